This is an optimization exercise on Yosys and OpenROAD, whose aim is small area and a short achievable clock period, not a production implementation. At most, simulation tests tie the RTL to the original design; equivalence was not proved. The runs stand in the order in which they began. Some may have run side by side, so a run need not build on the results above it, and the first need not be the original design. Some runs may be left out. An edit can pass the tests and still lose a function that they never use. The RTL of runs 2 to 4 was laid out without a check of its function. Power is estimated from default activity; no workload was simulated.

## flow/constraint.sdc

```tcl
create_clock -name core_clock -period 12.5 [get_ports {clk}]
set_input_delay 2.5000 -clock core_clock [delete_from_list [all_inputs] [get_ports {clk}]]
set_output_delay 2.5000 -clock core_clock [all_outputs]
set_load 0.01 [all_outputs]
```

## flow/config.mk

```make
export PLATFORM = sky130hd
export DESIGN_NAME = AGC
export DESIGN_NICKNAME = AGC
export VERILOG_FILES = /design/flow/design.v
export SDC_FILE = /design/flow/constraint.sdc
export NUM_CORES = 4
export LEC_CHECK = 0
export CAP_MARGIN = 20
export CORE_MARGIN = 2
export CORE_UTILIZATION = 40
export SLEW_MARGIN = 20
```

## flow/run.sh

```bash
#!/bin/bash
# synth_recipe.tcl (not shown) runs the flow's synth.tcl, then flattens the netlist and writes it again
# the make line also repeats each setting of config.mk as NAME=value (left out here)
make -C /OpenROAD-flow-scripts/flow DESIGN_CONFIG=/design/flow/config.mk WORK_HOME=/design/flow/orfs CLKGATE_MAP_FILE= SYNTH_SCRIPT=/design/flow/synth_recipe.tcl finish
```

## flow/design.v

```verilog
`default_nettype none
module isqrt
  #(parameter WIDTH = 8)
   (input  wire  [WIDTH*2-1:0] x,
    output logic [WIDTH-1:0] root);
    logic [WIDTH+3:0] rem;
    logic [WIDTH+3:0] trial;
    integer i;
    always_comb begin
        rem = '0;
        root = '0;
        for (i = WIDTH-1; i >= 0; i = i - 1) begin
            rem = {rem[WIDTH+1:0], x[2*i+1], x[2*i]};
            trial = {2'b00, root, 2'b01};
            if (rem >= trial) begin
                rem = rem - trial;
                root = {root[WIDTH-2:0], 1'b1};
            end else begin
                root = {root[WIDTH-2:0], 1'b0};
            end
        end
    end
endmodule
`default_nettype none
module udiv
  #(parameter DW = 16,
    parameter VW = 8,
    parameter QW = 8,
    parameter BITS_PER_STAGE = 2)
   (input  wire clk, reset_n,
    input  wire  [DW-1:0] dividend,
    input  wire  [VW-1:0] divisor,
    input  wire  in_valid,
    output logic [QW-1:0] quotient,
    output logic out_valid);
    localparam STAGES = DW / BITS_PER_STAGE;
    logic [VW:0]   rem_q [STAGES-1:0];
    logic [DW-1:0] dd_q  [STAGES-1:0];    
    logic [QW-1:0] quo_q [STAGES-1:0];
    logic [VW-1:0] dv_q  [STAGES-1:0];
    logic [STAGES-1:0] v_q;
    logic [VW:0]   rem_n [STAGES-1:0];
    logic [DW-1:0] dd_n  [STAGES-1:0];
    logic [QW-1:0] quo_n [STAGES-1:0];
    logic [VW-1:0] dv_n  [STAGES-1:0];
    integer s, b;
    always_comb begin
        for (s = 0; s < STAGES; s = s + 1) begin
            if (s == 0) begin
                rem_n[s] = '0;
                dd_n[s]  = dividend;
                quo_n[s] = '0;
                dv_n[s]  = divisor;
            end else begin
                rem_n[s] = rem_q[s-1];
                dd_n[s]  = dd_q[s-1];
                quo_n[s] = quo_q[s-1];
                dv_n[s]  = dv_q[s-1];
            end
            for (b = 0; b < BITS_PER_STAGE; b = b + 1) begin
                rem_n[s] = {rem_n[s][VW-1:0], dd_n[s][DW-1]};
                dd_n[s]  = {dd_n[s][DW-2:0], 1'b0};
                if (rem_n[s] >= {1'b0, dv_n[s]}) begin
                    rem_n[s] = rem_n[s] - {1'b0, dv_n[s]};
                    quo_n[s] = {quo_n[s][QW-2:0], 1'b1};
                end else begin
                    quo_n[s] = {quo_n[s][QW-2:0], 1'b0};
                end
            end
        end
    end
    always_ff @(posedge clk) begin
        if (~reset_n) begin
            for (s = 0; s < STAGES; s = s + 1) begin
                rem_q[s] <= '0;
                dd_q[s]  <= '0;
                quo_q[s] <= '0;
                dv_q[s]  <= '0;
            end
            v_q <= '0;
        end else begin
            for (s = 0; s < STAGES; s = s + 1) begin
                rem_q[s] <= rem_n[s];
                dd_q[s]  <= dd_n[s];
                quo_q[s] <= quo_n[s];
                dv_q[s]  <= dv_n[s];
            end
            v_q <= {v_q[STAGES-2:0], in_valid};
        end
    end
    assign quotient  = quo_q[STAGES-1];
    assign out_valid = v_q[STAGES-1];
endmodule
`default_nettype none
module RMS
  #(parameter WIDTH = 8,
    parameter WINDOW_2N = 8)
   (input  wire signed [WIDTH-1:0] s_TDATA,  
    input  wire s_TVALID,
    output logic [WIDTH-1:0] rms_TDATA,      
    output logic rms_TVALID,
    input  wire clk, reset_n);
    logic [WINDOW_2N-1:0] write_idx;
    logic [WINDOW_2N:0] initial_write_cntr;
    reg [WIDTH*2-1:0] fifo [(2**WINDOW_2N-1):0];
    logic [WIDTH*2-1:0] tail;
    logic filled;
    assign filled = initial_write_cntr >= (1 << WINDOW_2N);
    logic [WIDTH*2-1:0] s_sq;
    logic sq_valid;
    logic [(WIDTH*2+WINDOW_2N-1):0] squares_sum;
    logic [WIDTH*2-1:0] sq_p0, sq_p1;
    logic v_p0, v_p1;
    always_ff @(posedge clk) begin
        if (~reset_n) begin
            sq_p0 <= '0; sq_p1 <= '0; s_sq <= '0;
            v_p0 <= 1'b0; v_p1 <= 1'b0; sq_valid <= 1'b0;
        end else begin
            sq_p0 <= s_TDATA * s_TDATA;
            sq_p1 <= sq_p0;
            s_sq  <= sq_p1;
            v_p0  <= s_TVALID;
            v_p1  <= v_p0;
            sq_valid <= v_p1;
        end
    end
    always_ff @(posedge clk) begin
        if (~reset_n) begin
            write_idx <= '0;
        end else if (sq_valid) begin
            fifo[write_idx] <= s_sq;
            write_idx <= write_idx + 1;
        end
    end
    always_ff @(posedge clk)
        if (~reset_n)
            initial_write_cntr <= '0;
        else if (~filled & sq_valid)
            initial_write_cntr <= initial_write_cntr + 1;
    assign tail = filled ? fifo[write_idx] : '0;
    always_ff @(posedge clk)
        if (~reset_n)
            squares_sum <= '0;
        else if (sq_valid)
            squares_sum <= squares_sum + s_sq - tail;
    logic [WIDTH*2-1:0] mean_sq;
    logic [WIDTH-1:0] sqrt_out;
    always_ff @(posedge clk)
        if (~reset_n)
            mean_sq <= '0;
        else
            mean_sq <= squares_sum[(WIDTH*2+WINDOW_2N-1):WINDOW_2N];
    isqrt #(.WIDTH(WIDTH)) sqrt1 (.x(mean_sq), .root(sqrt_out));
    always_ff @(posedge clk)
        if (~reset_n)
            rms_TDATA <= '0;
        else
            rms_TDATA <= sqrt_out;
    assign rms_TVALID = filled;  
endmodule
`default_nettype none
module AGC
  #(parameter TARGET  = 81,
    parameter WINDOW_2N = 8,
    parameter INIT_POS = 128)
   (input  wire [7:0] S_TDATA,
    input  wire S_TVALID,
    output logic [7:0] M_TDATA,
    output logic M_TVALID,
    input wire clk, reset_n);
    logic [7:0] rms_tdata;
    logic rms_tvalid;
    RMS #(.WIDTH(8),
          .WINDOW_2N(WINDOW_2N)) rms_0(.s_TDATA(S_TDATA),
                                       .s_TVALID(S_TVALID),
                                       .rms_TDATA(rms_tdata),
                                       .rms_TVALID(rms_tvalid),
                                       .clk(clk), .reset_n(reset_n));
    logic [7:0] current_pos;
    logic [15:0] product;
    always_ff @(posedge clk) begin
        if (~reset_n)
            product <= '0;
        else begin
            product <= current_pos * TARGET;
        end
    end
    logic [7:0] quotient;
    logic div_out_tvalid;
    udiv #(.DW(16), .VW(8), .QW(8), .BITS_PER_STAGE(2)) div_0 (
        .clk(clk), .reset_n(reset_n),
        .dividend(product), .divisor(rms_tdata), .in_valid(rms_tvalid),
        .quotient(quotient), .out_valid(div_out_tvalid));
    always_ff @(posedge clk) begin
        if (~reset_n)
            current_pos <= INIT_POS;
        else if (div_out_tvalid)
            current_pos <= quotient;
    end
    always_ff @(posedge clk)
        if (~reset_n) M_TVALID <= 0;
        else          M_TVALID <= div_out_tvalid;
    assign M_TDATA = current_pos;
endmodule
```

==> results of run 1 <==
## kinds of logic after synthesis
logic type      count (synthesis)  share of synthesized area, %
fa+ha+maj                     322                         2.745
compound gates                426                         1.621
other cells                     2                      0.004474
flops                        4181                         72.77
buf+inv                       691                         1.570
xor+xnor                      137                        0.7149
simple gates                 1103                         3.132
mux                          1328                         17.45
## final timing paths
path | start | end | slack, ps | cells past startpoint
hold reg to reg | div_0.v_q[5]$_SDFF_PN0_ | div_0.v_q[6]$_SDFF_PN0_ | 430 | 1
hold / removal | div_0.v_q[5]$_SDFF_PN0_ | div_0.v_q[6]$_SDFF_PN0_ | 430 | 1
setup / recovery | rms_0.mean_sq[13]$_SDFF_PN0_ | rms_0.rms_TDATA[0]$_SDFF_PN0_ | 740 | 54
setup reg to reg | rms_0.mean_sq[13]$_SDFF_PN0_ | rms_0.rms_TDATA[0]$_SDFF_PN0_ | 740 | 54
## cells in the mapped netlist, types with 8 or more instances
cell type  number
edfxtp_1     3840
mux4_2       1275
nor2_1        524
dfxtp_1       341
clkbuf_1      310
inv_1         285
ha_1          245
and2_1        173
a21oi_1       136
nand2_1       128
o21ai_0       107
xnor2_1       106
buf_1          82
fa_1           77
nor2b_1        62
a21o_1         52
nand3_1        46
nand4_1        31
xor2_1         31
nand2b_1       30
nor3_1         29
mux2_2         26
mux2i_1        26
a211oi_1       21
and3_1         14
or3_1          14
o21a_1         13
a2bb2oi_1      10
o31ai_1        10
or2_2           9
a311oi_1        8
o21bai_1        8
or4_1           8
## cell type report
| cell class | instances | area (sq um) |
|---|---|---|
| Tap cell | 5497 | 6878 |
| Fill cell | 34500 | 226500 |
| Antenna cell | 15 | 37.54 |
| Timing Repair Buffer | 451 | 3902 |
| Clock buffer | 545 | 11130 |
| Multi-Input combinational cell | 3320 | 43290 |
| Inverter | 287 | 1087 |
| Sequential cell | 4181 | 122200 |
| Clock inverter | 219 | 2212 |
## power by group
group	internal, mW	switching, mW	total [mW]
combinational	1.97	2.52	4.49
sequential	15.5	0.133	15.7
clock	7.02	5.26	12.3
total	24.5	7.91	32.5
## what timing repair did
item / in CTS / in global routing
hold buffers: 0 / 0
setup endpoints to repair: 0 / 1
gates resized for setup: 0 / 21
setup buffers: 0 / 3
## cells in the final DEF (no fill, tap or decap), types with 10 or more instances in the layout
cell / instances
dfxtp_1: 318
and3_1: 13
and2_1: 173
a21o_1: 52
edfxtp_1: 3840
nand2_1: 126
a21oi_1: 132
inv_1: 284
o31ai_1: 10
a211oi_1: 21
clkinv_2: 66
mux2i_1: 26
nor2_2: 23
mux2_2: 26
ha_1: 243
clkbuf_16: 421
diode_2: 15
or3_1: 13
o21ai_0: 106
nor2b_1: 62
nand3_1: 42
nor3_1: 29
buf_12: 32
inv_6: 11
clkdlybuf4s50_1: 18
clkbuf_1: 111
o21a_1: 13
xnor2_1: 105
nand4_1: 31
buf_4: 395
clkinv_1: 79
nor2_1: 500
bufinv_16: 36
dfxtp_4: 21
clkbuf_8: 13
xor2_1: 31
fa_1: 77
mux4_2: 1275
a2bb2oi_1: 10
nand2b_1: 30
## flip-flops by register name (all words and copies together) (netlist names), 9 cells and up, named ones only
name	cells
rms_0.sq_p0	15
product	15
div_0.quo_q	20
div_0.rem_q	56
rms_0.s_sq	15
rms_0.sq_p1	15
rms_0.mean_sq	16
div_0.dv_q	56
rms_0.fifo	3840
rms_0.squares_sum	24
rms_0.initial_write_cntr	9
div_0.dd_q	56
## routing by layer
| layer | vias to the layer above | global-route usage, % | part of all wire (%) |
|---|---|---|---|
| met2 | 2928 | 30.29 | 48 |
| met4 | 6 | 5.376 | 2.8 |
| li1 | 34220 | - | - |
| met3 | 602 | 3.016 | 7.1 |
| met1 | 43890 | 27.23 | 43 |
| met5 | - | 0 | 0.013 |
## metrics by stage
stage | area [sq um] | setup WS, ps
5_1_grt | 190700 | 36.85
3_5_place_dp | 177100 | 196.1
6_report | 190800 | 742.7
2_1_floorplan | 167900 | 324.6
3_3_place_gp | 177100 | 193.8
4_1_cts | 190500 | 150.5
==> results.tsv, run 1 <==
metric	value	unit
outcome	complete, no violations	
CTS H-tree lvls	5	
post-layout util	45.72	%
layout cells sized above 1	26.71	%
die width	651.8	microns
GR Util All Layers	19.02	%
Post-Syn Area	167800	sq um
Max VDD drop	0.0001283	V
Post-synth EDFFs	3840	
PwrDens	170.1	nW/um^2
core area	417200	sq um
Critical Path AT	12590	ps
Seq cells post-synth	4181	
Vias/cell	5.625	
vias in the first global route	83400	
Fmax	85.05	MHz
CTS max path bufs	4	
Non-Filler Instances	14520	
clk sink count	4181	
leading area contributor after synthesis	edfxtp_1	
first-pass GRT wire length	591.6	mm
RSZ-0062 raised after global routing	false	
gpl congestion	0.8060	
total CTS buffers	416	
time the worst path needs with I/O delays and setup	11760	ps
# setup viols final	0	
crit start category	register	
Max-slew headroom	18.01	%
worst slew pin tran	1230	ps
asr flop ratio synth	0	%
CTS tree	built	
sequential-to-total area share from yosys stat	72.77	%
Routed wire per std cell	28.21	microns
max-slew violations	0	
Synth Flop Type	edfxtp_1	
root buf cell	clkbuf_16	
Final Cycle Share	94.06	%
warning count from the yosys run	12	
placed insts	13730	
Buf/Inv on CP	7	
DIE AREA	424800	sq um
cell mode on critical path	ha_1	
CP max stage cell	or4b_4	
critical path's top delay family	simple AND/OR/NAND/NOR gates	
average size of a mapped cell	20.49	sq um
Setup Total Neg Slack	0	ps
initial antenna violation count	25	
min-delay worst type	reg2reg	
Starting Density	40.23	%
detailed placer's ending HPWL	240.7	mm
hold slack	430.2	ps
Iteration-0 DRC Markers	9009	
P&R area growth vs syn	13.65	%
WL final	409.5	mm
first drt pass iteration count	5	
final hold violations	0	
fin nets	8990	
Clock Latency Late Sink	990	ps
max cap viols	0	
Clock Skew	64.91	ps
Die Height	651.8	microns
Ports	20	
total global routing overflow	0	
leakage	60.06	nW
Setup Crit Path Kind	reg2reg	
total power	32.45	mW
post-synth top area share	68.70	%
main area contributors after synthesis	edfxtp_1 69%, mux4_2 17%, dfxtp_1 4.1%, ha_1 1.8%, nor2_1 1.2%	
Critical Path End Type	register	
cells after synthesis	8190	
CP required	13330	ps
Worst path max stage delay	540	ps
DR vias	81640	
largest net degree at the start of global routing	237	
DRC	0	
Core Rows	237	
Post-DRT Antenna Nets	0	
worst-path fanout max	8	
clock slew at reported path FFs	60	ps
Yosys cell types	83	
IO Port Bufs	19	
==> run 2, diff against run 1 <==
==> flow/design.v (replaced) <==
`default_nettype none
module isqrt_pipe
   (input  wire clk,
    input  wire  [14:0] x,
    output logic [7:0] root);
    function automatic [17:0] sstep(input [9:0] rem, input [7:0] rt, input [1:0] xb);
        logic [9:0] t, trial, d;
        t     = {rem[7:0], xb};
        trial = {rt, 2'b01};
        d     = t - trial;
        if (t >= trial) sstep = {d, rt[6:0], 1'b1};
        else            sstep = {t, rt[6:0], 1'b0};
    endfunction
    logic [15:0] xx;
    assign xx = {1'b0, x};
    logic [3:0] rem1;
    logic [2:0] rt1;
    logic [9:0] x1;
    logic [17:0] a0, a1, a2;
    assign a0 = sstep(10'd0, 8'd0, xx[15:14]);
    assign a1 = sstep(a0[17:8], a0[7:0], xx[13:12]);
    assign a2 = sstep(a1[17:8], a1[7:0], xx[11:10]);
    always_ff @(posedge clk) begin
        rem1 <= a2[11:8];
        rt1  <= a2[2:0];
        x1   <= xx[9:0];
    end
    logic [5:0] rem2;
    logic [4:0] rt2;
    logic [5:0] x2;
    logic [17:0] b0, b1;
    assign b0 = sstep({6'd0, rem1}, {5'd0, rt1}, x1[9:8]);
    assign b1 = sstep(b0[17:8], b0[7:0], x1[7:6]);
    always_ff @(posedge clk) begin
        rem2 <= b1[13:8];
        rt2  <= b1[4:0];
        x2   <= x1[5:0];
    end
    logic [7:0] rem3;
    logic [6:0] rt3;
    logic [1:0] x3;
    logic [17:0] c0, c1;
    assign c0 = sstep({4'd0, rem2}, {3'd0, rt2}, x2[5:4]);
    assign c1 = sstep(c0[17:8], c0[7:0], x2[3:2]);
    always_ff @(posedge clk) begin
        rem3 <= c1[15:8];
        rt3  <= c1[6:0];
        x3   <= x2[1:0];
    end
    logic [9:0] t4, trial4;
    assign t4     = {rem3, x3};
    assign trial4 = {1'b0, rt3, 2'b01};
    always_ff @(posedge clk)
        root <= {rt3, (t4 >= trial4)};
endmodule
`default_nettype none
module udiv
   (input  wire clk,
    input  wire  [14:0] dividend,
    input  wire  [7:0]  divisor,
    output logic [7:0]  quotient);
    function automatic [7:0] dstep(input [6:0] rem, input b, input [7:0] dv);
        logic [8:0] t, d;
        t = {1'b0, rem, b};
        d = t - {1'b0, dv};
        if (!d[8]) dstep = {1'b1, d[6:0]};
        else       dstep = {1'b0, t[6:0]};
    endfunction
    logic [6:0]  rem_q [0:6];
    logic [14:0] dd_q  [0:6];
    logic [7:0]  quo_q [0:6];
    logic [7:0]  dv_q  [0:6];
    genvar k;
    generate
        for (k = 0; k < 7; k = k + 1) begin : st
            wire [6:0]  rem_i;
            wire [14:0] dd_i;
            wire [7:0]  quo_i, dv_i;
            if (k == 0) begin : first
                assign rem_i = 7'd0;
                assign dd_i  = dividend;
                assign quo_i = 8'd0;
                assign dv_i  = divisor;
            end else begin : next
                assign rem_i = rem_q[k-1];
                assign dd_i  = dd_q[k-1];
                assign quo_i = quo_q[k-1];
                assign dv_i  = dv_q[k-1];
            end
            wire [7:0]  s0 = dstep(rem_i, dd_i[14], dv_i);
            wire [7:0]  s1 = dstep(s0[6:0], dd_i[13], dv_i);
            always_ff @(posedge clk) begin
                rem_q[k] <= s1[6:0];
                dd_q[k]  <= {dd_i[12:0], 2'b00};
                quo_q[k] <= {quo_i[5:0], s0[7], s1[7]};
                dv_q[k]  <= dv_i;
            end
        end
    endgenerate
    logic [7:0] s_last;
    assign s_last   = dstep(rem_q[6], dd_q[6][14], dv_q[6]);
    assign quotient = {quo_q[6][6:0], s_last[7]};
endmodule
`default_nettype none
module RMS
   (input  wire  signed [7:0] s_TDATA,
    input  wire  s_TVALID,
    output logic [7:0] rms_TDATA,
    output logic filled,
    input  wire  clk, reset_n);
    logic signed [7:0] x0, x1;
    logic v0, v1;
    logic [14:0] sq1;
    always_ff @(posedge clk) begin
        if (~reset_n) begin
            v0 <= 1'b0;
            v1 <= 1'b0;
        end else begin
            v0 <= s_TVALID;
            v1 <= v0;
        end
    end
    logic [15:0] x0_sq;
    assign x0_sq = x0 * x0;
    always_ff @(posedge clk) begin
        x0  <= s_TDATA;
        x1  <= x0;
        sq1 <= x0_sq[14:0];
    end
    logic [8*255-1:0] sr;
    logic [14:0] tail_sq;
    logic [7:0]  sr_last;
    logic [15:0] last_sq;
    assign sr_last = sr[8*255-1 -: 8];
    assign last_sq = $signed(sr_last) * $signed(sr_last);
    always_ff @(posedge clk)
        if (v1) begin
            sr      <= {sr[8*254-1:0], x1};
            tail_sq <= last_sq[14:0];
        end
    logic [8:0] cntr;
    assign filled = cntr[8];
    always_ff @(posedge clk)
        if (~reset_n)
            cntr <= '0;
        else if (v1 & ~filled)
            cntr <= cntr + 1'b1;
    logic [22:0] sum;
    always_ff @(posedge clk)
        if (~reset_n)
            sum <= '0;
        else if (v1)
            sum <= sum + {8'd0, sq1} - {8'd0, (filled ? tail_sq : 15'd0)};
    isqrt_pipe sqrt0 (.clk(clk), .x(sum[22:8]), .root(rms_TDATA));
endmodule
`default_nettype none
module AGC
  #(parameter TARGET  = 81,
    parameter WINDOW_2N = 8,
    parameter INIT_POS = 128)
   (input  wire [7:0] S_TDATA,
    input  wire S_TVALID,
    output logic [7:0] M_TDATA,
    output logic M_TVALID,
    input wire clk, reset_n);
    logic [7:0] rms_tdata;
    logic filled;
    RMS rms_0(.s_TDATA(S_TDATA), .s_TVALID(S_TVALID),
              .rms_TDATA(rms_tdata), .filled(filled),
              .clk(clk), .reset_n(reset_n));
    logic [7:0] current_pos;
    logic [7:0] pos_d;
    logic [14:0] product;
    always_ff @(posedge clk) begin
        pos_d   <= current_pos;
        product <= pos_d * TARGET;
    end
    logic [7:0] quotient;
    udiv div_0 (.clk(clk), .dividend(product), .divisor(rms_tdata),
                .quotient(quotient));
    logic [8:0] vchain;
    always_ff @(posedge clk)
        if (~reset_n) vchain <= '0;
        else          vchain <= {vchain[7:0], filled};
    logic div_out_tvalid;
    assign div_out_tvalid = vchain[8];
    always_ff @(posedge clk) begin
        if (~reset_n)
            current_pos <= INIT_POS;
        else if (div_out_tvalid)
            current_pos <= quotient;
    end
    always_ff @(posedge clk)
        if (~reset_n) M_TVALID <= 0;
        else          M_TVALID <= div_out_tvalid;
    assign M_TDATA = current_pos;
endmodule
==> results.tsv, run 2 <==
metric	value	unit	change
outcome	complete, no violations		unchanged
Fmax	196.6	MHz	was 85.05 MHz
max-slew violations	0		unchanged
FILL cells	16900		was 34500
GR Util All Layers	10.24	%	was 19.02%
sequential-to-total area share from yosys stat	83.73	%	was 72.77%
Combinational Power Share	20.9	%	was 13.8%
final worst setup slack	7415	ps	was 742.7 ps
clk sink count	2387		was 4181
Post-Syn Area	81620	sq um	was 167800 sq um
total global routing overflow	0		unchanged
first drt pass iteration count	6		was 5
largest net degree at the start of global routing	197		was 237
Clock Latency Late Sink	830	ps	was 990 ps
final hold violations	0		unchanged
total power	19.96	mW	was 32.45 mW
DR vias	32550		was 81640
Yosys cell types	58		was 83
Starting Density	40.30	%	was 40.23%
IO Port Bufs	19		unchanged
Critical Path End Type	register		unchanged
clock slew at reported path FFs	60	ps	about the same
WL final	107.2	mm	was 409.5 mm
first-pass GRT wire length	174.9	mm	was 591.6 mm
root buf cell	clkbuf_16		unchanged
placed insts	6765		was 13730
Post-synth EDFFs	2054		was 3840
main area contributors after synthesis	edfxtp_1 76%, dfxtp_1 8.2%, ha_1 4.0%, fa_1 2.8%, inv_1 1.6%		was edfxtp_1 69%, mux4_2 17%, dfxtp_1 4.1%, ha_1 1.8%, nor2_1 1.2%
Core Rows	165		was 237
Placement Setup Slack	7477	ps	was 196.1 ps
post-layout util	45.76	%	was 45.72%
Net Sw Power	5.209	mW	was 7.910 mW
Sw Share	26.10	%	was 24.38%
leading area contributor after synthesis	edfxtp_1		unchanged
Clock Skew	27.64	ps	was 64.91 ps
PwrDens	215.4	nW/um^2	was 170.1 nW/um^2
Clock Power Share	33.4	%	was 37.8%
critical path's top delay family	compound AO/OA/AOI/OAI gates		was simple AND/OR/NAND/NOR gates
Regs by FF count	rms_0.sr (2040), div_0.dv_q (56)		
RSZ-0062 raised after global routing	false		unchanged
Max-slew headroom	28.83	%	was 18.01%
DRC	0		unchanged
Worst path max stage delay	620	ps	was 540 ps
initial antenna violation count	3		was 25
crit-path cells	inv_1 -> fa_1 -> a21o_1 -> a21oi_1 -> o21ai_0 -> a21o_1 -> a21oi_1 -> mux2_2 -> ha_1 -> nor2b_1 -> o21ai_0 -> a21boi_0 -> o21ai_0 -> nand2b_1 -> a21o_1 -> a21oi_2 -> mux2_2		
Post-CTS Setup Bufs	0		unchanged
gpl congestion	0.7775		was 0.8060
hold_buf cts	0		unchanged
average size of a mapped cell	20.00	sq um	was 20.49 sq um
detailed placer's ending HPWL	56.98	mm	was 240.7 mm
Die Height	455.7	microns	was 651.8 microns
Seq cells post-synth	2387		was 4181
time the worst path needs with I/O delays and setup	5086	ps	was 11760 ps
vias in the first global route	32490		was 83400
CTS tree	built		unchanged
P&R area growth vs syn	13.53	%	was 13.65%
die width	455.7	microns	was 651.8 microns
leakage	27.36	nW	was 60.06 nW
Ports	20		unchanged
sequential power share	45.7	%	was 48.3%
max cap viols	0		unchanged
CTS H-tree lvls	4		was 5
fin nets	4700		was 8990
CTS max path bufs	3		was 4
min-delay worst type	reg2reg		unchanged
number of gates resized after cts	0		unchanged
crit start category	register		unchanged
Iteration-0 DRC Markers	2588		was 9009
Max VDD drop	0.0001351	V	was 0.0001283 V
Buf/Inv on CP	1		was 7
Critical Path AT	5780	ps	was 12590 ps
register with the most flip-flops	rms_0.sr		was rms_0.fifo
number of flip-flops in the largest register	2040		was 3840
Non-Filler Instances	7182		was 14520
layout cells sized above 1	9.956	%	was 26.71%
cell with the most instances after synthesis	edfxtp_1		unchanged
commonest non-fill, non-tap cell in the layout	edfxtp_1		unchanged
Final Cycle Share	40.68	%	was 94.06%
Routed wire per std cell	14.92	microns	was 28.21 microns
CP max stage cell	a21oi_1		was or4b_4
commonest cells after routing, fill and taps aside	2054 x edfxtp_1, 349 x inv_1, 332 x dfxtp_1, 260 x ha_1, 225 x clkbuf_16		was 3840 x edfxtp_1, 1275 x mux4_2, 500 x nor2_1, 421 x clkbuf_16, 395 x buf_4
Vias/cell	4.531		was 5.625
CP required	13190	ps	was 13330 ps
worst slew pin tran	1068	ps	was 1230 ps
top cells by count, synth	2054 x edfxtp_1, 349 x inv_1, 333 x dfxtp_1		was 3840 x edfxtp_1, 1275 x mux4_2, 524 x nor2_1
warning count from the yosys run	8		was 12
Post-DRT Antenna Nets	0		unchanged
DIE AREA	207700	sq um	was 424800 sq um
worst-path fanout max	11		was 8
P_int	14.75	mW	was 24.54 mW
Ant. Diodes	0		was 15
# setup viols final	0		unchanged
core area	202500	sq um	was 417200 sq um
post-synth top area share	75.56	%	was 68.70%
Setup Crit Path Kind	reg2reg		unchanged
asr flop ratio synth	0	%	unchanged
Synth Flop Type	edfxtp_1		unchanged
total CTS buffers	220		was 416
cells after synthesis	4082		was 8190
run 2: changes by cell type in the layout (fill, tap and decap cells not counted), sizes merged, moves of 27 or more:
cell,previous run,this run
mux4,1275,0
clkinv,159,96
buf,433,22
clkbuf,545,279
mux2,27,66
nor2,526,70
inv,304,356
nand3,46,16
nand2,129,86
edfxtp,3840,2054
and2,174,58
a21oi,136,100
fa,77,113
xor2,31,58
run 2: path summary, 6_finish.rpt:
| path | startpoint | to | slack [ps] | cells after the start |
|---|---|---|---|---|
| setup / recovery | div_0.dv_q[4][1]$_DFF_P_ | div_0.rem_q[5][6]$_DFF_P_ | 7410 | 17 |
| hold / removal | product[9]$_DFF_P_ | div_0.dd_q[0][11]$_DFF_P_ | 320 | 0 |
| setup reg to reg | div_0.dv_q[4][1]$_DFF_P_ | div_0.rem_q[5][6]$_DFF_P_ | 7410 | 17 |
| hold reg to reg | product[9]$_DFF_P_ | div_0.dd_q[0][11]$_DFF_P_ | 320 | 0 |
run 2: metrics by stage:
stage	hold WS (ps)	TNS [ps]	area [sq um]
after floorplan	309.6	-4935270	81640
after global placement	310.1	0	85260
after detailed placement	312.1	0	85260
after CTS	318.3	0	92640
after global routing	320.4	0	92670
final	318.1	0	92670
run 2: power groups by stage:
stage / logic (mW) / clock network [mW] / registers [mW]
finish: 4.17 / 6.67 / 9.12
global route: 4.76 / 7.24 / 9.15
CTS: 4.20 / 6.93 / 9.13
detailed placement: 4.15 / 0 / 9.30
global placement: 4.06 / 0 / 9.30
floorplan: 3.38 / 0 / 9.40
run 2: metal layers:
layer	global-route usage, %	part of all wire [%]
met4	3.364	2.3
met3	2.410	3.9
met1	15.93	53
met5	0	0
met2	14.01	41
run 2: kinds of logic (layout without fill, tap and decap cells):
logic type,Yosys count,in the layout,share of synthesized area (%)
fa+ha+maj,373,373,6.757
buf+inv,379,805,1.758
flops,2387,2387,83.73
xor+xnor,154,154,1.652
simple gates,353,353,2.197
compound gates,339,339,2.621
other cells,1,3,0.004594
mux,96,96,1.278
run 2: area by class of cell:
class                   count  area (sq um)  area share, %
flip-flops and latches   2387         68350          73.76
multi-input cells        1318         11850          12.79
clock buffers             279          5934          6.404
well taps                2672          3343          3.608
clock inverters           137          1439          1.553
inverters                 349          1310          1.414
repair buffers             40         441.7         0.4766
==> run 3, diff against run 2 <==
--- a/flow/design.v
+++ b/flow/design.v
@@ -66,40 +66,100 @@
         if (!d[8]) dstep = {1'b1, d[6:0]};
         else       dstep = {1'b0, t[6:0]};
     endfunction
-    logic [6:0]  rem_q [0:6];
-    logic [14:0] dd_q  [0:6];
-    logic [7:0]  quo_q [0:6];
-    logic [7:0]  dv_q  [0:6];
-    genvar k;
-    generate
-        for (k = 0; k < 7; k = k + 1) begin : st
-            wire [6:0]  rem_i;
-            wire [14:0] dd_i;
-            wire [7:0]  quo_i, dv_i;
-            if (k == 0) begin : first
-                assign rem_i = 7'd0;
-                assign dd_i  = dividend;
-                assign quo_i = 8'd0;
-                assign dv_i  = divisor;
-            end else begin : next
-                assign rem_i = rem_q[k-1];
-                assign dd_i  = dd_q[k-1];
-                assign quo_i = quo_q[k-1];
-                assign dv_i  = dv_q[k-1];
-            end
-            wire [7:0]  s0 = dstep(rem_i, dd_i[14], dv_i);
-            wire [7:0]  s1 = dstep(s0[6:0], dd_i[13], dv_i);
-            always_ff @(posedge clk) begin
-                rem_q[k] <= s1[6:0];
-                dd_q[k]  <= {dd_i[12:0], 2'b00};
-                quo_q[k] <= {quo_i[5:0], s0[7], s1[7]};
-                dv_q[k]  <= dv_i;
-            end
-        end
-    endgenerate
-    logic [7:0] s_last;
-    assign s_last   = dstep(rem_q[6], dd_q[6][14], dv_q[6]);
-    assign quotient = {quo_q[6][6:0], s_last[7]};
+    function automatic [8:0] qstep(input [6:0] rem, input [1:0] b, input [7:0] dv);
+        logic [10:0] x, d1, d2, d3;
+        x  = {2'b00, rem, b};
+        d1 = x - {3'b000, dv};
+        d2 = x - {2'b00, dv, 1'b0};
+        d3 = x - {3'b000, dv} - {2'b00, dv, 1'b0};
+        if (!d3[10])      qstep = {2'd3, d3[6:0]};
+        else if (!d2[10]) qstep = {2'd2, d2[6:0]};
+        else if (!d1[10]) qstep = {2'd1, d1[6:0]};
+        else              qstep = {2'd0, x[6:0]};
+    endfunction
+    logic [2:0]  remA;
+    logic [11:0] ddA;
+    logic [7:0]  dvA;
+    logic [7:0]  a14, a13, a12;
+    assign a14 = dstep(7'd0, dividend[14], divisor);
+    assign a13 = dstep({6'd0, a14[0]}, dividend[13], divisor);
+    assign a12 = dstep({5'd0, a13[1:0]}, dividend[12], divisor);
+    always_ff @(posedge clk) begin
+        remA <= a12[2:0];
+        ddA  <= dividend[11:0];
+        dvA  <= divisor;
+    end
+    logic [4:0] remB;
+    logic [9:0] ddB;
+    logic [7:0] dvB;
+    logic [8:0] b10;
+    assign b10 = qstep({4'd0, remA}, ddA[11:10], dvA);
+    always_ff @(posedge clk) begin
+        remB <= b10[4:0];
+        ddB  <= ddA[9:0];
+        dvB  <= dvA;
+    end
+    logic [6:0] remC;
+    logic [7:0] ddC;
+    logic [7:0] dvC;
+    logic [8:0] c8;
+    assign c8 = qstep({2'd0, remB}, ddB[9:8], dvB);
+    always_ff @(posedge clk) begin
+        remC <= c8[6:0];
+        ddC  <= ddB[7:0];
+        dvC  <= dvB;
+    end
+    logic [6:0] remD;
+    logic [5:0] ddD;
+    logic [7:0] dvD;
+    logic [1:0] quoD;
+    logic [8:0] d6;
+    assign d6 = qstep(remC, ddC[7:6], dvC);
+    always_ff @(posedge clk) begin
+        remD <= d6[6:0];
+        ddD  <= ddC[5:0];
+        dvD  <= dvC;
+        quoD <= d6[8:7];
+    end
+    logic [6:0] remE;
+    logic [3:0] ddE;
+    logic [7:0] dvE;
+    logic [3:0] quoE;
+    logic [8:0] e4;
+    assign e4 = qstep(remD, ddD[5:4], dvD);
+    always_ff @(posedge clk) begin
+        remE <= e4[6:0];
+        ddE  <= ddD[3:0];
+        dvE  <= dvD;
+        quoE <= {quoD, e4[8:7]};
+    end
+    logic [6:0] remF;
+    logic [1:0] ddF;
+    logic [7:0] dvF;
+    logic [5:0] quoF;
+    logic [8:0] f2;
+    assign f2 = qstep(remE, ddE[3:2], dvE);
+    always_ff @(posedge clk) begin
+        remF <= f2[6:0];
+        ddF  <= ddE[1:0];
+        dvF  <= dvE;
+        quoF <= {quoE, f2[8:7]};
+    end
+    logic [6:0] remG;
+    logic       ddG;
+    logic [7:0] dvG;
+    logic [6:0] quoG;
+    logic [7:0] g1;
+    assign g1 = dstep(remF, ddF[1], dvF);
+    always_ff @(posedge clk) begin
+        remG <= g1[6:0];
+        ddG  <= ddF[0];
+        dvG  <= dvF;
+        quoG <= {quoF, g1[7]};
+    end
+    logic [8:0] t0;
+    assign t0       = {1'b0, remG, ddG};
+    assign quotient = {quoG, (t0 >= {1'b0, dvG})};
 endmodule
 `default_nettype none
 module RMS
@@ -108,9 +168,25 @@
     output logic [7:0] rms_TDATA,
     output logic filled,
     input  wire  clk, reset_n);
+    function automatic [22:0] sqparts(input [7:0] x);
+        logic signed [4:0] h;
+        logic [4:0] l;
+        logic signed [9:0] hh, hl, ll;
+        h  = {x[7], x[7:4]};
+        l  = {1'b0, x[3:0]};
+        hh = h * h;
+        ll = l * l;
+        hl = h * $signed(l);
+        sqparts = {hl[7:0], hh[6:0], ll[7:0]};
+    endfunction
+    function automatic [14:0] sqjoin(input [22:0] p);
+        logic [15:0] s;
+        s = {1'b0, p[14:0]} + {{3{p[22]}}, p[22:15], 5'd0};
+        sqjoin = s[14:0];
+    endfunction
     logic signed [7:0] x0, x1;
     logic v0, v1;
-    logic [14:0] sq1;
+    logic [22:0] sqp1;
     always_ff @(posedge clk) begin
         if (~reset_n) begin
             v0 <= 1'b0;
@@ -120,23 +196,19 @@
             v1 <= v0;
         end
     end
-    logic [15:0] x0_sq;
-    assign x0_sq = x0 * x0;
-    always_ff @(posedge clk) begin
-        x0  <= s_TDATA;
-        x1  <= x0;
-        sq1 <= x0_sq[14:0];
-    end
-    logic [8*255-1:0] sr;
+    always_ff @(posedge clk) begin
+        x0   <= s_TDATA;
+        x1   <= x0;
+        sqp1 <= sqparts(x0);
+    end
+    logic [8*254-1:0] sr;
+    logic [22:0] last_p;
     logic [14:0] tail_sq;
-    logic [7:0]  sr_last;
-    logic [15:0] last_sq;
-    assign sr_last = sr[8*255-1 -: 8];
-    assign last_sq = $signed(sr_last) * $signed(sr_last);
     always_ff @(posedge clk)
         if (v1) begin
-            sr      <= {sr[8*254-1:0], x1};
-            tail_sq <= last_sq[14:0];
+            sr      <= {sr[8*253-1:0], x1};
+            last_p  <= sqparts(sr[8*254-1 -: 8]);
+            tail_sq <= sqjoin(last_p);
         end
     logic [8:0] cntr;
     assign filled = cntr[8];
@@ -150,7 +222,8 @@
         if (~reset_n)
             sum <= '0;
         else if (v1)
-            sum <= sum + {8'd0, sq1} - {8'd0, (filled ? tail_sq : 15'd0)};
+            sum <= sum + {8'd0, sqp1[14:0]} + {{10{sqp1[22]}}, sqp1[22:15], 5'd0}
+                       - {8'd0, (filled ? tail_sq : 15'd0)};
     isqrt_pipe sqrt0 (.clk(clk), .x(sum[22:8]), .root(rms_TDATA));
 endmodule
 `default_nettype none
@@ -169,10 +242,11 @@
               .rms_TDATA(rms_tdata), .filled(filled),
               .clk(clk), .reset_n(reset_n));
     logic [7:0] current_pos;
+    logic [7:0] current_pos_n;    
     logic [7:0] pos_d;
     logic [14:0] product;
     always_ff @(posedge clk) begin
-        pos_d   <= current_pos;
+        pos_d   <= ~current_pos_n;
         product <= pos_d * TARGET;
     end
     logic [7:0] quotient;
@@ -190,6 +264,12 @@
         else if (div_out_tvalid)
             current_pos <= quotient;
     end
+    always_ff @(posedge clk) begin
+        if (~reset_n)
+            current_pos_n <= ~INIT_POS;
+        else if (div_out_tvalid)
+            current_pos_n <= ~quotient;
+    end
     always_ff @(posedge clk)
         if (~reset_n) M_TVALID <= 0;
         else          M_TVALID <= div_out_tvalid;
==> results.tsv, run 3 <==
metric	value	unit	change
Compound-Gate Fraction of Synth Area	3.267	%	was 2.621%
Critical Path AT	1830	ps	was 5780 ps
worst slew pin tran	1150	ps	was 1068 ps
reg2reg path depth	15		was 17
time the worst path needs with I/O delays and setup	4335	ps	was 5086 ps
r2r startpoint	rms_0.sqrt0.x2[4]$_DFF_P_		was div_0.dv_q[4][1]$_DFF_P_
top cells by count, synth	2067 x edfxtp_1, 338 x dfxtp_1, 297 x ha_1		was 2054 x edfxtp_1, 349 x inv_1, 333 x dfxtp_1
vias in the first global route	33050		was 32490
Routed wire per std cell	15.18	microns	was 14.92 microns
r2r setup slk	8180	ps	was 7410 ps
number of flip-flops in the largest register	2032		was 2040
Post-synth EDFFs	2067		was 2054
detailed placer's ending HPWL	59.11	mm	was 56.98 mm
Worst path max stage delay	580	ps	was 620 ps
Regs by FF count	rms_0.sr (2032), rms_0.sum (23), rms_0.last_p (21)		was rms_0.sr (2040), div_0.dv_q (56)
CTS max path bufs	3		unchanged
DIE AREA	208600	sq um	was 207700 sq um
hold_buf cts	0		unchanged
min-delay worst type	reg2reg		unchanged
Starting Density	40.15	%	was 40.30%
initial antenna violation count	4		was 3
Setup Crit Path Kind	reg2out		was reg2reg
cell with the most instances after synthesis	edfxtp_1		unchanged
DRC	0		unchanged
crit-path cells	clkdlybuf4s50_1		was inv_1 -> fa_1 -> a21o_1 -> a21oi_1 -> o21ai_0 -> a21o_1 -> a21oi_1 -> mux2_2 -> ha_1 -> nor2b_1 -> o21ai_0 -> a21boi_0 -> o21ai_0 -> nand2b_1 -> a21o_1 -> a21oi_2 -> mux2_2
fin nets	4761		was 4700
commonest non-fill, non-tap cell in the layout	edfxtp_1		unchanged
warning count from the yosys run	4		was 8
total power	19.70	mW	was 19.96 mW
worst-path fanout max	2		was 11
final hold violations	0		unchanged
max cap viols	0		unchanged
instance area at placement	85620	sq um	was 85260 sq um
Buf/Inv on CP	1		unchanged
crit start category	register		unchanged
fin area	93100	sq um	was 92670 sq um
Ports	20		unchanged
first drt pass iteration count	7		was 6
Non-Filler Instances	7266		was 7182
DR vias	33340		was 32550
total global routing overflow	0		unchanged
area share of and/or/nand/nor cells after synthesis	2.774	%	was 2.197%
P&R area growth vs syn	13.59	%	was 13.53%
WL final	110.3	mm	was 107.2 mm
Post-CTS Setup Bufs	0		unchanged
Placement Setup Slack	8169	ps	was 7477 ps
die width	456.7	microns	was 455.7 microns
Fmax	230.7	MHz	was 196.6 MHz
clock slew at reported path FFs	60	ps	about the same
Seq cells post-synth	2405		was 2387
Critical Path Stages	1		was 17
Post-Syn Area	81970	sq um	was 81620 sq um
asr flop ratio synth	0	%	unchanged
CTS H-tree lvls	4		unchanged
leading area contributor after synthesis	edfxtp_1		unchanged
average size of a mapped cell	19.74	sq um	was 20.00 sq um
Clock Skew	41.20	ps	was 27.64 ps
adder-cell area share of the yosys netlist	6.194	%	was 6.757%
main area contributors after synthesis	edfxtp_1 76%, dfxtp_1 8.3%, ha_1 4.5%, fa_1 1.7%, xnor2_1 1.2%		was edfxtp_1 76%, dfxtp_1 8.2%, ha_1 4.0%, fa_1 2.8%, inv_1 1.6%
core area	204200	sq um	was 202500 sq um
commonest cells after routing, fill and taps aside	2067 x edfxtp_1, 337 x dfxtp_1, 297 x ha_1, 256 x inv_1, 226 x clkbuf_16		was 2054 x edfxtp_1, 349 x inv_1, 332 x dfxtp_1, 260 x ha_1, 225 x clkbuf_16
Post-DRT Antenna Nets	0		unchanged
Critical Path End Type	output port		was register
Clock Latency Late Sink	830	ps	about the same
post-synthesis mux area share	0.8167	%	was 1.278%
CP max stage cell	clkdlybuf4s50_1		was a21oi_1
largest family of logic cells by synthesized area	adder cells		unchanged
Die Height	456.7	microns	was 455.7 microns
register with the most flip-flops	rms_0.sr		unchanged
clk sink count	2405		was 2387
Max VDD drop	0.0001505	V	was 0.0001351 V
Worst R2R End	rms_0.sqrt0.rem3[4]$_DFF_P_		was div_0.rem_q[5][6]$_DFF_P_
Final Cycle Share	34.68	%	was 40.68%
total CTS buffers	223		was 220
gpl congestion	0.8034		was 0.7775
number of gates resized after cts	0		unchanged
layout cells sized above 1	8.805	%	was 9.956%
leakage	27.06	nW	was 27.36 nW
cells after synthesis	4153		was 4082
PwrDens	211.6	nW/um^2	was 215.4 nW/um^2
outcome	complete, no violations		unchanged
end point of the critical path	M_TDATA[2]		was div_0.rem_q[5][6]$_DFF_P_
xor/xnor share of the synthesized area	1.612	%	was 1.652%
register area	68840	sq um	was 68350 sq um
GR Util All Layers	10.47	%	was 10.24%
Synth Flop Type	edfxtp_1		unchanged
Core Rows	166		was 165
max-slew violations	0		unchanged
root buf cell	clkbuf_16		unchanged
Max-slew headroom	23.37	%	was 28.83%
final worst setup slack	8165	ps	was 7415 ps
post-synth top area share	75.72	%	was 75.56%
CP required	10000	ps	was 13190 ps
Iteration-0 DRC Markers	2511		was 2588
CP startpoint	current_pos[2]$_SDFFE_PN0P_		was div_0.dv_q[4][1]$_DFF_P_
CTS tree	built		unchanged
area of the multi-input gates	12040	sq um	was 11850 sq um
largest net degree at the start of global routing	214		was 197
sequential-to-total area share from yosys stat	83.98	%	was 83.73%
placed insts	6846		was 6765
first-pass GRT wire length	178.0	mm	was 174.9 mm
# setup viols final	0		unchanged
FILL cells	17030		was 16900
IO Port Bufs	19		unchanged
post-layout util	45.60	%	was 45.76%
RSZ-0062 raised after global routing	false		unchanged
Yosys cell types	70		was 58
Vias/cell	4.588		was 4.531
critical path's top delay family	buffers and inverters		was compound AO/OA/AOI/OAI gates
## run 3: worst min path at each step
stage                          from  depth (start not counted)  slack (ps)                   end
6_report         product[0]$_DFF_P_                          0         300  div_0.ddA[0]$_DFF_P_
5_1_grt          product[0]$_DFF_P_                          0         310  div_0.ddA[0]$_DFF_P_
4_1_cts          product[0]$_DFF_P_                          0         310  div_0.ddA[0]$_DFF_P_
3_5_place_dp     product[6]$_DFF_P_                          0         310  div_0.ddA[6]$_DFF_P_
3_3_place_gp   div_0.ddB[5]$_DFF_P_                          0         310  div_0.ddC[5]$_DFF_P_
2_1_floorplan    product[0]$_DFF_P_                          0         310  div_0.ddA[0]$_DFF_P_
## run 3: logic make-up after synthesis
family          count (synthesis)
flops                        2405
compound gates                417
xor+xnor                      150
buf+inv                       293
mux                            64
fa+ha+maj                     365
simple gates                  459
## run 3: final cells by class
cell class	count	share of cell area, %
well taps	2688	3.612
diodes	1	0.002688
flip-flops and latches	2405	73.94
clock inverters	133	1.594
inverters	257	1.036
clock buffers	284	6.375
multi-input cells	1455	12.93
repair buffers	43	0.5147
## run 3: metal layers
metal,GRT usage (%),vias to the layer above,part of all wire [%],routed length [microns]
met5,0,-,0,0
met4,3.578,0,2.2,2466
met3,2.346,204,3.8,4143
met2,14.70,427,42,46330
met1,15.98,16710,52,57370
li1,-,16000,-,-
## run 3: through the flow
stage               hold slack, ps  TNS [ps]
floorplan                    309.6  -5130560
global placement             309.7         0
detailed placement           312.1         0
CTS                          309.8         0
global route                 314.8         0
finish                       304.7         0
## run 3: report_power, final
part | internal, mW | switching (mW) | total (mW)
clock network | 3.84 | 2.86 | 6.70
registers | 8.95 | 0.192 | 9.14
logic | 1.70 | 2.16 | 3.86
==> run 4, diff against run 3 <==
--- a/flow/design.v
+++ b/flow/design.v
@@ -168,6 +168,7 @@
     output logic [7:0] rms_TDATA,
     output logic filled,
     input  wire  clk, reset_n);
+    localparam NPAIRS = 126;
     function automatic [22:0] sqparts(input [7:0] x);
         logic signed [4:0] h;
         logic [4:0] l;
@@ -184,7 +185,18 @@
         s = {1'b0, p[14:0]} + {{3{p[22]}}, p[22:15], 5'd0};
         sqjoin = s[14:0];
     endfunction
-    logic signed [7:0] x0, x1;
+    function automatic [14:0] pack(input [7:0] a, input [7:0] b);
+        if (a[7])      pack = {2'b10, 5'd0, b};
+        else if (b[7]) pack = {2'b11, 6'd0, a[6:0]};
+        else           pack = {1'b0, a[6:0], b[6:0]};
+    endfunction
+    function automatic [15:0] unpack(input [14:0] p);    
+        if (!p[14])     unpack = {1'b0, p[13:7], 1'b0, p[6:0]};
+        else if (!p[13]) unpack = {8'd128, p[7:0]};
+        else            unpack = {1'b0, p[6:0], 8'd128};
+    endfunction
+    logic signed [7:0] x0;
+    logic [7:0] a1;
     logic v0, v1;
     logic [22:0] sqp1;
     always_ff @(posedge clk) begin
@@ -198,17 +210,27 @@
     end
     always_ff @(posedge clk) begin
         x0   <= s_TDATA;
-        x1   <= x0;
+        a1   <= x0[7] ? 8'd0 - x0 : x0;
         sqp1 <= sqparts(x0);
     end
-    logic [8*254-1:0] sr;
-    logic [22:0] last_p;
-    logic [14:0] tail_sq;
-    always_ff @(posedge clk)
-        if (v1) begin
-            sr      <= {sr[8*253-1:0], x1};
-            last_p  <= sqparts(sr[8*254-1 -: 8]);
-            tail_sq <= sqjoin(last_p);
+    logic ph;
+    always_ff @(posedge clk)
+        if (~reset_n)  ph <= 1'b0;
+        else if (v1)   ph <= ~ph;
+    logic [7:0] held;
+    always_ff @(posedge clk)
+        if (v1 & ~ph) held <= a1;
+    logic [15*NPAIRS-1:0] psr;
+    logic [15:0] last_ab;
+    logic [45:0] last_p;       
+    logic [14:0] tail_a, tail_b;
+    assign last_ab = unpack(psr[15*NPAIRS-1 -: 15]);
+    always_ff @(posedge clk)
+        if (v1 & ph) begin
+            psr    <= {psr[15*(NPAIRS-1)-1:0], pack(held, a1)};
+            last_p <= {sqparts(last_ab[15:8]), sqparts(last_ab[7:0])};
+            tail_a <= sqjoin(last_p[45:23]);
+            tail_b <= sqjoin(last_p[22:0]);
         end
     logic [8:0] cntr;
     assign filled = cntr[8];
@@ -217,13 +239,15 @@
             cntr <= '0;
         else if (v1 & ~filled)
             cntr <= cntr + 1'b1;
+    logic [14:0] tail;
+    assign tail = ~filled ? 15'd0 : ph ? tail_b : tail_a;
     logic [22:0] sum;
     always_ff @(posedge clk)
         if (~reset_n)
             sum <= '0;
         else if (v1)
             sum <= sum + {8'd0, sqp1[14:0]} + {{10{sqp1[22]}}, sqp1[22:15], 5'd0}
-                       - {8'd0, (filled ? tail_sq : 15'd0)};
+                       - {8'd0, tail};
     isqrt_pipe sqrt0 (.clk(clk), .x(sum[22:8]), .root(rms_TDATA));
 endmodule
 `default_nettype none
==> results.tsv, run 4 <==
metric	value	unit	change
outcome	complete, no violations		unchanged
HP Start	rms_0.sqrt0.x1[2]$_DFF_P_		was product[0]$_DFF_P_
min-delay worst type	reg2reg		unchanged
DIE AREA	206700	sq um	was 208600 sq um
leakage	28.15	nW	was 27.06 nW
met1 Track Usage GR	16.31	%	was 15.98%
total CTS buffers	220		was 223
detailed placer's ending HPWL	65.11	mm	was 59.11 mm
hold slack	303.7	ps	was 304.7 ps
clock slew at reported path FFs	60	ps	about the same
IO Port Bufs	19		unchanged
Setup Crit Path Kind	reg2reg		was reg2out
max-slew violations	0		unchanged
Ant. Diodes	0		was 1
layout cells sized above 1	9.137	%	was 8.805%
Vias/cell	4.646		was 4.588
CP required	12900	ps	was 10000 ps
Clock Latency Late Sink	860	ps	was 830 ps
post-synth top area share	72.76	%	was 75.72%
average size of a mapped cell	18.69	sq um	was 19.74 sq um
r2r startpoint	rms_0.ph$_SDFFE_PN0P_		was rms_0.sqrt0.x2[4]$_DFF_P_
final hold violations	0		unchanged
root buf cell	clkbuf_16		unchanged
hold_buf cts	0		unchanged
worst slew pin tran	1066	ps	was 1150 ps
die width	454.6	microns	was 456.7 microns
Critical Path End Type	register		was output port
Ports	20		unchanged
Post-DRT Antenna Nets	0		unchanged
top cells by count, synth	1968 x edfxtp_1, 340 x dfxtp_1, 334 x ha_1		was 2067 x edfxtp_1, 338 x dfxtp_1, 297 x ha_1
met3 usage	2.386	%	was 2.346%
Sw Share	28.03	%	was 26.48%
DR vias	34540		was 33340
largest net degree at the start of global routing	192		was 214
Setup Total Neg Slack	0	ps	unchanged
Net Sw Power	5.622	mW	was 5.216 mW
CTS H-tree lvls	4		unchanged
CTS tree	built		unchanged
number of gates resized after cts	0		unchanged
Yosys cell types	81		was 70
fin nets	4992		was 4761
Starting Density	40.23	%	was 40.15%
cell with the most instances after synthesis	edfxtp_1		unchanged
Die Height	454.6	microns	was 456.7 microns
Combinational Power Share	23.0	%	was 19.6%
first drt pass iteration count	5		was 7
sequential power share	43.9	%	was 46.4%
Seq cells post-synth	2308		was 2405
met2 Track Usage GR	15.77	%	was 14.70%
Post-CTS Setup Bufs	0		unchanged
CP startpoint	rms_0.ph$_SDFFE_PN0P_		was current_pos[2]$_SDFFE_PN0P_
initial antenna violation count	0		was 4
commonest non-fill, non-tap cell in the layout	edfxtp_1		unchanged
first-pass GRT wire length	184.3	mm	was 178.0 mm
DRC	0		unchanged
worst-path fanout max	77		was 2
Synth Flop Type	edfxtp_1		unchanged
crit start category	register		unchanged
core area	201900	sq um	was 204200 sq um
Placement Setup Slack	7726	ps	was 8169 ps
time the worst path needs with I/O delays and setup	4744	ps	was 4335 ps
Critical Path AT	5150	ps	was 1830 ps
# setup viols final	0		unchanged
total global routing overflow	0		unchanged
Fmax	210.8	MHz	was 230.7 MHz
number of flip-flops in the largest register	1890		was 2032
Clock Skew	110.4	ps	was 41.20 ps
vias in the first global route	34620		was 33050
cells after synthesis	4345		was 4153
asr flop ratio synth	0	%	unchanged
gpl congestion	0.8238		was 0.8034
Routed wire per std cell	15.33	microns	was 15.18 microns
placed insts	7018		was 6846
warning count from the yosys run	4		unchanged
Regs by FF count	rms_0.psr (1890), rms_0.last_p (42), rms_0.sum (23)		was rms_0.sr (2032), rms_0.sum (23), rms_0.last_p (21)
sequential-to-total area share from yosys stat	81.14	%	was 83.98%
P&R area growth vs syn	13.59	%	about the same
main area contributors after synthesis	edfxtp_1 73%, dfxtp_1 8.4%, ha_1 5.1%, fa_1 1.9%, inv_1 1.3%		was edfxtp_1 76%, dfxtp_1 8.3%, ha_1 4.5%, fa_1 1.7%, xnor2_1 1.2%
PwrDens	217.4	nW/um^2	was 211.6 nW/um^2
max cap viols	0		unchanged
Core Rows	165		was 166
Final Cycle Share	37.95	%	was 34.68%
Non-Filler Instances	7433		was 7266
CTS max path bufs	3		unchanged
Iteration-0 DRC Markers	2571		was 2511
GR Util All Layers	10.98	%	was 10.47%
final worst setup slack	7756	ps	was 8165 ps
FILL cells	17000		was 17030
post-layout util	45.69	%	was 45.60%
Post-synth EDFFs	1968		was 2067
RSZ-0062 raised after global routing	false		unchanged
WL final	114.0	mm	was 110.3 mm
leading area contributor after synthesis	edfxtp_1		unchanged
Max VDD drop	0.0001636	V	was 0.0001505 V
Clock Power Share	33.1	%	was 34.0%
Max-slew headroom	28.91	%	was 23.37%
clk sink count	2308		was 2405
busiest grt layer	met1		unchanged
register with the most flip-flops	rms_0.psr		was rms_0.sr
Post-Syn Area	81220	sq um	was 81970 sq um
commonest cells after routing, fill and taps aside	1968 x edfxtp_1, 339 x dfxtp_1, 334 x ha_1, 289 x inv_1, 222 x clkbuf_16		was 2067 x edfxtp_1, 337 x dfxtp_1, 297 x ha_1, 256 x inv_1, 226 x clkbuf_16
P_int	14.43	mW	was 14.48 mW
run 4: cell count changes after synthesis, moves of 9 or more:
| cell | change |
|---|---|
| fa_1 | +11 |
| mux2_2 | +23 |
| and3_1 | +17 |
| nor2_1 | +39 |
| nand2_1 | +12 |
| a21o_1 | -13 |
| ha_1 | +37 |
| inv_1 | +33 |
| edfxtp_1 | -99 |
| nand3_1 | +15 |
| xor2_1 | +21 |
| o21ai_0 | +21 |
| clkbuf_1 | +9 |
run 4: final timing paths:
kind	endpoint	slack, ps	depth (start not counted)
max	rms_0.psr[985]$_DFFE_PP_	7760	4
min	rms_0.sqrt0.x2[2]$_DFF_P_	300	0
max reg2reg	rms_0.psr[985]$_DFFE_PP_	7760	4
min reg2reg	rms_0.sqrt0.x2[2]$_DFF_P_	300	0
run 4: cells by family (layout without fill, tap and decap cells):
group                    after synthesis  in the layout  share of synthesized area (%)
other                                  2              4                       0.009247
flip-flops                          2308           2308                          81.14
AND/OR/NAND/NOR                      554            554                          3.386
AO/OA/AOI/OAI                        478            478                          3.845
XOR/XNOR                             173            173                          1.875
multiplexers                          83             83                          1.094
buffers and inverters                334            748                          1.556
adder cells (fa/ha/maj)              413            413                          7.093
run 4: final cells by class:
class | count | area, sq um | area share [%]
inverters | 290 | 1089 | 1.180
well taps | 2672 | 3343 | 3.624
multi-input cells | 1705 | 14070 | 15.25
clock buffers | 290 | 5932 | 6.430
clock inverters | 125 | 1496 | 1.622
repair buffers | 43 | 422.9 | 0.4584
flip-flops and latches | 2308 | 65900 | 71.44
run 4: power by group through the flow:
stage / clock, mW / combinational (mW) / sequential, mW
after floorplan: 0 / 3.68 / 8.90
after global placement: 0 / 4.50 / 8.98
after detailed placement: 0 / 4.57 / 8.98
after CTS: 6.88 / 4.61 / 8.82
after global routing: 7.18 / 5.25 / 8.84
final: 6.64 / 4.61 / 8.81
run 4: critical path: stages, from the launching register on:
cell and delay [ps]:
dfxtp_1 830, and2_4 810, buf_4 820, buf_4 840, buf_4 830
run 4: per-layer routing:
metal,routed length [microns],vias up
met5,0,-
met4,3147,0
met3,4584,220
met2,48410,498
met1,57810,17140
li1,-,16670
run 4: stage by stage:
| step | total power [mW] | area [sq um] |
|---|---|---|
| after floorplan | 12.57 | 81270 |
| after global placement | 13.48 | 84810 |
| after detailed placement | 13.55 | 84820 |
| after CTS | 20.30 | 92240 |
| after global routing | 21.27 | 92260 |
| final | 20.06 | 92260 |
==> run 5, diff against run 4 <==
--- a/flow/design.v
+++ b/flow/design.v
@@ -171,13 +171,13 @@
     localparam NPAIRS = 126;
     function automatic [22:0] sqparts(input [7:0] x);
         logic signed [4:0] h;
-        logic [4:0] l;
+        logic signed [4:0] l;
         logic signed [9:0] hh, hl, ll;
         h  = {x[7], x[7:4]};
         l  = {1'b0, x[3:0]};
         hh = h * h;
         ll = l * l;
-        hl = h * $signed(l);
+        hl = h * l;
         sqparts = {hl[7:0], hh[6:0], ll[7:0]};
     endfunction
     function automatic [14:0] sqjoin(input [22:0] p);
==> flow/flow/run.sh (new file) <==
#!/bin/bash
set -euo pipefail
bash standard.sh SETUP_SLACK_MARGIN=8.8 finish > flow_make.log 2>&1
==> flow/standard.sh (new file) <==
#!/bin/bash
# synth_recipe.tcl (not shown) runs the flow's synth.tcl, then flattens the netlist and writes it again
# the make line also repeats each setting of config.mk as NAME=value (left out here)
make -C /OpenROAD-flow-scripts/flow DESIGN_CONFIG=/design/flow/config.mk WORK_HOME=/design/flow/orfs CLKGATE_MAP_FILE= SYNTH_SCRIPT=/design/flow/synth_recipe.tcl "${@:-finish}"
--- a/flow/config.mk
+++ b/flow/config.mk
@@ -8,4 +8,6 @@
 export CAP_MARGIN = 20
 export CORE_MARGIN = 2
 export CORE_UTILIZATION = 40
+export CTS_CLUSTER_DIAMETER = 100
+export CTS_CLUSTER_SIZE = 30
 export SLEW_MARGIN = 20
removed: flow/run.sh
==> results.tsv, run 5 <==
metric	value	unit	change
Critical Path End Type	register		unchanged
CTS max path bufs	3		unchanged
cells after synthesis	4345		unchanged
cell with the most instances after synthesis	edfxtp_1		unchanged
largest net degree at the start of global routing	192		unchanged
vias in the first global route	33330		was 34620
max-slew violations	0		unchanged
Ant. Diodes	0		unchanged
core area	201900	sq um	unchanged
min-delay worst type	reg2reg		unchanged
Starting Density	40.23	%	unchanged
detailed placer's ending HPWL	65.11	mm	unchanged
CTS H-tree lvls	3		was 4
Post-DRT Antenna Nets	0		unchanged
time the worst path needs with I/O delays and setup	3784	ps	was 4744 ps
Combinational Power Share	29.1	%	was 23.0%
register area	65940	sq um	was 65900 sq um
DR vias	33890		was 34540
Clock Skew	24.77	ps	was 110.4 ps
register with the most flip-flops	rms_0.psr		unchanged
outcome	complete, no violations		unchanged
die width	454.6	microns	unchanged
Die Height	454.6	microns	unchanged
fin nets	4906		was 4992
asr flop ratio synth	0	%	unchanged
Synth Flop Type	edfxtp_1		unchanged
hold slack	334.7	ps	was 303.7 ps
placed insts	7018		unchanged
commonest non-fill, non-tap cell in the layout	edfxtp_1		unchanged
Net Sw Power	5.228	mW	was 5.622 mW
worst slew pin tran	1023	ps	was 1066 ps
total CTS buffers	93		was 220
average size of a mapped cell	18.69	sq um	unchanged
Core Rows	165		unchanged
final hold violations	0		unchanged
leakage	26.22	nW	was 28.15 nW
Fmax	264.3	MHz	was 210.8 MHz
WL final	112.5	mm	was 114.0 mm
warning count from the yosys run	4		unchanged
commonest cells after routing, fill and taps aside	1968 x edfxtp_1, 324 x dfxtp_1, 310 x ha_1, 276 x inv_1, 149 x nor2_1		was 1968 x edfxtp_1, 339 x dfxtp_1, 334 x ha_1, 289 x inv_1, 222 x clkbuf_16
Max-slew headroom	31.79	%	was 28.91%
# setup viols final	0		unchanged
layout cells sized above 1	8.574	%	was 9.137%
PwrDens	198.4	nW/um^2	was 217.4 nW/um^2
total power	17.61	mW	was 20.06 mW
FILL cells	17390		was 17000
first-pass GRT wire length	179.5	mm	was 184.3 mm
Non-Filler Instances	7209		was 7433
hold_buf cts	0		unchanged
top cells by count, synth	1968 x edfxtp_1, 340 x dfxtp_1, 334 x ha_1		unchanged
Regs by FF count	rms_0.psr (1890), rms_0.last_p (42), rms_0.sum (23)		unchanged
sequential-to-total area share from yosys stat	81.14	%	unchanged
gpl congestion	0.8238		unchanged
Post-synth EDFFs	1968		unchanged
post-synth top area share	72.76	%	unchanged
CP required	13000	ps	was 12900 ps
Setup Crit Path Kind	reg2reg		unchanged
clk sink count	2308		unchanged
Post-Syn Area	81220	sq um	unchanged
IO Port Bufs	19		unchanged
leading area contributor after synthesis	edfxtp_1		unchanged
Clock Power Share	20.9	%	was 33.1%
GR Util All Layers	10.66	%	was 10.98%
Ports	20		unchanged
Final Cycle Share	30.27	%	was 37.95%
initial antenna violation count	0		unchanged
DRC	0		unchanged
r2r setup slk	8720	ps	was 7760 ps
Iteration-0 DRC Markers	2558		was 2571
first drt pass iteration count	7		was 5
worst-path fanout max	5		was 77
sequential power share	49.9	%	was 43.9%
main area contributors after synthesis	edfxtp_1 73%, dfxtp_1 8.4%, ha_1 5.1%, fa_1 1.9%, inv_1 1.3%		unchanged
Seq cells post-synth	2308		unchanged
P_int	12.38	mW	was 14.43 mW
Routed wire per std cell	15.60	microns	was 15.33 microns
clock slew at reported path FFs	110	ps	was 60 ps
Clock Latency Late Sink	750	ps	was 860 ps
P&R area growth vs syn	9.272	%	was 13.59%
Critical Path AT	4280	ps	was 5150 ps
RSZ-0062 raised after global routing	true		was false
number of flip-flops in the largest register	1890		unchanged
area of the multi-input gates	14720	sq um	was 14070 sq um
Yosys cell types	81		unchanged
DIE AREA	206700	sq um	unchanged
Vias/cell	4.701		was 4.646
CTS tree	built		unchanged
total global routing overflow	0		unchanged
Max VDD drop	0.0001393	V	was 0.0001636 V
Setup Total Neg Slack	0	ps	unchanged
max cap viols	0		unchanged
Sw Share	29.70	%	was 28.03%
crit start category	register		unchanged
root buf cell	clkbuf_16		unchanged
[run 5: worst max-delay path, stage by stage (launching register included)]
cell and delay [ps]:
edfxtp_1 520, buf_6 150, nand2_4 50, and2_4 150
nand2b_4 130, fa_1 510, fa_1 560, inv_1 50
fa_1 490, ha_2 190, inv_2 40, fa_2 370
inv_2 60, a21o_1 120, a21oi_2 60, xnor2_1 120
[run 5: layout make-up]
| cell class | instances | area share (%) |
|---|---|---|
| clock buffer | 128 | 2.818 |
| clock inverter | 22 | 0.3510 |
| inverter | 290 | 1.235 |
| multi-input combinational | 1707 | 16.58 |
| sequential | 2308 | 74.30 |
| tap | 2672 | 3.767 |
| timing repair buffer | 82 | 0.9488 |
[run 5: cell families after synthesis]
kind of cell             Yosys count  share of synthesized area (%)
AO/OA/AOI/OAI                    478                          3.845
other                              2                       0.009247
buffers and inverters            334                          1.556
flip-flops                      2308                          81.14
multiplexers                      83                          1.094
XOR/XNOR                         173                          1.875
AND/OR/NAND/NOR                  554                          3.386
adder cells (fa/ha/maj)          413                          7.093
[run 5: power by group through the flow]
stage	Clock (mW)	Combinational, mW	Sequential [mW]
floorplan	0	3.68	8.90
global placement	0	4.50	8.98
detailed placement	0	4.57	8.98
CTS	3.89	4.77	8.81
global route	4.12	5.77	8.83
finish	3.69	5.13	8.79
[run 5: per-layer routing]
metal	share of wire, %	track usage [%]	vias to the layer above
li1	-	-	16350
met1	51	16.02	17060
met2	44	16.05	341
met3	3.0	1.851	147
met4	2.3	2.747	0
met5	0	0	-
[run 5: final timing paths]
path / start / end / cells after the start
min: div_0.quoF[3]$_DFF_P_ / div_0.quoG[4]$_DFF_P_ / 0
min reg2reg: div_0.quoF[3]$_DFF_P_ / div_0.quoG[4]$_DFF_P_ / 0
max reg2reg: rms_0.psr[1889]$_DFFE_PP_ / rms_0.last_p[22]$_DFFE_PP_ / 15
max: rms_0.psr[1889]$_DFFE_PP_ / rms_0.last_p[22]$_DFFE_PP_ / 15
[run 5: repair_timing]
item                       4_1_cts  5_1_grt
resized for setup              149      105
buffers inserted                24       14
cloned                           2        1
setup endpoints to repair     1186      464
pin swaps                       27       43
[run 5: stage by stage]
| step | util [%] | setup WS (ps) | area [sq um] |
|---|---|---|---|
| after floorplan | - | -2075 | 81270 |
| after global placement | 42.01 | 7859 | 84810 |
| after detailed placement | 42.01 | 7726 | 84820 |
| after CTS | 43.69 | 8635 | 88220 |
| after global routing | 43.96 | 8597 | 88750 |
| final | 43.96 | 8717 | 88750 |
==> run 6, diff against run 5 <==
--- a/flow/design.v
+++ b/flow/design.v
@@ -196,9 +196,7 @@
         else            unpack = {1'b0, p[6:0], 8'd128};
     endfunction
     logic signed [7:0] x0;
-    logic [7:0] a1;
     logic v0, v1;
-    logic [22:0] sqp1;
     always_ff @(posedge clk) begin
         if (~reset_n) begin
             v0 <= 1'b0;
@@ -208,11 +206,6 @@
             v1 <= v0;
         end
     end
-    always_ff @(posedge clk) begin
-        x0   <= s_TDATA;
-        a1   <= x0[7] ? 8'd0 - x0 : x0;
-        sqp1 <= sqparts(x0);
-    end
     logic ph;
     always_ff @(posedge clk)
         if (~reset_n)  ph <= 1'b0;
@@ -239,15 +232,28 @@
             cntr <= '0;
         else if (v1 & ~filled)
             cntr <= cntr + 1'b1;
-    logic [14:0] tail;
-    assign tail = ~filled ? 15'd0 : ph ? tail_b : tail_a;
+    logic [22:0] x0_p;
+    logic [14:0] tail_now, tail_next, next_a;
+    logic        filled_next;
+    assign x0_p        = sqparts(x0);
+    assign next_a      = sqjoin(last_p[45:23]);
+    assign tail_now    = ph ? tail_b : tail_a;
+    assign tail_next   = ~v1 ? tail_now : ph ? next_a : tail_b;
+    assign filled_next = filled | (v1 & (cntr == 9'd255));
+    logic [7:0]  a1;
+    logic [15:0] delta;        
+    always_ff @(posedge clk) begin
+        x0    <= s_TDATA;
+        a1    <= x0[7] ? 8'd0 - x0 : x0;
+        delta <= {1'b0, x0_p[14:0]} + {{3{x0_p[22]}}, x0_p[22:15], 5'd0}
+               - {1'b0, (filled_next ? tail_next : 15'd0)};
+    end
     logic [22:0] sum;
     always_ff @(posedge clk)
         if (~reset_n)
             sum <= '0;
         else if (v1)
-            sum <= sum + {8'd0, sqp1[14:0]} + {{10{sqp1[22]}}, sqp1[22:15], 5'd0}
-                       - {8'd0, tail};
+            sum <= sum + {{7{delta[15]}}, delta};
     isqrt_pipe sqrt0 (.clk(clk), .x(sum[22:8]), .root(rms_TDATA));
 endmodule
 `default_nettype none
==> results.tsv, run 6 <==
metric	value	unit	change
core area	201900	sq um	unchanged
Worst R2R End	rms_0.delta[14]$_DFF_P_		was rms_0.last_p[22]$_DFFE_PP_
Post-synth EDFFs	1968		unchanged
Combinational Power Share	24.2	%	was 29.1%
first-pass GRT wire length	177.7	mm	was 179.5 mm
Clock Power Share	22.0	%	was 20.9%
register with the most flip-flops	rms_0.psr		unchanged
Final Cycle Share	37.08	%	was 30.27%
Die Height	454.5	microns	was 454.6 microns
crit start category	register		unchanged
total global routing overflow	0		unchanged
vias in the first global route	32770		was 33330
cells after synthesis	4362		was 4345
layout cells sized above 1	8.526	%	was 8.574%
P&R area growth vs syn	9.291	%	was 9.272%
Hold Path Sink	div_0.ddC[6]$_DFF_P_		was div_0.quoG[4]$_DFF_P_
total CTS buffers	88		was 93
Critical Path AT	5270	ps	was 4280 ps
CTS tree	built		unchanged
Ports	20		unchanged
main area contributors after synthesis	edfxtp_1 73%, dfxtp_1 8.3%, ha_1 5.2%, fa_1 1.6%, xnor2_1 1.4%		was edfxtp_1 73%, dfxtp_1 8.4%, ha_1 5.1%, fa_1 1.9%, inv_1 1.3%
RSZ-0062 raised after global routing	true		unchanged
outcome	complete, no violations		unchanged
leading area contributor after synthesis	edfxtp_1		unchanged
warning count from the yosys run	4		unchanged
worst slew pin tran	1035	ps	was 1023 ps
Setup Crit Path Kind	reg2reg		unchanged
final hold violations	0		unchanged
commonest non-fill, non-tap cell in the layout	edfxtp_1		unchanged
Post-DRT Antenna Nets	0		unchanged
number of flip-flops in the largest register	1890		unchanged
DIE AREA	206600	sq um	was 206700 sq um
hold depth	0		unchanged
max-slew violations	0		unchanged
Synth Flop Type	edfxtp_1		unchanged
leakage	26.34	nW	was 26.22 nW
Post-Syn Area	81180	sq um	was 81220 sq um
PwrDens	182.2	nW/um^2	was 198.4 nW/um^2
initial antenna violation count	9		was 0
Yosys cell types	73		was 81
GR Util All Layers	10.59	%	was 10.66%
hold_buf cts	0		unchanged
reg2reg path depth	19		was 15
Max VDD drop	0.0001366	V	was 0.0001393 V
Routed wire per std cell	15.45	microns	was 15.60 microns
post-synth top area share	72.80	%	was 72.76%
# setup viols final	0		unchanged
WL final	112.0	mm	was 112.5 mm
root buf cell	clkbuf_16		unchanged
largest net degree at the start of global routing	190		was 192
cell with the most instances after synthesis	edfxtp_1		unchanged
first drt pass iteration count	7		unchanged
clock slew at reported path FFs	120	ps	was 110 ps
max cap viols	0		unchanged
min-delay worst type	reg2reg		unchanged
DR vias	33870		was 33890
Iteration-0 DRC Markers	2732		was 2558
Fmax	215.7	MHz	was 264.3 MHz
r2r startpoint	rms_0.x0[0]$_DFF_P_		was rms_0.psr[1889]$_DFFE_PP_
sequential-to-total area share from yosys stat	81.08	%	was 81.14%
DRC	0		unchanged
sequential power share	53.8	%	was 49.9%
gpl congestion	0.7825		was 0.8238
asr flop ratio synth	0	%	unchanged
top cells by count, synth	1968 x edfxtp_1, 339 x ha_1, 336 x dfxtp_1		was 1968 x edfxtp_1, 340 x dfxtp_1, 334 x ha_1
Clock Latency Late Sink	740	ps	was 750 ps
r2r setup slk	7860	ps	was 8720 ps
Vias/cell	4.674		was 4.701
Starting Density	40.21	%	was 40.23%
time the worst path needs with I/O delays and setup	4635	ps	was 3784 ps
fin nets	4928		was 4906
Max-slew headroom	30.51	%	was 31.79%
Seq cells post-synth	2304		was 2308
P_int	11.76	mW	was 12.38 mW
CTS max path bufs	3		unchanged
Regs by FF count	rms_0.psr (1890), rms_0.last_p (42), rms_0.sum (23)		unchanged
final worst setup slack	7865	ps	was 8717 ps
CTS H-tree lvls	3		unchanged
Core Rows	165		unchanged
CP required	13130	ps	was 13000 ps
average size of a mapped cell	18.61	sq um	was 18.69 sq um
worst-path fanout max	2		was 5
Sw Share	27.28	%	was 29.70%
Critical Path End Type	register		unchanged
HP Start	div_0.ddB[6]$_DFF_P_		was div_0.quoF[3]$_DFF_P_
Placement Setup Slack	7220	ps	was 7726 ps
hold slack	312.9	ps	was 334.7 ps
detailed placer's ending HPWL	64.56	mm	was 65.11 mm
commonest cells after routing, fill and taps aside	1968 x edfxtp_1, 328 x ha_1, 312 x dfxtp_1, 263 x inv_1, 132 x nand2_1		was 1968 x edfxtp_1, 324 x dfxtp_1, 310 x ha_1, 276 x inv_1, 149 x nor2_1
IO Port Bufs	19		unchanged
clk sink count	2304		was 2308
Net Sw Power	4.410	mW	was 5.228 mW
die width	454.5	microns	was 454.6 microns
total power	16.17	mW	was 17.61 mW
Clock Skew	57.62	ps	was 24.77 ps
-- run 6: through the flow --
stage	cell area, sq um	util, %	instances	setup TNS (ps)
6_report	88720	43.94	7247	0
5_1_grt	88720	43.94	7247	0
4_1_cts	88200	43.69	7223	0
3_5_place_dp	84770	41.99	7029	0
3_3_place_gp	84770	41.98	7029	0
2_1_floorplan	81230	-	4365	-4057120
-- run 6: logic make-up (layout without fill, tap and decap cells) --
| group | after synthesis | in the layout | share of synthesized area, % |
|---|---|---|---|
| DFF | 2304 | 2304 | 81.08 |
| adders and majority gates | 405 | 405 | 6.852 |
| other | 2 | 6 | 0.009251 |
| muxes | 96 | 96 | 1.231 |
| xor gates and xnor gates | 189 | 189 | 2.039 |
| buffers and inverters | 333 | 541 | 1.564 |
| AOI/OAI and AO/OA | 511 | 511 | 4.064 |
| and+or+nand+nor | 522 | 523 | 3.158 |
-- run 6: final cells by class --
cell class                 instances  area (sq um)
fill                           17400        113200
sequential                      2304         65880
multi-input combinational       1729         14630
tap                             2672          3343
clock buffer                     141          2436
timing repair buffer             107          1154
inverter                         282          1071
clock inverter                    11         205.2
antenna                            1         2.502
-- run 6: how the worst max path moves through the flow --
stage | startpoint | to | slack (ps)
detailed placement | rms_0.x0[0]$_DFF_P_ | rms_0.delta[15]$_DFF_P_ | 7220
global placement | rms_0.x0[7]$_DFF_P_ | rms_0.delta[15]$_DFF_P_ | 7310
CTS | rms_0.x0[0]$_DFF_P_ | rms_0.delta[15]$_DFF_P_ | 7870
finish | rms_0.x0[0]$_DFF_P_ | rms_0.delta[14]$_DFF_P_ | 7860
global route | rms_0.x0[6]$_DFF_P_ | rms_0.delta[14]$_DFF_P_ | 7710
floorplan | rms_0.ph$_SDFFE_PN0P_ | rms_0.delta[15]$_DFF_P_ | -3520
-- run 6: layer usage --
metal	vias to the layer above	share of wire [%]	GRT usage [%]	wire, microns
li1	16390	-	-	-
met1	17050	51	16.14	57440
met2	281	44	15.90	49260
met3	147	2.5	1.556	2754
met4	0	2.3	2.737	2532
met5	-	0	0	0
-- run 6: repair_timing --
item                       4_1_cts  5_1_grt
gates cloned                     3        0
resized for setup              167       96
pin swaps                       42       40
setup endpoints to repair      405      646
buffers inserted                39       22
-- run 6: power groups by stage --
stage / combinational [mW] / clock (mW) / sequential (mW)
after global placement: 3.45 / 0 / 8.88
after CTS: 3.74 / 3.74 / 8.71
final: 3.92 / 3.55 / 8.70
after global routing: 4.40 / 3.97 / 8.73
after floorplan: 2.89 / 0 / 8.83
after detailed placement: 3.53 / 0 / 8.88
-- run 6: critical path, cell delays in order (launching register included) --
cell and delay [ps]:
dfxtp_4 370, inv_4 50, nand2_2 40, fa_1 460
fa_1 520, fa_2 440, inv_2 80, ha_4 140
inv_2 40, fa_2 350, xnor2_2 150, fa_1 480
ha_4 300, nand2_2 70, or3_4 410, a211oi_4 240
o21ai_1 110, nand2b_1 100, a21oi_2 60, xnor2_1 120
==> run 7, diff against run 6 <==
--- a/flow/design.v
+++ b/flow/design.v
@@ -180,10 +180,17 @@
         hl = h * l;
         sqparts = {hl[7:0], hh[6:0], ll[7:0]};
     endfunction
-    function automatic [14:0] sqjoin(input [22:0] p);
+    function automatic [14:0] sqmag(input [7:0] a);
+        logic [3:0] h, l;
+        logic [7:0] hh, ll, hl;
         logic [15:0] s;
-        s = {1'b0, p[14:0]} + {{3{p[22]}}, p[22:15], 5'd0};
-        sqjoin = s[14:0];
+        h  = a[7:4];
+        l  = a[3:0];
+        hh = h * h;
+        ll = l * l;
+        hl = h * l;
+        s  = {1'b0, hh[6:0], ll} + {3'd0, hl[7:0], 5'd0};
+        sqmag = s[14:0];
     endfunction
     function automatic [14:0] pack(input [7:0] a, input [7:0] b);
         if (a[7])      pack = {2'b10, 5'd0, b};
@@ -214,17 +221,20 @@
     always_ff @(posedge clk)
         if (v1 & ~ph) held <= a1;
     logic [15*NPAIRS-1:0] psr;
-    logic [15:0] last_ab;
-    logic [45:0] last_p;       
+    logic [15:0] last_ab;      
+    logic [14:0] next_a, next_b;
     logic [14:0] tail_a, tail_b;
-    assign last_ab = unpack(psr[15*NPAIRS-1 -: 15]);
     always_ff @(posedge clk)
         if (v1 & ph) begin
-            psr    <= {psr[15*(NPAIRS-1)-1:0], pack(held, a1)};
-            last_p <= {sqparts(last_ab[15:8]), sqparts(last_ab[7:0])};
-            tail_a <= sqjoin(last_p[45:23]);
-            tail_b <= sqjoin(last_p[22:0]);
+            psr     <= {psr[15*(NPAIRS-1)-1:0], pack(held, a1)};
+            last_ab <= unpack(psr[15*NPAIRS-1 -: 15]);
+            tail_a  <= next_a;
+            tail_b  <= next_b;
         end
+    always_ff @(posedge clk) begin
+        next_a <= sqmag(last_ab[15:8]);
+        next_b <= sqmag(last_ab[7:0]);
+    end
     logic [8:0] cntr;
     assign filled = cntr[8];
     always_ff @(posedge clk)
@@ -232,28 +242,27 @@
             cntr <= '0;
         else if (v1 & ~filled)
             cntr <= cntr + 1'b1;
-    logic [22:0] x0_p;
-    logic [14:0] tail_now, tail_next, next_a;
+    logic [14:0] tail_now, tail_next;
     logic        filled_next;
-    assign x0_p        = sqparts(x0);
-    assign next_a      = sqjoin(last_p[45:23]);
     assign tail_now    = ph ? tail_b : tail_a;
     assign tail_next   = ~v1 ? tail_now : ph ? next_a : tail_b;
     assign filled_next = filled | (v1 & (cntr == 9'd255));
     logic [7:0]  a1;
-    logic [15:0] delta;        
+    logic [22:0] sqp1;
+    logic [14:0] tail1;        
     always_ff @(posedge clk) begin
         x0    <= s_TDATA;
         a1    <= x0[7] ? 8'd0 - x0 : x0;
-        delta <= {1'b0, x0_p[14:0]} + {{3{x0_p[22]}}, x0_p[22:15], 5'd0}
-               - {1'b0, (filled_next ? tail_next : 15'd0)};
+        sqp1  <= sqparts(x0);
+        tail1 <= filled_next ? tail_next : 15'd0;
     end
     logic [22:0] sum;
     always_ff @(posedge clk)
         if (~reset_n)
             sum <= '0;
         else if (v1)
-            sum <= sum + {{7{delta[15]}}, delta};
+            sum <= sum + {8'd0, sqp1[14:0]} + {{10{sqp1[22]}}, sqp1[22:15], 5'd0}
+                       - {8'd0, tail1};
     isqrt_pipe sqrt0 (.clk(clk), .x(sum[22:8]), .root(rms_TDATA));
 endmodule
 `default_nettype none
@@ -282,12 +291,12 @@
     logic [7:0] quotient;
     udiv div_0 (.clk(clk), .dividend(product), .divisor(rms_tdata),
                 .quotient(quotient));
-    logic [8:0] vchain;
+    logic [3:0] vcnt;
     always_ff @(posedge clk)
-        if (~reset_n) vchain <= '0;
-        else          vchain <= {vchain[7:0], filled};
+        if (~reset_n)                  vcnt <= '0;
+        else if (filled & (vcnt != 9)) vcnt <= vcnt + 1'b1;
     logic div_out_tvalid;
-    assign div_out_tvalid = vchain[8];
+    assign div_out_tvalid = (vcnt == 9);
     always_ff @(posedge clk) begin
         if (~reset_n)
             current_pos <= INIT_POS;
==> flow/flow/run.sh (replaced) <==
#!/bin/bash
set -euo pipefail
bash standard.sh SETUP_SLACK_MARGIN=8.9 finish > flow_make.log 2>&1
--- a/flow/config.mk
+++ b/flow/config.mk
@@ -7,7 +7,8 @@
 export LEC_CHECK = 0
 export CAP_MARGIN = 20
 export CORE_MARGIN = 2
-export CORE_UTILIZATION = 40
+export CORE_UTILIZATION = 60
 export CTS_CLUSTER_DIAMETER = 100
-export CTS_CLUSTER_SIZE = 30
+export CTS_CLUSTER_SIZE = 25
+export PLACE_DENSITY = 0.72
 export SLEW_MARGIN = 20
==> results.tsv, run 7 <==
metric	value	unit	change
cell with the most instances after synthesis	edfxtp_1		unchanged
vias in the first global route	33190		was 32770
area share of and/or/nand/nor cells after synthesis	3.221	%	was 3.158%
final hold violations	0		unchanged
leakage	26.47	nW	was 26.34 nW
critical path's top delay family	flip-flops		was adder cells
CTS H-tree lvls	3		unchanged
RSZ-0062 raised after global routing	true		unchanged
CTS tree	built		unchanged
met2 Track Usage GR	25.80	%	was 15.90%
Post-DRT Antenna Nets	0		unchanged
crit start category	register		unchanged
DRC	0		unchanged
commonest non-fill, non-tap cell in the layout	edfxtp_1		unchanged
Critical Path AT	1200	ps	was 5270 ps
placed insts	6121		was 7029
fin area	87350	sq um	was 88720 sq um
leading area contributor after synthesis	edfxtp_1		unchanged
Non-Filler Instances	6330		was 7247
sequential-to-total area share from yosys stat	81.21	%	was 81.08%
P&R area growth vs syn	7.706	%	was 9.291%
IO Port Bufs	19		unchanged
main area contributors after synthesis	edfxtp_1 72%, dfxtp_1 9.3%, ha_1 5.0%, fa_1 1.7%, inv_1 1.4%		was edfxtp_1 73%, dfxtp_1 8.3%, ha_1 5.2%, fa_1 1.6%, xnor2_1 1.4%
Ant. Diodes	0		was 1
WL final	116.6	mm	was 112.0 mm
CP max stage cell	dfxtp_4		was fa_1
clock slew at reported path FFs	90	ps	was 120 ps
Post-Syn Area	81100	sq um	was 81180 sq um
Ports	20		unchanged
Worst path max stage delay	370	ps	was 520 ps
cells after synthesis	4365		was 4362
Die Height	371.6	microns	was 454.5 microns
Vias/cell	5.399		was 4.674
Critical Path End Type	output port		was register
core area	133800	sq um	was 201900 sq um
largest family of logic cells by synthesized area	adder cells		unchanged
Seq cells post-synth	2319		was 2304
busiest grt layer	met1		unchanged
GR Util All Layers	16.83	%	was 10.59%
asr flop ratio synth	0	%	unchanged
layout cells sized above 1	7.716	%	was 8.526%
CTS max path bufs	3		unchanged
xor/xnor share of the synthesized area	1.728	%	was 2.039%
number of flip-flops in the largest register	1890		unchanged
max-slew violations	0		unchanged
Compound-Gate Fraction of Synth Area	4.189	%	was 4.064%
Setup Crit Path Kind	reg2out		was reg2reg
fin nets	4918		was 4928
register with the most flip-flops	rms_0.psr		unchanged
met1 Track Usage GR	25.83	%	was 16.14%
total global routing overflow	0		unchanged
outcome	complete, no violations		unchanged
initial antenna violation count	2		was 9
final worst setup slack	8800	ps	was 7865 ps
crit-path cells	buf_6		was inv_4 -> nand2_2 -> fa_1 -> fa_1 -> fa_2 -> inv_2 -> ha_4 -> inv_2 -> fa_2 -> xnor2_2 -> fa_1 -> ha_4 -> nand2_2 -> or3_4 -> a211oi_4 -> o21ai_1 -> nand2b_1 -> a21oi_2 -> xnor2_1
clk sink count	2319		was 2304
Yosys cell types	71		was 73
DIE AREA	138100	sq um	was 206600 sq um
root buf cell	clkbuf_16		unchanged
CP required	10000	ps	was 13130 ps
met3 usage	2.553	%	was 1.556%
top cells by count, synth	1942 x edfxtp_1, 377 x dfxtp_1, 325 x ha_1		was 1968 x edfxtp_1, 339 x ha_1, 336 x dfxtp_1
post-synth top area share	71.91	%	was 72.80%
Max-slew headroom	25.73	%	was 30.51%
Setup Total Neg Slack	0	ps	unchanged
die width	371.6	microns	was 454.5 microns
max cap viols	0		unchanged
Starting Density	60.61	%	was 40.21%
Iteration-0 DRC Markers	2743		was 2732
post-layout util	65.29	%	was 43.94%
Post-synth EDFFs	1942		was 1968
Clock Skew	32.63	ps	was 57.62 ps
DR vias	34170		was 33870
warning count from the yosys run	4		unchanged
time the worst path needs with I/O delays and setup	3700	ps	was 4635 ps
Clock Latency Late Sink	730	ps	was 740 ps
detailed placer's ending HPWL	65.19	mm	was 64.56 mm
PwrDens	192.9	nW/um^2	was 182.2 nW/um^2
Regs by FF count	rms_0.psr (1890), rms_0.sum (23), rms_0.sqp1 (21)		was rms_0.psr (1890), rms_0.last_p (42), rms_0.sum (23)
min-delay worst type	reg2reg		unchanged
first-pass GRT wire length	181.2	mm	was 177.7 mm
gpl congestion	0.8134		was 0.7825
Synth Flop Type	edfxtp_1		unchanged
Fmax	270.3	MHz	was 215.7 MHz
commonest cells after routing, fill and taps aside	1942 x edfxtp_1, 355 x dfxtp_1, 314 x ha_1, 295 x inv_1, 134 x nor2_1		was 1968 x edfxtp_1, 328 x ha_1, 312 x dfxtp_1, 263 x inv_1, 132 x nand2_1
post-synthesis mux area share	1.299	%	was 1.231%
adder-cell area share of the yosys netlist	6.693	%	was 6.852%
Max VDD drop	0.0002706	V	was 0.0001366 V
Placement Setup Slack	7701	ps	was 7220 ps
worst slew pin tran	1114	ps	was 1035 ps
instance area at placement	83500	sq um	was 84770 sq um
worst-path fanout max	2		unchanged
total CTS buffers	103		was 88
largest net degree at the start of global routing	220		was 190
Final Cycle Share	29.60	%	was 37.08%
Routed wire per std cell	18.43	microns	was 15.45 microns
first drt pass iteration count	5		was 7
average size of a mapped cell	18.58	sq um	was 18.61 sq um
Buf/Inv on CP	1		was 3
# setup viols final	0		unchanged
Core Rows	134		was 165
[run 7: cell types whose count changed after synthesis, sizes merged, moves of 19 or more]
cell and change:
a211oi +24, dfxtp +41, inv +20, edfxtp -26, xnor2 -19, and2 +28
[run 7: final timing paths]
check | start | endpoint | slack (ps) | cells after the start
max | current_pos[0]$_SDFFE_PN0P_ | M_TDATA[0] | 8800 | 1
min | div_0.ddE[0]$_DFF_P_ | div_0.ddF[0]$_DFF_P_ | 330 | 0
max reg2reg | rms_0.last_ab[1]$_DFFE_PP_ | rms_0.next_b[14]$_DFF_P_ | 9010 | 16
min reg2reg | div_0.ddE[0]$_DFF_P_ | div_0.ddF[0]$_DFF_P_ | 330 | 0
[run 7: power by group]
group | leakage [nW] | internal (mW) | total, mW | switching [mW]
sequential | 16.6 | 8.59 | 8.80 | 0.218
combinational | 8.44 | 1.99 | 4.33 | 2.34
clock | 1.39 | 1.56 | 3.72 | 2.16
[run 7: area by class of cell]
cell class                 instances  area [sq um]
sequential                      2319         65900
fill                            8924         46450
multi-input combinational       1700         14260
clock buffer                     145          2756
tap                             1768          2212
inverter                         301          1137
timing repair buffer              89         954.7
clock inverter                     8         126.4
[run 7: cells by family after synthesis]
group,Yosys count
mux,101
simple gates,526
xor+xnor,160
fa+ha+maj,393
compound gates,516
flops,2319
buf+inv,350
[run 7: worst register-to-register path: cells and delay by family, from the launching register on]
family                   cells  cell delay (ps)
XOR/XNOR                     2              280
adder cells (fa/ha/maj)      4             1810
flip-flops                   1              410
AND/OR/NAND/NOR              2              160
buffers and inverters        3              160
AO/OA/AOI/OAI                5              570
[run 7: per-stage QoR]
stage               total power, mW  hold WS, ps
finish                        16.85        329.1
global route                  17.80        338.6
CTS                           16.75        334.5
detailed placement            12.93        312.1
global placement              12.82        310.9
floorplan                     12.14        309.6
[run 7: per-layer routing]
metal | routed length, microns | up-vias | share of wire, %
li1 | - | 16390 | -
met1 | 57360 | 17180 | 49
met2 | 52920 | 464 | 45
met3 | 3978 | 138 | 3.4
met4 | 2369 | 0 | 2.0
met5 | 0 | - | 0
[run 7: repair_timing]
| item | CTS | global route |
|---|---|---|
| endpoints found under the setup margin | 1041 | 532 |
| pin swaps | 7 | 38 |
| endpoints found under the hold margin | 0 | 0 |
| hold buffers | 0 | 0 |
| buffers inserted | 22 | 24 |
| resized for setup | 82 | 86 |
| gates cloned | 3 | 4 |
==> run 8, diff against run 7 <==
--- a/flow/config.mk
+++ b/flow/config.mk
@@ -5,6 +5,7 @@
 export SDC_FILE = /design/flow/constraint.sdc
 export NUM_CORES = 4
 export LEC_CHECK = 0
+export ABC_AREA = 1
 export CAP_MARGIN = 20
 export CORE_MARGIN = 2
 export CORE_UTILIZATION = 60
==> results.tsv, run 8 <==
metric	value	unit	change
fin nets	5435		was 4918
instance area at placement	84050	sq um	was 83500 sq um
CTS tree	built		unchanged
Synth Flop Type	edfxtp_1		unchanged
Ports	20		unchanged
Regs by FF count	rms_0.psr (1890), rms_0.sum (23), rms_0.sqp1 (21)		unchanged
final hold violations	0		unchanged
r2r startpoint	rms_0.last_ab[2]$_DFFE_PP_		was rms_0.last_ab[1]$_DFFE_PP_
Vias/cell	5.238		was 5.399
register area	65880	sq um	was 65900 sq um
fin area	87510	sq um	was 87350 sq um
Max-slew headroom	26.23	%	was 25.73%
Met3 Wirelength	4.223	mm	was 3.978 mm
commonest cells after routing, fill and taps aside	1942 x edfxtp_1, 577 x nand2_1, 540 x inv_1, 367 x dfxtp_1, 319 x ha_1		was 1942 x edfxtp_1, 355 x dfxtp_1, 314 x ha_1, 295 x inv_1, 134 x nor2_1
Post-synth EDFFs	1942		unchanged
die width	372.8	microns	was 371.6 microns
leading area contributor after synthesis	edfxtp_1		unchanged
Seq cells post-synth	2319		unchanged
leakage	28.27	nW	was 26.47 nW
top cells by count, synth	1942 x edfxtp_1, 583 x nand2_1, 547 x inv_1		was 1942 x edfxtp_1, 377 x dfxtp_1, 325 x ha_1
first-pass GRT wire length	184.5	mm	was 181.2 mm
layout cells sized above 1	5.286	%	was 7.716%
max cap viols	0		unchanged
Clock Skew	36.51	ps	was 32.63 ps
initial antenna violation count	2		unchanged
sequential-to-total area share from yosys stat	80.71	%	was 81.21%
Final Cycle Share	29.50	%	was 29.60%
DR top layer	met5		was met4
Die Height	372.8	microns	was 371.6 microns
Setup Total Neg Slack	0	ps	unchanged
Setup Crit Path Kind	reg2out		unchanged
area of the multi-input gates	13560	sq um	was 14260 sq um
CTS max path bufs	3		unchanged
Post-Route M1 WL	56.28	mm	was 57.36 mm
CP startpoint	current_pos[5]$_SDFFE_PN0P_		was current_pos[0]$_SDFFE_PN0P_
clk sink count	2319		unchanged
PwrDens	179.5	nW/um^2	was 192.9 nW/um^2
max-slew violations	0		unchanged
warning count from the yosys run	4		unchanged
CP required	10000	ps	about the same
IO Port Bufs	19		unchanged
Clock Latency Late Sink	740	ps	was 730 ps
cell with the most instances after synthesis	edfxtp_1		unchanged
gpl congestion	0.8626		was 0.8134
WL met2	53.25	mm	was 52.92 mm
RSZ-0062 raised after global routing	true		unchanged
CTS H-tree lvls	3		unchanged
DRC	0		unchanged
worst-path fanout max	2		unchanged
outcome	complete, no violations		unchanged
Yosys cell types	53		was 71
Core Rows	135		was 134
HP Start	div_0.quoF[2]$_DFF_P_		was div_0.ddE[0]$_DFF_P_
min-delay worst type	reg2reg		unchanged
Fmax	271.2	MHz	was 270.3 MHz
Post-DRT Antenna Nets	0		unchanged
DIE AREA	139000	sq um	was 138100 sq um
FILL cells	9292		was 8924
GR Util All Layers	16.61	%	was 16.83%
DR vias	35980		was 34170
Worst path max stage delay	360	ps	was 370 ps
critical path's top delay family	flip-flops		unchanged
cells after synthesis	4902		was 4365
total CTS buffers	104		was 103
Non-Filler Instances	6870		was 6330
CP max stage cell	dfxtp_2		was dfxtp_4
Post-Syn Area	81610	sq um	was 81100 sq um
main area contributors after synthesis	edfxtp_1 71%, dfxtp_1 9.2%, ha_1 5.0%, nand2_1 2.7%, inv_1 2.5%		was edfxtp_1 72%, dfxtp_1 9.3%, ha_1 5.0%, fa_1 1.7%, inv_1 1.4%
total global routing overflow	0		unchanged
Routed wire per std cell	16.88	microns	was 18.43 microns
commonest non-fill, non-tap cell in the layout	edfxtp_1		unchanged
asr flop ratio synth	0	%	unchanged
time the worst path needs with I/O delays and setup	3687	ps	was 3700 ps
# setup viols final	0		unchanged
clock slew at reported path FFs	100	ps	was 90 ps
largest net degree at the start of global routing	199		was 220
number of flip-flops in the largest register	1890		unchanged
Iteration-0 DRC Markers	2705		was 2743
WL final	116.0	mm	was 116.6 mm
post-synth top area share	71.46	%	was 71.91%
vias in the first global route	35080		was 33190
root buf cell	clkbuf_16		unchanged
average size of a mapped cell	16.65	sq um	was 18.58 sq um
crit-path cells	buf_6		unchanged
Starting Density	60.32	%	was 60.61%
placed insts	6676		was 6121
Buf/Inv on CP	1		unchanged
Critical Path AT	1190	ps	was 1200 ps
register with the most flip-flops	rms_0.psr		unchanged
Ant. Diodes	0		unchanged
Max VDD drop	0.0001201	V	was 0.0002706 V
Critical Path End Type	output port		unchanged
worst slew pin tran	1107	ps	was 1114 ps
core area	135300	sq um	was 133800 sq um
P&R area growth vs syn	7.234	%	was 7.706%
crit start category	register		unchanged
detailed placer's ending HPWL	67.39	mm	was 65.19 mm
first drt pass iteration count	5		unchanged
run 8: final timing paths:
| path | to | slack, ps | depth (start not counted) |
|---|---|---|---|
| max reg2reg | rms_0.next_b[13]$_DFF_P_ | 9030 | 17 |
| min reg2reg | div_0.quoG[3]$_DFF_P_ | 330 | 0 |
| min | div_0.quoG[3]$_DFF_P_ | 330 | 0 |
| max | M_TDATA[5] | 8810 | 1 |
run 8: per-stage QoR:
| stage | hold WS (ps) | utilization [%] | setup WS, ps | power [mW] |
|---|---|---|---|---|
| floorplan | 309.6 | - | 6505 | 11.34 |
| global placement | 309.7 | 62.12 | 7936 | 11.99 |
| detailed placement | 312.1 | 62.12 | 7896 | 12.05 |
| CTS | 334.5 | 64.51 | 8735 | 15.86 |
| global route | 335.0 | 64.68 | 8748 | 16.63 |
| finish | 328.9 | 64.68 | 8813 | 15.71 |
run 8: logic make-up after synthesis:
family,synth area share [%]
DFF,80.71
and+or+nand+nor,5.172
buffers and inverters,2.804
AOI/OAI and AO/OA,3.027
adders and majority gates,6.651
xor gates and xnor gates,1.599
muxes,0.03986
run 8: cell type report:
type / count / share of cell area, %
Sequential cell: 2319 / 75.28
Timing Repair Buffer: 70 / 0.8150
Inverter: 552 / 2.399
Clock inverter: 11 / 0.1859
Clock buffer: 153 / 3.268
Multi-Input combinational cell: 1983 / 15.49
Timing Repair inverter: 1 / 0.01001
Tap cell: 1781 / 2.546
run 8: routing by layer:
layer,global-route usage [%],vias up
li1,-,17550
met1,25.02,17750
met2,26.02,524
met3,2.129,155
met4,4.356,2
met5,0,-
run 8: repair_timing:
action                     in CTS  in global routing
resized for setup              64                 34
pin swaps                       0                 13
gates cloned                    2                  0
hold buffers                    0                  0
setup endpoints to repair    1271                607
buffers inserted               13                 14
run 8: report_power, final:
group,internal (mW),switching [mW]
Combinational,1.21,2.01
Clock,1.63,2.17
Sequential,8.53,0.167
Total,11.4,4.34

[afterwards: timing with drivers on the ports]
The flow's constraints put no driver on any port. The routed layouts listed below were extracted and timed again, unchanged, in two steps.
Step 1 sets driving cells, clkbuf_16 on the clock port and buf_2 on the other inputs (assumed; they add their load-dependent delay and slew).
Step 2 adds t to the input delays and takes it off the output delays; t is the mean of the earliest and latest rising clock arrival at the registers after step 1. Input paths then give back, and output paths get back, about the clock's delay inside the block.
Three values: no drivers, after step 1, after step 2; two values: the first two.
| run | shift t [ns] | setup slack, ns | hold slack, ns | worst setup path after step 2 |
|---|---|---|---|---|
| run 1 | 1.067 | 0.743 / 0.743 / 0.743 | 0.430 / 0.430 / 0.430 | register to register |
| run 2 | 0.890 | 7.414 / 7.414 / 7.414 | 0.318 / 0.318 / 0.318 | register to register |
| run 3 | 0.887 | 8.165 / 8.089 / 8.175 | 0.305 / 0.305 / 0.305 | register to register |
| run 4 | 0.887 | 7.756 / 7.756 / 7.756 | 0.304 / 0.304 / 0.304 | register to register |
| run 5 | 0.811 | 8.717 / 8.677 / 8.264 | 0.335 / 0.335 / 0.335 | input to register |
| run 6 | 0.795 | 7.865 / 7.865 / 7.865 | 0.313 / 0.313 / 0.313 | register to register |
| run 7 | 0.794 | 8.800 / 8.725 / 8.236 | 0.329 / 0.329 / 0.329 | input to register |
| run 8 | 0.796 | 8.813 / 8.736 / 8.424 | 0.329 / 0.329 / 0.329 | input to register |
After both steps setup and hold are still met in every run listed. For run 7, which loses most, drivers alone change the setup slack by -0.075 ns; drivers and shift together by -0.564 ns.
